From an optimization exercise on the open Yosys and OpenROAD flow, aimed at small area and a short achievable clock period; shortcuts taken in it are not production practice. Where RTL was checked, it was by simulation tests only, not by an equivalence proof against the original. Runs are listed by start time; runs that overlapped did not see each other's results, and the first one shown may already differ from the original design. Not every run is shown, and edits may drop behaviour that the tests do not exercise. No functional check of the RTL was part of run 2. No activity file was given, so power comes from the tool's default toggle rates.

==> flow/design.v <==
`timescale 1ns / 1ps
module hammingDistance #(
    parameter BIT_WIDTH                      = 512,
    parameter LOG_BIT_SIZE                   = 9,
    parameter THRESHOLD                      = 32,
    parameter PIPELINE_PROFILE               = {LOG_BIT_SIZE{1'b0}},  
    parameter NUM_PIPELINE_STAGES            = 0
) (
    input clk,
    input rstb,
    input valid,
    input wnr,
    input [BIT_WIDTH - 1 : 0] vector,
    input [BIT_WIDTH - 1 : 0] address,
    output [BIT_WIDTH - 1 : 0] addressPipelined,
    output decisionReady,
    output wnrDelayed,
    output hit
);
genvar p;
generate
    if (NUM_PIPELINE_STAGES > 0) begin:pipelineStages
        reg [1 : 0] pipe[0 : NUM_PIPELINE_STAGES - 1];
        reg [BIT_WIDTH - 1 : 0] addressPipeline[0 : NUM_PIPELINE_STAGES - 1];
        for (p = 0; p < NUM_PIPELINE_STAGES; p = p + 1) begin:pipeStages
            always @(posedge clk or negedge rstb) begin
                if (~rstb) begin
                    pipe[p] <= 2'b0;
                    addressPipeline[p] <= {BIT_WIDTH{1'b0}};
                end
                else begin
                    pipe[p] <= (p == 0) ? {valid, wnr} : pipe[p - 1];
                    addressPipeline[p] <= (p == 0) ? vector : addressPipelined[p - 1];
                end
            end
        end
        assign {decisionReady, wnrDelayed} = pipe[NUM_PIPELINE_STAGES - 1];
        assign addressPipelined = addressPipeline[NUM_PIPELINE_STAGES - 1];
    end
    else begin:noPipelineStages
        assign {decisionReady, wnrDelayed} = {valid, wnr};
        assign addressPipelined = vector;
    end
endgenerate
genvar k, l, m;
generate
    for (k = 0; k <= LOG_BIT_SIZE; k = k + 1) begin:hammingLoop  
        reg [k : 0] sums[0 : BIT_WIDTH/{1'b1, {(k){1'b0}}} - 1];  
        if (k == 0) begin:zeroCaseSpecialCase
            for (l = 0; l < BIT_WIDTH/{1'b1, {(k){1'b0}}}; l = l + 1) begin:innerLoop
                if (PIPELINE_PROFILE[0] == 0) begin
                    always@* sums[l] <= vector[l] ^ address[l];
                end
                else begin
                    always @(posedge clk or negedge rstb) begin
                        if (~rstb) begin
                            sums[l] <= {BIT_WIDTH/{1'b1, {(k){1'b0}}}{1'b0}};
                        end
                        else begin
                            sums[l] <= vector[l] ^ address[l];
                        end
                    end
                end
            end
        end
        else begin:allOtherCases
            for (m = 0; m < BIT_WIDTH/{1'b1, {(k){1'b0}}}; m = m + 1) begin:innerLoop
                if (PIPELINE_PROFILE[k] == 0) begin
                    always@* sums[m] = hammingLoop[k - 1].sums[2 * (m + 1) - 1] + hammingLoop[k - 1].sums[2 * m]; 
                end
                else begin
                    always @(posedge clk or negedge rstb) begin
                        if (~rstb) begin
                            sums[m] <= {BIT_WIDTH/{1'b1, {(k){1'b0}}}{1'b0}};
                        end
                        else begin
                            sums[m] <= hammingLoop[k - 1].sums[2 * (m + 1) - 1] + hammingLoop[k - 1].sums[2 * m]; 
                        end
                    end
                end
            end
        end
    end
endgenerate
assign hit = hammingLoop[LOG_BIT_SIZE].sums[0] <= THRESHOLD;
endmodule
`timescale 1ps / 1ps
module memCell #(
    parameter BIT_WIDTH            = 512,
    parameter LOG_BIT_SIZE         = 9,
    parameter THRESHOLD            = 32,
    parameter HYSTERISIS           = 8,
    parameter HYSTERISIS_THRESHOLD = 25,
    parameter COUNTER_WIDTH        = 8
) (
    input clk,
    input rstb,
    input [BIT_WIDTH - 1 : 0] address,
    input valid,
    input wnr,
    input setAddress,
    input otherHit,
    output [BIT_WIDTH - 1 : 0] rdata,
    output decisionValid,
    output decisionSuccess,
    output reg locationEmpty,
    output locationStrong,
    output hit
);
reg [BIT_WIDTH - 1 : 0]                    softLocation;
reg [1 : 0]                                state;
wire                                       hammingDistanceReady;
wire                                       wnrDelayed;
wire                                       hammingHit;
reg                                        rdMemDelayed;
wire [BIT_WIDTH - 1 : 0]                   addressPipelined;
reg [BIT_WIDTH - 1 : 0]                    addressDelayed;
wire [BIT_WIDTH - 1 : 0]                   decisionPerBit;
reg [COUNTER_WIDTH * BIT_WIDTH - 1 : 0]    mem;
reg [COUNTER_WIDTH * BIT_WIDTH - 1 : 0]    new_data;
wire                                       modifyMem;
wire [BIT_WIDTH - 1 : 0]                   strength;
hammingDistance #(
    .BIT_WIDTH(BIT_WIDTH),
    .LOG_BIT_SIZE(LOG_BIT_SIZE),
    .THRESHOLD(THRESHOLD),
    .PIPELINE_PROFILE(0),
    .NUM_PIPELINE_STAGES(0)
) distance (
    .clk(clk),
    .rstb(rstb),
    .valid(valid),
    .wnr(wnr),
    .vector(address),
    .address(softLocation),
    .decisionReady(hammingDistanceReady),
    .wnrDelayed(wnrDelayed),
    .hit(hammingHit),
    .addressPipelined(addressPipelined)
);
assign hit           = hammingHit & ~locationEmpty;
assign decisionValid = hammingDistanceReady;
always @(posedge clk or negedge rstb) begin
    if (~rstb) begin
        locationEmpty <= 1'b1;
    end
    else begin
        if (setAddress) begin
            locationEmpty <= 1'b0;
        end
        else begin
            if (hit & otherHit & hammingDistanceReady & wnrDelayed & ~(&strength)) locationEmpty <= 1'b1;  
        end
    end
end
assign modifyMem = setAddress | ((hit & ~otherHit) & wnrDelayed & hammingDistanceReady);
always @(posedge clk) begin
    if (modifyMem) begin
        mem <= new_data;
    end
end
genvar k;
generate
    for (k = 0; k < BIT_WIDTH; k = k + 1) begin:strengthLoop
        wire [COUNTER_WIDTH - 1 : 0] magnitude = -mem[(k + 1) * COUNTER_WIDTH - 1 : k * COUNTER_WIDTH];  
        assign strength[k] = mem[(k + 1) * COUNTER_WIDTH - 1] ? magnitude >= HYSTERISIS : mem[(k + 1) * COUNTER_WIDTH - 1 : k * COUNTER_WIDTH] >= HYSTERISIS;
    end
endgenerate
genvar l;
generate
    for (l = 0; l < BIT_WIDTH; l = l + 1) begin:writeDataLoop
        wire [COUNTER_WIDTH - 1 : 0] negNewData = -new_data[(l + 1) * COUNTER_WIDTH - 1 : l * COUNTER_WIDTH];  
        wire [7 : 0] negMemContents = ~mem[(l + 1) * COUNTER_WIDTH - 1 : l * COUNTER_WIDTH] + {{(COUNTER_WIDTH - 2){1'b0}}, 2'b10};
        always @* begin
            if (setAddress) begin
                new_data[(l + 1) * COUNTER_WIDTH - 1 : l * COUNTER_WIDTH] <= addressPipelined[l] ? {{(COUNTER_WIDTH - 1){1'b0}}, 1'b1} : {(COUNTER_WIDTH){1'b1}};  
            end
            else begin
                if (addressPipelined[l]) begin
                    if ((~mem[(l + 1) *COUNTER_WIDTH - 1]) && (mem[(l + 1) * COUNTER_WIDTH - 1 : l * COUNTER_WIDTH] + {{(COUNTER_WIDTH - 1){1'b0}}, 1'b1} > HYSTERISIS_THRESHOLD)) begin
                        new_data[(l + 1) * COUNTER_WIDTH - 1 : l * COUNTER_WIDTH] <= HYSTERISIS_THRESHOLD;
                    end
                    else begin
                        new_data[(l + 1) * COUNTER_WIDTH - 1 : l * COUNTER_WIDTH] <= mem[(l + 1) * COUNTER_WIDTH - 1: l * COUNTER_WIDTH] + 1;
                    end
                end
                else begin
                    if ((mem[(l + 1) * COUNTER_WIDTH - 1]) && (negMemContents > HYSTERISIS_THRESHOLD)) begin
                        new_data[(l + 1) * COUNTER_WIDTH - 1 : l * COUNTER_WIDTH] <= -HYSTERISIS_THRESHOLD;
                    end
                    else begin
                        new_data[(l + 1) * COUNTER_WIDTH - 1 : l * COUNTER_WIDTH] <= mem[(l + 1) * COUNTER_WIDTH - 1: l * COUNTER_WIDTH] - 1;
                    end
                end
            end
        end
        always @(posedge clk or negedge rstb) begin
            if (~rstb) begin
                softLocation[l] <= 1'b0;
            end
            else begin
                if (setAddress) begin
                    softLocation[l] <= addressPipelined[l];  
                end
                else begin
                    if (modifyMem) begin  
                        softLocation[l] <=  (~new_data[(l + 1) * COUNTER_WIDTH - 1]) && new_data[(l + 1) * COUNTER_WIDTH - 1 : l * COUNTER_WIDTH] >= HYSTERISIS ? 1'b1 : 
                                          (new_data[(l + 1) * COUNTER_WIDTH - 1]) && negNewData >= HYSTERISIS ? 1'b0 :
                                           softLocation[l];
                    end
                end
            end
        end
        assign decisionPerBit[l] = mem[(l + 1) * COUNTER_WIDTH - 1] ? (strengthLoop[l].magnitude >= HYSTERISIS) :
                                                                          mem[(l + 1) * COUNTER_WIDTH - 1 : l * COUNTER_WIDTH] >= HYSTERISIS;
        assign rdata[l]          = ~mem[(l + 1) * COUNTER_WIDTH - 1] & hit & decisionValid;  
    end
endgenerate
assign decisionSuccess = &decisionPerBit;
assign locationStrong  = &strength;
endmodule
`timescale 1ns / 1ps
module trainedSDM #(
    parameter BIT_WIDTH              = 32,
    parameter BIT_WIDTH_SIZE         = 5,
    parameter THRESHOLD              = 4,
    parameter HYSTERISIS             = 4,
    parameter COUNTER_WIDTH          = 8,
    parameter NUM_LOCATIONS          = 8,
    parameter NUM_LOCATIONS_BIT_SIZE = 3
) (
    input clk,
    input rstb,
    input [BIT_WIDTH - 1 : 0] address,
    input valid,
    input wnr,
    output readValid,
    output readSuccess,
    output [BIT_WIDTH - 1 : 0] data
);
wire [NUM_LOCATIONS - 1 : 0]             hit;
wire [NUM_LOCATIONS - 1 : 0]             decisionValid;
wire [NUM_LOCATIONS - 1 : 0]             decisionSuccess;
wire [NUM_LOCATIONS - 1 : 0]             otherHit;
wire [NUM_LOCATIONS - 1 : 0]             setAddress;
wire [NUM_LOCATIONS - 1 : 0]             moreThanOneHit;
wire [BIT_WIDTH - 1 : 0]                 datac[0 : NUM_LOCATIONS - 1];
wire [NUM_LOCATIONS : 0]                 locationEmpty;
wire [NUM_LOCATIONS - 1 : 0]             locationStrong;
assign readValid   = |decisionValid;  
assign readSuccess = (|hit) & (~|moreThanOneHit) & (|(decisionSuccess & decisionValid & ~locationEmpty));
genvar p, q, r;
generate
    wire [NUM_LOCATIONS - 1 : 0] dataTranspose[0 : BIT_WIDTH - 1];
    for (p = 0; p < NUM_LOCATIONS; p = p + 1) begin:dataOuter
        for (q = 0; q < BIT_WIDTH; q = q + 1) begin:dataInner
            assign dataTranspose[q][p] = datac[p][q];
        end
    end
    for (r = 0; r < BIT_WIDTH; r = r + 1) begin:genData
        assign data[r] = |dataTranspose[r];
    end
endgenerate
genvar m;
generate
    assign locationEmpty[NUM_LOCATIONS] = 1'b0;
    for (m = 0; m < NUM_LOCATIONS; m = m + 1) begin:addressSetLoop
        assign setAddress[m] =  ~(|hit) & locationEmpty[m] & ~(|locationEmpty[NUM_LOCATIONS : m + 1]) & readValid;  
    end
endgenerate
genvar cells;
generate
    for (cells = 0; cells < NUM_LOCATIONS; cells = cells + 1) begin:memoryCells
        memCell #(
            .BIT_WIDTH(BIT_WIDTH),
            .LOG_BIT_SIZE(BIT_WIDTH_SIZE),
            .THRESHOLD(THRESHOLD),
            .HYSTERISIS(HYSTERISIS),
            .COUNTER_WIDTH(COUNTER_WIDTH)
        ) memcell (
            .clk(clk),
            .rstb(rstb),
            .address(address),
            .valid(valid),
            .wnr(wnr),
            .setAddress(setAddress[cells]),
            .otherHit(otherHit[cells]),
            .rdata(datac[cells]),
            .decisionValid(decisionValid[cells]),
            .decisionSuccess(decisionSuccess[cells]),
            .locationStrong(locationStrong[cells]),
            .locationEmpty(locationEmpty[cells]),
            .hit(hit[cells])
        );
    end
endgenerate
genvar k;
generate
    for (k = 0; k < NUM_LOCATIONS; k = k + 1) begin:otherHitGenerate
        wire [NUM_LOCATIONS - 1 : 0] maskedHits;
        if (k == 0) begin:zeroCaseSpecialCase
            assign maskedHits = {hit[NUM_LOCATIONS - 1 : 1], 1'b0};
        end
        else if (k == NUM_LOCATIONS - 1) begin:MSBCaseSpecialCase
            assign maskedHits = {1'b0, hit[NUM_LOCATIONS - 2 : 0]};
        end
        else begin:allOtherCases
            assign maskedHits = {hit[NUM_LOCATIONS - 1 : k + 1], 1'b0, hit[k - 1 : 0]};
        end
        assign otherHit[k] = |maskedHits;  
    end
endgenerate
assign moreThanOneHit = otherHit & hit;
endmodule
==> flow/run.sh <==
#!/bin/bash
# synth_recipe.tcl (not shown) runs the flow's synth.tcl, then flattens the netlist and writes it again
# the make line also repeats each setting of config.mk as NAME=value (left out here)
make -C /OpenROAD-flow-scripts/flow DESIGN_CONFIG=/design/flow/config.mk WORK_HOME=/design/flow/orfs CLKGATE_MAP_FILE= SYNTH_SCRIPT=/design/flow/synth_recipe.tcl finish
==> flow/config.mk <==
export PLATFORM = sky130hd
export DESIGN_NAME = trainedSDM
export DESIGN_NICKNAME = trainedSDM
export VERILOG_FILES = /design/flow/design.v
export SDC_FILE = /design/flow/constraint.sdc
export NUM_CORES = 8
export LEC_CHECK = 0
export CAP_MARGIN = 20
export CORE_MARGIN = 2
export CORE_UTILIZATION = 40
export SETUP_SLACK_MARGIN = 0.25
export SLEW_MARGIN = 20
==> flow/constraint.sdc <==
create_clock -name core_clock -period 13.0 [get_ports {clk}]
set_input_delay 2.6000 -clock core_clock [delete_from_list [all_inputs] [get_ports {clk}]]
set_output_delay 2.6000 -clock core_clock [all_outputs]
set_load 0.01 [all_outputs]
==> results of run 1 <==
what timing repair did:
action	CTS	global route
resized for setup	3	10
endpoints found under the setup margin	2	3
pin swaps	0	1
hold endpoints to repair	0	0
gates cloned	0	0
synthesized netlist by cell type, types with 176 or more instances:
cell type	count
and3_1	301
edfxtp_1	2048
buf_1	347
nor2_1	3131
and2_1	182
nand4_1	579
a21o_1	218
nand3_1	1227
inv_1	1567
fa_1	192
o211ai_1	305
ha_1	1634
o22ai_1	334
dfrtp_1	256
o21bai_1	200
nand2b_1	306
nand2_1	3252
nor3_1	1046
o21ai_0	2315
a21oi_1	2180
or3_1	337
clkbuf_1	1936
nor4_1	465
xor2_1	957
nor3b_1	277
nor2b_1	344
xnor2_1	1564
a21boi_0	176
a31oi_1	946
o31ai_1	364
per-stage QoR:
stage               cells  utilization [%]  instance area, um^2  setup TNS, ps  hold slack, ps
floorplan           32400                -               252000         -77080             469
global placement    39000             41.3               259000              0             486
detailed placement  39000             41.3               259000              0             489
CTS                 39500             43.0               269000              0             502
global route        39600             43.0               270000              0             524
finish              39600             43.0               270000              0             499
registers in the layout, indices dropped and copies added, names as in the netlist:
name / cells
memoryCells.memcell.mem: 2048
memoryCells.memcell.softLocation: 256
memoryCells.memcell.locationEmpty: 8
metal layers:
layer  up-vias  global-route usage [%]
met1    121000                    37.6
li1     115000                       -
met4        38                    22.0
met5         -                       0
met2     11200                    45.5
met3      2164                    5.28
area by class of cell:
type | count | area, um^2 | share of cell area [%]
diodes | 62 | 155 | 0.0575
clock buffers | 406 | 8560 | 3.17
clock inverters | 161 | 1960 | 0.727
inverters | 1584 | 6030 | 2.24
multi-input cells | 26100 | 169000 | 62.5
flip-flops and latches | 2312 | 68100 | 25.3
well taps | 8350 | 10400 | 3.87
repair buffers | 636 | 5820 | 2.16
cells by family (layout without fill, tap and decap cells):
family / after synthesis / count (layout) / share of synthesized area (%)
AO/OA/AOI/OAI: 9239 / 9239 / 23.5
other: 0 / 62 / 0
buffers and inverters: 4044 / 2787 / 6.15
XOR/XNOR: 2521 / 2521 / 8.79
flip-flops: 2312 / 2312 / 27.1
adder cells (fa/ha/maj): 1853 / 1853 / 9.78
multiplexers: 177 / 177 / 0.744
AND/OR/NAND/NOR: 12300 / 12300 / 23.9
final timing paths:
| kind | startpoint | endpoint | slack, ps | cells past startpoint |
|---|---|---|---|---|
| worst max-delay path | address[25] | data[12] | 260 | 19 |
| min in group asynchronous | rstb | memoryCells[0].memcell.softLocation[10]$_DFFE_PN0P_ | 1600 | 1 |
| worst min-delay path | memoryCells[2].memcell.softLocation[29]$_DFFE_PN0P_ | memoryCells[2].memcell.softLocation[29]$_DFFE_PN0P_ | 500 | 1 |
| worst max register to register | memoryCells[7].memcell.softLocation[13]$_DFFE_PN0P_ | memoryCells[6].memcell.softLocation[24]$_DFFE_PN0P_ | 3700 | 25 |
| max in group asynchronous | rstb | memoryCells[7].memcell.softLocation[6]$_DFFE_PN0P_ | 9090 | 3 |
| worst min register to register | memoryCells[2].memcell.softLocation[29]$_DFFE_PN0P_ | memoryCells[2].memcell.softLocation[29]$_DFFE_PN0P_ | 500 | 1 |
layout by cell type, fill, tap and decap left out, types with 318 or more instances in the layout:
cell and n:
buf_4 505, a21oi_1 2180, o31ai_1 363, nor2b_1 343, or3_1 333, nand3_1 1220, clkbuf_16 318, o22ai_1 333
xor2_1 956, nor2_1 3124, inv_1 1539, edfxtp_1 2048, nand4_1 579, a31oi_1 945, xnor2_1 1527, o21ai_0 2313
nor4_1 451, nor3_1 1022, nand2_1 3250, ha_1 1631
worst max-delay path, cell delays in order:
cell and delay [ps]:
buf_6 410, buf_4 390, xnor2_1 320, fa_1 530
fa_1 530, fa_1 440, fa_1 510, fa_1 440
fa_1 540, inv_1 40, ha_1 210, fa_1 400
and4b_1 340, o221ai_4 190, buf_12 230, o221ai_1 400
nor3_1 140, nor2_1 660, clkdlybuf4s50_1 700
==> impl_metrics.ini, run 1 <==
[placement]
io_buffer_count = 69
finalWeightedCongestion = 0.986
hpwl_mm = 744
dp_slack_ps = 68.1

[yosys]
syn_area_um2 = 251000
ys_warn_count = 9
synth_area_leaders = edfxtp_1, ha_1, xnor2_1
synth-seq-area-share_pct = 27.1
synth_top_area_cell = edfxtp_1
ys_types = 105
syn_inst = 32400
syn_area_per_cell_um2 = 7.74
synth_ff_type = edfxtp_1
netlist.area_leader.share_pct = 24.5
async_flop_share_pct = 11.4
syn_nets = 34300
ys_ff_latch = 2312
synth_edf_count = 2048

[sta]
max_slew_margin_pct = 17.1
fin_skew_ps = 47.3
setup_viol = 0
post-route-period-util_pct = 98.0
final_hold_viol_count = 0
rsz0062_at_grt = no
drv_slew = 0
max_freq_ghz = 0.0785
fin_ws_ps = 262
period_needed_ps = 12740
worst_slew_pin_slew_ps = 1240

[detailed_routing]
wl_met2_mm = 425
highest_layer = met5
drtIter0Drc = 29000
wl_met1_mm = 397
first_pass_iters = 9
wl_per_cell_um = 25.2
drt_wl_total_mm = 996
num_vias = 249000
dr_wl_met3_mm = 87.6
antenna_left = 0
via_per_inst = 6.30
drc = 0

[layout]
nets = 32800
fillers = 62700
layout-drive-gt1-share_pct = 5.62
area_growth_pct = 7.38

[clock_tree]
cts_tree = done
clkTransAtPathRegs_ps = 60
cts_made_buffers = 309
cts_root_buf = clkbuf_16
cts_hold_buffers = 0
clock_latency_ps = 1040
clockBufferDepth = 4
cts_setup_buffers = 0
cts.sinks = 2312
htree_levels = 5

[die]
core-area_um2 = 627000
fp.dieH_um = 796
die_w_um = 796
dieArea_um2 = 634000
start_util_pct = 40.1
row_count = 291
io_pins = 70

[worst_setup_path]
cp-end-kind = primary output
startpoint_type = input port
crit_arrival_ps = 10140
crit_required_ps = 10400
path_max_fanout = 24
crit_type = input port to primary output

[global_routing]
overflow = 0
grt_pass1_wl_mm = 1470
grt_use_total_pct = 29.8
first_global_vias = 229000
antenna_found_initial = 93
grt_start_max_net_pins = 113

[run_status]
status = finished clean

[job]
maxCapViolCount = 0

[worst_hold_path]
hp-class = flip-flop to flip-flop
Power of run 1 is left out: the tool's default activity adds up to more than one toggle a clock period on the data nets, which glitch-free logic cannot reach.
==> inputs of run 2 (changes only) <==
==> flow/design.v (replaced) <==
module hammingDistance (
    input  [31:0] vector,
    input  [31:0] address,
    output        hit
);
wire [31:0] x = vector ^ address;
wire [1:0] s2 [0:15];
wire [2:0] s4 [0:7];
wire [2:0] s8 [0:3];
wire [2:0] s16 [0:1];
function [2:0] sat5;
    input [3:0] v;
    sat5 = (v > 4'd5) ? 3'd5 : v[2:0];
endfunction
genvar g;
generate
    for (g = 0; g < 16; g = g + 1) begin : pairs
        assign s2[g] = {1'b0, x[2*g]} + {1'b0, x[2*g+1]};
    end
    for (g = 0; g < 8; g = g + 1) begin : quads
        assign s4[g] = {1'b0, s2[2*g]} + {1'b0, s2[2*g+1]};
    end
    for (g = 0; g < 4; g = g + 1) begin : octets
        assign s8[g] = sat5({1'b0, s4[2*g]} + {1'b0, s4[2*g+1]});
    end
    for (g = 0; g < 2; g = g + 1) begin : hexes
        assign s16[g] = sat5({1'b0, s8[2*g]} + {1'b0, s8[2*g+1]});
    end
endgenerate
wire [3:0] total = {1'b0, s16[0]} + {1'b0, s16[1]};
assign hit = total <= 4'd4;
endmodule
module memCell (
    input             clk,
    input             write,
    input      [31:0] newA,
    input      [159:0] newU,
    output reg [31:0] softAddr,
    output     [159:0] cnt,
    output     [31:0] nonNeg,      
    output            allStrong    
);
reg  [4:0]  u [0:31];
wire [31:0] isStrong;
genvar b;
generate
    for (b = 0; b < 32; b = b + 1) begin : bits
        always @(posedge clk) begin
            if (write) begin
                softAddr[b] <= newA[b];
                u[b]        <= newU[5*b +: 5];
            end
        end
        assign cnt[5*b +: 5] = u[b];
        assign isStrong[b] = u[b] >= 5'd8;
        assign nonNeg[b]   = softAddr[b] ? (u[b] >= 5'd4) : (u[b] <= 5'd4);
    end
endgenerate
assign allStrong = &isStrong;
endmodule
module counterUpdate (
    input        load,
    input        addr,
    input        a,
    input  [4:0] u,
    output       newA,
    output [4:0] newU
);
wire toward = addr ~^ a;
assign newA = load ? addr : ((~toward && u == 5'd1) ? ~a : a);
assign newU = load ? 5'd5 :
              toward ? ((u == 5'd29) ? u : u + 5'd1) :
              (u == 5'd1) ? 5'd8 : u - 5'd1;
endmodule
`timescale 1ns / 1ps
module trainedSDM (
    input         clk,
    input         rstb,
    input  [31:0] address,
    input         valid,
    input         wnr,
    output        readValid,
    output        readSuccess,
    output [31:0] data
);
wire [7:0]   near;
wire [7:0]   hit;
wire [7:0]   allStrong;
reg  [7:0]   empty;
wire [31:0]  softAddr [0:7];
wire [159:0] cnt      [0:7];
wire [31:0]  nonNeg   [0:7];
wire [7:0]   load;
wire [7:0]   update;
wire [7:0]   otherHit;
wire [7:0]   topEmpty;    
wire anyHit  = |hit;
wire multHit = |(hit & otherHit);
reg [31:0]  selA;
reg [159:0] selU;
integer j;
always @* begin
    selA = 32'd0;
    selU = 160'd0;
    for (j = 0; j < 8; j = j + 1) begin
        selA = selA | (softAddr[j] & {32{hit[j]}});
        selU = selU | (cnt[j] & {160{hit[j]}});
    end
end
wire [31:0]  newA;
wire [159:0] newU;
genvar i;
generate
    for (i = 0; i < 32; i = i + 1) begin : upd
        counterUpdate cu (
            .load(~anyHit),
            .addr(address[i]),
            .a(selA[i]),
            .u(selU[5*i +: 5]),
            .newA(newA[i]),
            .newU(newU[5*i +: 5])
        );
    end
    for (i = 0; i < 8; i = i + 1) begin : loc
        hammingDistance hd (
            .vector(address),
            .address(softAddr[i]),
            .hit(near[i])
        );
        memCell mc (
            .clk(clk),
            .write(load[i] | update[i]),
            .newA(newA),
            .newU(newU),
            .softAddr(softAddr[i]),
            .cnt(cnt[i]),
            .nonNeg(nonNeg[i]),
            .allStrong(allStrong[i])
        );
        assign hit[i]      = near[i] & ~empty[i];
        assign otherHit[i] = |(hit & ~(8'd1 << i));
        if (i == 7) begin : top
            assign topEmpty[i] = empty[i];
        end
        else begin : lower
            assign topEmpty[i] = empty[i] & ~|empty[7:i+1];
        end
        assign load[i]   = valid & ~anyHit & topEmpty[i];
        assign update[i] = valid & wnr & hit[i] & ~otherHit[i];
        always @(posedge clk or negedge rstb) begin
            if (~rstb)
                empty[i] <= 1'b1;
            else if (load[i])
                empty[i] <= 1'b0;
            else if (valid & wnr & hit[i] & otherHit[i] & ~allStrong[i])
                empty[i] <= 1'b1;
        end
    end
endgenerate
assign readValid   = valid;
assign readSuccess = valid & anyHit & ~multHit & |(allStrong & ~empty);
genvar b;
generate
    for (b = 0; b < 32; b = b + 1) begin : dbits
        assign data[b] = valid & |{hit[7] & nonNeg[7][b], hit[6] & nonNeg[6][b],
                                   hit[5] & nonNeg[5][b], hit[4] & nonNeg[4][b],
                                   hit[3] & nonNeg[3][b], hit[2] & nonNeg[2][b],
                                   hit[1] & nonNeg[1][b], hit[0] & nonNeg[0][b]};
    end
endgenerate
endmodule
==> run 2 against run 1 <==
Net effect: synthesized cell count shrank 78%; synthesized area shrank 66%; still clean on timing, DRC and antenna; register-to-register slack lost 500 ps; largest cell class is now flip-flops and latches; highest routed layer unchanged; sequential share of layout area grew 21 points; final cell count shrank 73%; non-clock buffer count grew 28.
==> impl_metrics.ini, run 2 <==
[yosys]
synth-seq-area-share_pct = 54.8
synth_mux_area_share_pct = 0.687
syn_area_per_cell_um2 = 11.7
syn_nets = 7647
synthSimpleGateAreaFrac_pct = 12.3
synth_xor_area_share_pct = 4.10
netlist.area_leader.share_pct = 54.6
async_flop_share_pct = 0.518
synth_ff_type = edfxtp_1
synthTopCellsByCount = edfxtp_1, a21oi_1, a22oi_1, nor2_1, o21ai_0
synth_top_family_by_area = compound AO/OA/AOI/OAI gates
synth_top_area_cell = edfxtp_1
synth-adder-area-share_pct = 7.51
ys_ff_latch = 1544
synth_edf_count = 1536
ys_types = 103
yosysMostFrequentCell = edfxtp_1
synth_compound_area_share_pct = 17.2
syn_area_um2 = 84500
syn_inst = 7195
ys_warn_count = 4
synth_area_leaders = edfxtp_1, a22oi_1, ha_1

[die]
row_count = 168
start_util_pct = 40.3
die_w_um = 464
fp.dieH_um = 464
core-area_um2 = 210000
dieArea_um2 = 215000
io_pins = 70

[clock_tree]
htree_levels = 4
cts_hold_buffers = 0
clock_latency_ps = 850
cts_tree = done
cts.sinks = 1544
cts_root_buf = clkbuf_16
cts_made_buffers = 166
clockBufferDepth = 3
clkTransAtPathRegs_ps = 60

[worst_setup_path]
cp-end-kind = primary output
cp_slowest_stage_delay_ps = 560
crit_path_top_delay_cell = fa_1
crit_type = input port to primary output
path_max_fanout = 8
ff2ff_setup_slack_ps = 3200
crit_arrival_ps = 10050
startpoint_type = input port
crit_required_ps = 10400
timing.rr.start = loc[6].mc.softAddr[0]$_DFFE_PP_
r2r_end = loc[2].mc.softAddr[30]$_DFFE_PP_
crit_top_cell = fa_1
critPathLaunch = address[3]
reg2regPathDepth = 33

[layout]
layout_common_cells = edfxtp_1, a21oi_1, a22oi_1, buf_4, nor2_1
top_regs = loc.mc.u x1280, loc.mc.softAddr x256, empty x8
final_area_um2 = 99600
final_common_cell = edfxtp_1
nets = 8140
layout-drive-gt1-share_pct = 15.2
regMostFlops = loc.mc.u
area_growth_pct = 17.9
final_util_pct = 47.5
largest_reg_flops = 1280

[sta]
drv_slew = 0
period_needed_ps = 12650
fin_skew_ps = 45.8
final_hold_viol_count = 0
max_slew_margin_pct = 17.8
fin_tns_setup_ps = 0
setup_viol = 0
worst_slew_pin_slew_ps = 1220
max_freq_ghz = 0.0791
rsz0062_at_grt = yes
post-route-period-util_pct = 97.3

[detailed_routing]
drt_wl_total_mm = 353
wl_per_cell_um = 33.1
via_per_inst = 6.62
drtIter0Drc = 11700
antenna_left = 0
first_pass_iters = 8
drc = 0
num_vias = 70600

[global_routing]
grt_start_max_net_pins = 101
grt_use_total_pct = 31.8
antenna_found_initial = 42
grt_pass1_wl_mm = 493
first_global_vias = 66400
overflow = 0

[placement]
io_buffer_count = 69
finalWeightedCongestion = 1.01
hpwl_mm = 249
placed_cell_area_um2 = 92500

[worst_hold_path]
hold_path_depth = 2
hp-start = empty[0]$_DFFE_PN1P_
hp-class = flip-flop to flip-flop
hold-path-endpoint = empty[0]$_DFFE_PN1P_

[run_status]
status = finished clean

[job]
maxCapViolCount = 0
==> run 2: changes by cell type in the layout (fill, tap and decap cells not counted), moves of 369 or more <==
cell and delta:
nor2_1 -2710, edfxtp_1 -512, nor3_1 -702, nor4_1 -369, xor2_1 -812, inv_1 -1230, o21ai_0 -1944, xnor2_1 -1323
a21oi_1 -1606, nand2_1 -3060, a31oi_1 -864, nand4_1 -483, nand3_1 -1035, ha_1 -1387
==> run 2: cells by family (layout without fill, tap and decap cells) <==
group	count (synthesis)	count (layout)
AO/OA/AOI/OAI	2183	2183
XOR/XNOR	392	392
adder cells (fa/ha/maj)	416	416
buffers and inverters	655	1287
flip-flops	1544	1544
multiplexers	55	55
other	0	30
AND/OR/NAND/NOR	1950	1950
==> run 2: area by class of cell <==
type / instances / area (um^2)
inverter: 316 / 1190
tap: 2805 / 3510
timing repair buffer: 664 / 6420
sequential: 1544 / 46300
clock buffer: 188 / 4260
antenna: 30 / 75.1
multi-input combinational: 4996 / 36600
fill: 18700 / 110000
clock inverter: 119 / 1240
==> run 2: repair_timing <==
item	in CTS	in global routing
gates cloned	5	2
setup buffers	19	16
gates resized for setup	157	148
pin swaps	49	91
endpoints found under the setup margin	33	33
==> run 2: worst max-delay path: cells and delay by family <==
kind                     cells  cell delay, ps
XOR/XNOR                     2             390
adder cells (fa/ha/maj)      8            3360
AO/OA/AOI/OAI                6            1000
AND/OR/NAND/NOR              4            1010
buffers and inverters       10            1670
==> run 2: how the worst max path moves through the flow <==
stage                                           end  slack (ps)  cells after the start
floorplan           loc[7].mc.softAddr[0]$_DFFE_PP_       -1080                     25
global placement                            data[1]        -200                     30
global route                                data[9]         170                     33
finish                                     data[28]         350                     30
detailed placement                          data[1]        -320                     30
CTS                                         data[1]          80                     31
==> run 2: through the flow <==
step	hold slack, ps	std cells	setup WS (ps)
floorplan	470	7195	-1080
global placement	530	10300	-201
detailed placement	541	10300	-319
CTS	547	10600	78.0
global route	565	10600	170
finish	551	10700	351
==> run 2: per-layer routing <==
metal | track usage, % | vias to the layer above | part of all wire [%]
met5 | 0 | - | 0.049
li1 | - | 29300 | -
met2 | 45.8 | 5634 | 42
met1 | 42.3 | 34500 | 37
met3 | 9.33 | 1081 | 14
met4 | 19.0 | 28 | 7.0
Power of run 2 is left out for the same reason.
==> inputs of run 3 (changes only) <==
==> flow/design.v (replaced) <==
module hammingDistance (
    input  [31:0] vector,
    input  [31:0] address,
    output        hit
);
wire [31:0] x = vector ^ address;
function [4:0] merge5;
    input [4:0] a;
    input [4:0] b;
    begin
        merge5[0] = a[0] | b[0];
        merge5[1] = a[1] | b[1] | (a[0] & b[0]);
        merge5[2] = a[2] | b[2] | (a[1] & b[0]) | (a[0] & b[1]);
        merge5[3] = a[3] | b[3] | (a[2] & b[0]) | (a[1] & b[1]) | (a[0] & b[2]);
        merge5[4] = a[4] | b[4] | (a[3] & b[0]) | (a[2] & b[1]) | (a[1] & b[2]) | (a[0] & b[3]);
    end
endfunction
wire [4:0] t2  [0:15];
wire [4:0] t4  [0:7];
wire [4:0] t8  [0:3];
wire [4:0] t16 [0:1];
wire [4:0] t32;
genvar g;
generate
    for (g = 0; g < 16; g = g + 1) begin : pairs
        assign t2[g] = {3'b000, x[2*g] & x[2*g+1], x[2*g] | x[2*g+1]};
    end
    for (g = 0; g < 8; g = g + 1) begin : quads
        assign t4[g] = merge5(t2[2*g], t2[2*g+1]);
    end
    for (g = 0; g < 4; g = g + 1) begin : octets
        assign t8[g] = merge5(t4[2*g], t4[2*g+1]);
    end
    for (g = 0; g < 2; g = g + 1) begin : hexes
        assign t16[g] = merge5(t8[2*g], t8[2*g+1]);
    end
endgenerate
assign t32 = merge5(t16[0], t16[1]);
assign hit = ~t32[4];
endmodule
module memCell (
    input              clk,
    input              write,
    input      [31:0]  newAn,
    input      [159:0] newU,
    output reg [31:0]  softAddrN,   
    output     [159:0] cnt,
    output     [31:0]  nonNeg,      
    output             allStrong    
);
reg  [4:0]  u [0:31];
wire [31:0] isStrong;
genvar b;
generate
    for (b = 0; b < 32; b = b + 1) begin : bits
        always @(posedge clk) begin
            if (write) begin
                softAddrN[b] <= newAn[b];
                u[b]         <= newU[5*b +: 5];
            end
        end
        assign cnt[5*b +: 5] = u[b];
        assign isStrong[b] = u[b][4] | u[b][3];
        assign nonNeg[b]   = softAddrN[b] ^ (u[b][4] | u[b][3] | u[b][2]);
    end
endgenerate
assign allStrong = &isStrong;
endmodule
module counterUpdate (
    input        addr,
    input        an,
    input  [4:0] u,
    output       newAn,
    output [4:0] newU
);
wire [5:0] o;
  wire _00_;
  wire _01_;
  wire _02_;
  wire _03_;
  wire _04_;
  wire _05_;
  wire _06_;
  wire _07_;
  wire _08_;
  wire _09_;
  wire _10_;
  wire _11_;
  wire _12_;
  wire _13_;
  wire _14_;
  wire _15_;
  wire _16_;
  wire _17_;
  wire _18_;
  wire _19_;
  wire _20_;
  wire _21_;
  wire _22_;
  wire _23_;
  wire _24_;
  wire _25_;
  wire _26_;
  wire _27_;
  wire _28_;
  wire _29_;
  assign _00_ = (~(u[4])&~(u[3]));
  assign _01_ = (~(an)&~(addr));
  assign _02_ = (~(an)) | (~(addr));
  assign _03_ = (~(_02_));
  assign _04_ = (~(_01_)&~(_03_));
  assign _05_ = (~(u[4])) | (~(u[2])) | (~(u[3]));
  assign _06_ = (~(_04_)) | (~(u[1])) | (~(_05_));
  assign _07_ = (~(_05_)) | (~(u[1]));
  assign _08_ = (~(_01_)&~(_03_)) | (~(_07_));
  assign _09_ = (~(_06_)) | (~(_08_));
  assign _10_ = (~(_00_)) | (~(u[1])) | (~(u[2])) | (~(an));
  assign _11_ = (~(u[1])&~(u[2]));
  assign _12_ = (~(_00_)) | (~(_11_));
  assign _13_ = ((u[0])) | (~(_10_)) | (~(_12_));
  assign _14_ = (~(_09_)) | (~(_13_));
  assign _15_ = (~(_14_));
  assign _16_ = (~(_15_)) | (~(u[2])) | (~(_08_));
  assign _17_ = (~(u[4]));
  assign _18_ = (~(u[1])&~(u[2])&~(_04_));
  assign _19_ = (~(u[0])&~(_12_));
  assign _20_ = (~(an));
  assign _21_ = (~(_19_)) | (~(_20_));
  assign _22_ = (~(addr)&~(_12_)) | (~(u[0]));
  assign _23_ = (~(_18_)) | (~(_21_)) | (~(_22_));
  assign _24_ = (~(_16_)&~(u[3])) | (~(_23_)&~(u[3]));
  assign o[4] = (~(_17_)&~(_24_)) | (~(_00_)&~(_16_));
  assign _25_ = (~(_16_)) | (~(_23_));
  assign o[3] = ((u[3])&~(_25_)) | (~(u[3])&(_25_));
  assign _26_ = ((_08_)&(u[2])) | ((_18_));
  assign _27_ = (~(_20_)&~(_26_)) | (~(_20_)&~(_14_)) | (~(_19_)&~(_26_)) | (~(_19_)&~(_14_));
  assign o[2] = (~(_14_)&~(_26_)) | (~(_27_));
  assign _28_ = (~(u[0])&~(_09_)) | (~(_05_)&~(_09_)) | (~(_10_)&~(_09_));
  assign o[1] = (~(_28_)&~(_15_));
  assign _29_ = (~(u[4])&~(u[2])&~(_02_));
  assign o[0] = (~(_13_)&~(_29_)) | ((_28_));
  assign o[5] = (~(_20_)&~(_19_)) | (~(addr)&~(_12_));
  assign out = o;
assign {newAn, newU} = o;
endmodule
`timescale 1ns / 1ps
module trainedSDM (
    input         clk,
    input         rstb,
    input  [31:0] address,
    input         valid,
    input         wnr,
    output        readValid,
    output        readSuccess,
    output [31:0] data
);
wire [7:0]   near;
wire [7:0]   hit;
wire [7:0]   allStrong;
reg  [7:0]   empty;
wire [31:0]  softAddrN [0:7];
wire [159:0] cnt       [0:7];
wire [31:0]  nonNeg    [0:7];
wire [7:0]   load;
wire [7:0]   update;
wire [7:0]   otherHit;
wire [7:0]   topEmpty;    
wire anyHit  = |hit;
wire multHit = |(hit & otherHit);
reg [31:0]  selAn;
reg [159:0] selU;
integer j;
always @* begin
    selAn = 32'd0;
    selU  = 160'd0;
    for (j = 0; j < 8; j = j + 1) begin
        selAn = selAn | (softAddrN[j] & {32{hit[j]}});
        selU  = selU  | (cnt[j] & {160{hit[j]}});
    end
end
wire [31:0]  newAn;
wire [159:0] newU;
genvar i;
generate
    for (i = 0; i < 32; i = i + 1) begin : upd
        counterUpdate cu (
            .addr(address[i]),
            .an(selAn[i]),
            .u(selU[5*i +: 5]),
            .newAn(newAn[i]),
            .newU(newU[5*i +: 5])
        );
    end
    for (i = 0; i < 8; i = i + 1) begin : loc
        hammingDistance hd (
            .vector(~address),
            .address(softAddrN[i]),
            .hit(near[i])
        );
        memCell mc (
            .clk(clk),
            .write(load[i] | update[i]),
            .newAn(newAn),
            .newU(newU),
            .softAddrN(softAddrN[i]),
            .cnt(cnt[i]),
            .nonNeg(nonNeg[i]),
            .allStrong(allStrong[i])
        );
        assign hit[i]      = near[i] & ~empty[i];
        assign otherHit[i] = |(hit & ~(8'd1 << i));
        if (i == 7) begin : top
            assign topEmpty[i] = empty[i];
        end
        else begin : lower
            assign topEmpty[i] = empty[i] & ~|empty[7:i+1];
        end
        assign load[i]   = valid & ~anyHit & topEmpty[i];
        assign update[i] = valid & wnr & hit[i] & ~otherHit[i];
        always @(posedge clk or negedge rstb) begin
            if (~rstb)
                empty[i] <= 1'b1;
            else if (load[i])
                empty[i] <= 1'b0;
            else if (valid & wnr & hit[i] & otherHit[i] & ~allStrong[i])
                empty[i] <= 1'b1;
        end
    end
endgenerate
assign readValid   = valid;
assign readSuccess = valid & anyHit & ~multHit & |(allStrong & ~empty);
genvar b;
generate
    for (b = 0; b < 32; b = b + 1) begin : dbits
        assign data[b] = valid & |{hit[7] & nonNeg[7][b], hit[6] & nonNeg[6][b],
                                   hit[5] & nonNeg[5][b], hit[4] & nonNeg[4][b],
                                   hit[3] & nonNeg[3][b], hit[2] & nonNeg[2][b],
                                   hit[1] & nonNeg[1][b], hit[0] & nonNeg[0][b]};
    end
endgenerate
endmodule
--- a/flow/config.mk
+++ b/flow/config.mk
@@ -7,6 +7,7 @@
 export LEC_CHECK = 0
 export CAP_MARGIN = 20
 export CORE_MARGIN = 2
-export CORE_UTILIZATION = 40
-export SETUP_SLACK_MARGIN = 0.25
+export CORE_UTILIZATION = 55
+export SETUP_SLACK_MARGIN = 5
 export SLEW_MARGIN = 20
+export TNS_END_PERCENT = 5
==> run 3 against run 2 <==
Net effect: count of clock-buffer cells in the layout did not move; synthesized cell count fell by 9.2%; register-to-register slack improved by 2500 ps; still clean on timing, DRC and antenna; synthesized area fell by 6.3%; largest cell class unchanged.
==> impl_metrics.ini, run 3 <==
[clock_tree]
cts_hold_buffers = 0
htree_levels = 4
clkTransAtPathRegs_ps = 60
clock_latency_ps = 840
clockBufferDepth = 3
cts.sinks = 1544
cts_root_buf = clkbuf_16
cts_tree = done
cts_made_buffers = 160

[layout]
finalNonFillerCells = 8979
area_growth_pct = 23.8
layout-drive-gt1-share_pct = 20.1
regArea_um2 = 46300
final_common_cell = edfxtp_1
regMostFlops = loc.mc.u
fillers = 10100
largest_reg_flops = 1280
final_area_um2 = 98000
top_regs = loc.mc.u x1280, loc.mc.softAddrN x256, empty x8
multi_input_area_um2 = 35400
layout_common_cells = edfxtp_1, a222oi_1, nand2_1, nor3_1, xnor2_1
nets = 7001

[yosys]
yosysMostFrequentCell = edfxtp_1
synthTopCellsByCount = edfxtp_1, a222oi_1, nand2_1, xnor2_1, nor3_1
syn_area_per_cell_um2 = 12.1
synth-seq-area-share_pct = 58.5
ys_warn_count = 5
synth_top_area_cell = edfxtp_1
synth_area_leaders = edfxtp_1, a222oi_1, xnor2_1
syn_inst = 6534
ys_types = 102
ys_ff_latch = 1544
synth_ff_type = edfxtp_1
syn_area_um2 = 79200
async_flop_share_pct = 0.518
synth_edf_count = 1536
syn_nets = 6602
netlist.area_leader.share_pct = 58.3

[worst_setup_path]
crit_type = input port to primary output
crit_path_top_delay_cell = xnor2_4
crit_top_cell = nor2_1
crit_required_ps = 10400
cp_slowest_stage_delay_ps = 380
crit_arrival_ps = 6530
startpoint_type = input port
path_max_fanout = 7
reg2regPathDepth = 20
crit_chain = buf_12 > buf_12 > xnor2_4 > buf_4 > o22ai_2 > nor2_1 > a2111oi_4 > buf_4 > o22ai_1 > nor3_1 > nor2_1 > nor3_4 > buf_12 > buf_4 > nor2_2 > nand2_2 > maj3_1 > nor2_1 > nor2_1 > nor2_1 > o2111a_2 > buf_6
cp-end-kind = primary output

[job]
maxCapViolCount = 0

[worst_hold_path]
hp-class = flip-flop to flip-flop
hold_path_depth = 2

[detailed_routing]
antenna_left = 0
wl_per_cell_um = 40.5
num_vias = 69900
drt_wl_total_mm = 363
first_pass_iters = 13
via_per_inst = 7.79
drtIter0Drc = 15100
drc = 0

[power]
power_density_nw_per_um2 = 110
comb_power_share_pct = 6.1
p_leak_nw = 30.5
seqPwrFrac_pct = 50.2
ir_drop_mv = 0.148
intPower_mw = 8.33
power_switching_share_pct = 23.0
power.switching_mw = 2.49
pwr-share-clk_pct = 43.8

[die]
core-area_um2 = 143000
start_util_pct = 55.2
dieArea_um2 = 147000
io_pins = 70
fp.dieH_um = 383
die_w_um = 383
row_count = 139

[placement]
hpwl_mm = 233
io_buffer_count = 69
finalWeightedCongestion = 1.08
placed_cell_area_um2 = 82500
dp_slack_ps = 1350
dp_cells = 8257

[global_routing]
overflow = 0
grt_start_max_net_pins = 122
met2_usage_pct = 66.8
grtUsageMet3_pct = 15.9
first_global_vias = 62700
grt_use_total_pct = 47.6
antenna_found_initial = 25
use_met1_pct = 62.3
grt_pass1_wl_mm = 487
top_usage_layer = met2

[sta]
final_hold_viol_count = 0
rsz0062_at_grt = yes
max_freq_ghz = 0.109
fin_skew_ps = 44.2
max_slew_margin_pct = 15.8
post-route-period-util_pct = 70.3
worst_slew_pin_slew_ps = 1250
fin_tns_setup_ps = 0
hold_ws_ps = 549
drv_slew = 0
setup_viol = 0
period_needed_ps = 9130
fin_ws_ps = 3870

[run_status]
status = finished clean
-- run 3: cell count changes after synthesis, moves of 116 or more --
cell,change
a22oi_1,-264
ha_1,-232
o22ai_1,+216
fa_1,-152
a222oi_1,+384
and3_1,-116
a21oi_1,-428
nand2_1,+219
inv_1,-205
xnor2_1,+163
-- run 3: kinds of logic after synthesis --
family,Yosys count,synth area share (%)
buffers and inverters,484,3.04
flip-flops,1544,58.5
AO/OA/AOI/OAI,1986,19.0
XOR/XNOR,580,6.50
AND/OR/NAND/NOR,1890,12.1
multiplexers,10,0.136
adder cells (fa/ha/maj),40,0.607
-- run 3: final timing paths --
kind                                              startpoint                                 to  slack [ps]
setup / recovery                                 address[29]                        readSuccess        3870
hold / removal                          empty[2]$_DFFE_PN1P_               empty[2]$_DFFE_PN1P_         550
setup reg to reg           loc[5].mc.softAddrN[23]$_DFFE_PP_  loc[1].mc.softAddrN[15]$_DFFE_PP_        5700
hold reg to reg                         empty[2]$_DFFE_PN1P_               empty[2]$_DFFE_PN1P_         550
max in group asynchronous                               rstb               empty[0]$_DFFE_PN1P_       10480
min in group asynchronous                               rstb               empty[2]$_DFFE_PN1P_        2490
-- run 3: area by class of cell --
class | count | area share (%)
multi-input cells | 4507 | 36.1
clock buffers | 188 | 4.26
flip-flops and latches | 1544 | 47.3
inverters | 112 | 0.433
well taps | 1903 | 2.43
repair buffers | 608 | 8.30
diodes | 10 | 0.0255
clock inverters | 107 | 1.22
-- run 3: worst max-delay path, delay by kind of cell --
family                   cells  cell delay [ps]
adder cells (fa/ha/maj)      1              370
buffers and inverters        7             1060
XOR/XNOR                     1              380
AO/OA/AOI/OAI                4              820
AND/OR/NAND/NOR              9             1270
-- run 3: power by group through the flow --
stage	combinational, mW	sequential, mW	clock (mW)
detailed placement	0.480	5.54	0
floorplan	0.306	5.53	0
finish	0.657	5.43	4.74
global placement	0.477	5.54	0
CTS	0.595	5.43	4.72
global route	0.674	5.43	4.92
-- run 3: per-stage QoR --
step | power, mW | utilization [%]
6_report | 10.8 | 68.4
3_5_place_dp | 6.02 | 57.5
5_1_grt | 11.0 | 68.4
2_1_floorplan | 5.84 | -
3_3_place_gp | 6.01 | 57.5
4_1_cts | 10.8 | 66.9
-- run 3: repair_timing --
| item | CTS | global route |
|---|---|---|
| pin swaps | 131 | 143 |
| gates cloned | 58 | 11 |
| setup buffers | 245 | 95 |
| resized for setup | 979 | 189 |
| setup endpoints to repair | 3022 | 1211 |
-- run 3: per-layer routing --
layer | routed length, um | up-vias
met5 | 253 | -
met4 | 32400 | 18
met3 | 60700 | 1510
met2 | 149000 | 6767
met1 | 121000 | 34000
li1 | - | 27700
==> inputs of run 4 (changes only) <==
==> flow/design.v (replaced) <==
module hammingDistance (
    input  [31:0] vector,
    input  [31:0] addressN,    
    input         empty,
    input         valid,
    input         wnr,
    output        hit,         
    output        validHit,    
    output        writeHit     
);
wire [31:0] x = vector ~^ addressN;
wire [1:0] pn [0:15];
wire [3:0] q  [0:7];
wire [4:0] on [0:3];
wire [4:0] h  [0:1];
genvar g;
generate
    for (g = 0; g < 16; g = g + 1) begin : pairs
        assign pn[g][0] = ~(x[2*g] | x[2*g+1]);
        assign pn[g][1] = ~(x[2*g] & x[2*g+1]);
    end
    for (g = 0; g < 8; g = g + 1) begin : quads
        wire [1:0] a = pn[2*g];
        wire [1:0] b = pn[2*g+1];
        assign q[g][0] = ~(a[0] & b[0]);
        assign q[g][1] = ~((a[0] | b[0]) & a[1] & b[1]);
        assign q[g][2] = ~((a[1] | b[0]) & (a[0] | b[1]));
        assign q[g][3] = ~(a[1] | b[1]);
    end
    for (g = 0; g < 4; g = g + 1) begin : octets
        wire [3:0] a = q[2*g];
        wire [3:0] b = q[2*g+1];
        assign on[g][0] = ~(a[0] | b[0]);
        assign on[g][1] = ~(a[1] | b[1] | (a[0] & b[0]));
        assign on[g][2] = ~(a[2] | b[2] | (a[1] & b[0]) | (a[0] & b[1]));
        assign on[g][3] = ~(a[3] | b[3] | (a[2] & b[0]) | (a[1] & b[1]) | (a[0] & b[2]));
        assign on[g][4] = ~((a[3] & b[0]) | (a[2] & b[1]) | (a[1] & b[2]) | (a[0] & b[3]));
    end
    for (g = 0; g < 2; g = g + 1) begin : sixteens
        wire [4:0] a = on[2*g];
        wire [4:0] b = on[2*g+1];
        assign h[g][0] = ~(a[0] & b[0]);
        assign h[g][1] = ~(a[1] & b[1] & (a[0] | b[0]));
        assign h[g][2] = ~(a[2] & b[2] & (a[1] | b[0]) & (a[0] | b[1]));
        assign h[g][3] = ~(a[3] & b[3] & (a[2] | b[0]) & (a[1] | b[1]) & (a[0] | b[2]));
        assign h[g][4] = ~(a[4] & b[4] & (a[3] | b[0]) & (a[2] | b[1]) & (a[1] | b[2]) & (a[0] | b[3]));
    end
endgenerate
wire far = h[0][4] | h[1][4] | (h[0][3] & h[1][0]) | (h[0][2] & h[1][1]) |
           (h[0][1] & h[1][2]) | (h[0][0] & h[1][3]);
assign hit      = ~(empty | far);
assign validHit = ~(empty | far | ~valid);
assign writeHit = ~(empty | far | ~wnr);
endmodule
module memCell (
    input              clk,
    input              write,
    input      [31:0]  newAn,
    input      [159:0] newU,
    output reg [31:0]  softAddrN,   
    output     [159:0] cnt,
    output     [31:0]  nonNeg,      
    output             allStrong    
);
reg  [4:0]  u [0:31];
wire [31:0] isStrong;
genvar b;
generate
    for (b = 0; b < 32; b = b + 1) begin : bits
        always @(posedge clk) begin
            if (write) begin
                softAddrN[b] <= newAn[b];
                u[b]         <= newU[5*b +: 5];
            end
        end
        assign cnt[5*b +: 5] = u[b];
        assign isStrong[b] = u[b][4] | u[b][3];
        assign nonNeg[b]   = softAddrN[b] ^ (u[b][4] | u[b][3] | u[b][2]);
    end
endgenerate
assign allStrong = &isStrong;
endmodule
module counterUpdate (
    input        addr,
    input        an,
    input  [4:0] u,
    output       newAn,
    output [4:0] newU
);
wire [5:0] o;
  wire _00_;
  wire _01_;
  wire _02_;
  wire _03_;
  wire _04_;
  wire _05_;
  wire _06_;
  wire _07_;
  wire _08_;
  wire _09_;
  wire _10_;
  wire _11_;
  wire _12_;
  wire _13_;
  wire _14_;
  wire _15_;
  wire _16_;
  wire _17_;
  wire _18_;
  wire _19_;
  wire _20_;
  wire _21_;
  wire _22_;
  wire _23_;
  wire _24_;
  wire _25_;
  wire _26_;
  wire _27_;
  wire _28_;
  wire _29_;
  assign _00_ = (~(u[4])&~(u[3]));
  assign _01_ = (~(an)&~(addr));
  assign _02_ = (~(an)) | (~(addr));
  assign _03_ = (~(_02_));
  assign _04_ = (~(_01_)&~(_03_));
  assign _05_ = (~(u[4])) | (~(u[2])) | (~(u[3]));
  assign _06_ = (~(_04_)) | (~(u[1])) | (~(_05_));
  assign _07_ = (~(_05_)) | (~(u[1]));
  assign _08_ = (~(_01_)&~(_03_)) | (~(_07_));
  assign _09_ = (~(_06_)) | (~(_08_));
  assign _10_ = (~(_00_)) | (~(u[1])) | (~(u[2])) | (~(an));
  assign _11_ = (~(u[1])&~(u[2]));
  assign _12_ = (~(_00_)) | (~(_11_));
  assign _13_ = ((u[0])) | (~(_10_)) | (~(_12_));
  assign _14_ = (~(_09_)) | (~(_13_));
  assign _15_ = (~(_14_));
  assign _16_ = (~(_15_)) | (~(u[2])) | (~(_08_));
  assign _17_ = (~(u[4]));
  assign _18_ = (~(u[1])&~(u[2])&~(_04_));
  assign _19_ = (~(u[0])&~(_12_));
  assign _20_ = (~(an));
  assign _21_ = (~(_19_)) | (~(_20_));
  assign _22_ = (~(addr)&~(_12_)) | (~(u[0]));
  assign _23_ = (~(_18_)) | (~(_21_)) | (~(_22_));
  assign _24_ = (~(_16_)&~(u[3])) | (~(_23_)&~(u[3]));
  assign o[4] = (~(_17_)&~(_24_)) | (~(_00_)&~(_16_));
  assign _25_ = (~(_16_)) | (~(_23_));
  assign o[3] = ((u[3])&~(_25_)) | (~(u[3])&(_25_));
  assign _26_ = ((_08_)&(u[2])) | ((_18_));
  assign _27_ = (~(_20_)&~(_26_)) | (~(_20_)&~(_14_)) | (~(_19_)&~(_26_)) | (~(_19_)&~(_14_));
  assign o[2] = (~(_14_)&~(_26_)) | (~(_27_));
  assign _28_ = (~(u[0])&~(_09_)) | (~(_05_)&~(_09_)) | (~(_10_)&~(_09_));
  assign o[1] = (~(_28_)&~(_15_));
  assign _29_ = (~(u[4])&~(u[2])&~(_02_));
  assign o[0] = (~(_13_)&~(_29_)) | ((_28_));
  assign o[5] = (~(_20_)&~(_19_)) | (~(addr)&~(_12_));
  assign out = o;
assign {newAn, newU} = o;
endmodule
`timescale 1ns / 1ps
module trainedSDM (
    input         clk,
    input         rstb,
    input  [31:0] address,
    input         valid,
    input         wnr,
    output        readValid,
    output        readSuccess,
    output [31:0] data
);
wire [7:0]   hit;
wire [7:0]   validHit;
wire [7:0]   allStrong;
reg  [7:0]   empty;
wire [31:0]  softAddrN [0:7];
wire [159:0] cnt       [0:7];
wire [255:0] nonNeg;
wire [7:0]   selHit;
wire [7:0]   write;
wire [7:0]   load;
wire [7:0]   kill;
decide dec (
    .hit(hit),
    .validHit(validHit),
    .empty(empty),
    .allStrong(allStrong),
    .nonNeg(nonNeg),
    .valid(valid),
    .wnr(wnr),
    .write(write),
    .load(load),
    .kill(kill),
    .readSuccess(readSuccess),
    .data(data)
);
wire [31:0]  newAn;
wire [159:0] newU;
selectUpdate su (
    .selHit(selHit),
    .address(address),
    .softAddrN({softAddrN[7], softAddrN[6], softAddrN[5], softAddrN[4],
                softAddrN[3], softAddrN[2], softAddrN[1], softAddrN[0]}),
    .cnt({cnt[7], cnt[6], cnt[5], cnt[4], cnt[3], cnt[2], cnt[1], cnt[0]}),
    .newAn(newAn),
    .newU(newU)
);
genvar i;
generate
    for (i = 0; i < 8; i = i + 1) begin : loc
        hammingDistance hd (
            .vector(address),
            .addressN(softAddrN[i]),
            .empty(empty[i]),
            .valid(valid),
            .wnr(wnr),
            .hit(hit[i]),
            .validHit(validHit[i]),
            .writeHit(selHit[i])
        );
        memCell mc (
            .clk(clk),
            .write(write[i]),
            .newAn(newAn),
            .newU(newU),
            .softAddrN(softAddrN[i]),
            .cnt(cnt[i]),
            .nonNeg(nonNeg[32*i +: 32]),
            .allStrong(allStrong[i])
        );
        always @(posedge clk or negedge rstb) begin
            if (~rstb)
                empty[i] <= 1'b1;
            else if (load[i])
                empty[i] <= 1'b0;
            else if (kill[i])
                empty[i] <= 1'b1;
        end
    end
endgenerate
assign readValid = valid;
endmodule
module decide (
    input  [7:0]   hit,         
    input  [7:0]   validHit,    
    input  [7:0]   empty,
    input  [7:0]   allStrong,
    input  [255:0] nonNeg,      
    input          valid,
    input          wnr,
    output [7:0]   write,       
    output [7:0]   load,        
    output [7:0]   kill,        
    output         readSuccess,
    output [31:0]  data
);
wire [7:0] otherHit;
wire [7:0] topEmpty;    
wire [3:0] any2  = hit[7:4] | hit[3:0];
wire [3:0] mult2 = hit[7:4] & hit[3:0];
wire [1:0] any4  = any2[3:2] | any2[1:0];
wire [1:0] mult4 = mult2[3:2] | mult2[1:0] | (any2[3:2] & any2[1:0]);
wire anyHit  = any4[1] | any4[0];
wire multHit = mult4[1] | mult4[0] | (any4[1] & any4[0]);
genvar i;
generate
    for (i = 0; i < 8; i = i + 1) begin : loc
        assign otherHit[i] = |(hit & ~(8'd1 << i));
        if (i == 7) begin : top
            assign topEmpty[i] = empty[i];
        end
        else begin : lower
            assign topEmpty[i] = empty[i] & ~|empty[7:i+1];
        end
        assign load[i]  = valid & ~anyHit & topEmpty[i];
        assign write[i] = valid & ~otherHit[i] & (hit[i] ? wnr : topEmpty[i]);
        assign kill[i]  = valid & wnr & hit[i] & otherHit[i] & ~allStrong[i];
    end
endgenerate
assign readSuccess = valid & |(allStrong & ~empty) & anyHit & ~multHit;
genvar b;
generate
    for (b = 0; b < 32; b = b + 1) begin : dbits
        assign data[b] = |{validHit[7] & nonNeg[224+b], validHit[6] & nonNeg[192+b],
                           validHit[5] & nonNeg[160+b], validHit[4] & nonNeg[128+b],
                           validHit[3] & nonNeg[96+b],  validHit[2] & nonNeg[64+b],
                           validHit[1] & nonNeg[32+b],  validHit[0] & nonNeg[b]};
    end
endgenerate
endmodule
module selectUpdate (
    input  [7:0]    selHit,
    input  [31:0]   address,
    input  [255:0]  softAddrN,    
    input  [1279:0] cnt,          
    output [31:0]   newAn,
    output [159:0]  newU
);
reg [31:0]  selAn;
reg [159:0] selU;
integer j;
always @* begin
    selAn = 32'd0;
    selU  = 160'd0;
    for (j = 0; j < 8; j = j + 1) begin
        selAn = selAn | (softAddrN[32*j +: 32] & {32{selHit[j]}});
        selU  = selU  | (cnt[160*j +: 160] & {160{selHit[j]}});
    end
end
genvar i;
generate
    for (i = 0; i < 32; i = i + 1) begin : upd
        counterUpdate cu (
            .addr(address[i]),
            .an(selAn[i]),
            .u(selU[5*i +: 5]),
            .newAn(newAn[i]),
            .newU(newU[5*i +: 5])
        );
    end
endgenerate
endmodule
==> flow/flow/run.sh (new file) <==
#!/bin/bash
# Own layout flow: the standard ORFS flow (standard.sh), run with a patched
# copy of ORFS's scripts folder:
#  - ABC maps the modules hammingDistance, decide and selectUpdate (the paths
#    from the address to the outputs and to the counters) on their own with
#    delay-driven scripts, and the rest with ORFS's speed script less its
#    final buffering and sizing,
#  - the resizer may resize to any footprint,
#  - the port buffers are buf_4 cells (every port is still buffered).
# Each tool's output is in the ORFS logs (orfs/logs/...); this script's own
# steps log to patch.log and flow.log.
set -euo pipefail
W=$PWD
rm -rf "$W/scripts"
cp -r "$FLOW_HOME/scripts" "$W/scripts"
python3 flow/patch.py "$W/scripts" > "$W/patch.log" 2>&1
cp flow/abc_speed.script "$W/scripts/abc_speed.script"
cp flow/abc_hamming.script flow/abc_decide.script flow/abc_update.script "$W/scripts/"
export SCRIPTS_DIR="$W/scripts"
export FAST_MODULES="hammingDistance=$W/scripts/abc_hamming.script decide=$W/scripts/abc_decide.script selectUpdate=$W/scripts/abc_update.script"
export BUFFER_PORTS_ARGS="-buffer_cell sky130_fd_sc_hd__buf_4"
bash standard.sh > "$W/flow.log" 2>&1
==> flow/flow/abc_decide.script (new file) <==
strash
dch
map -D 600
upsize -D 600
dnsize -D 600
==> flow/flow/abc_hamming.script (new file) <==
strash
dch
map -D 1600
upsize -D 1600
dnsize -D 1600
==> flow/flow/abc_speed.script (new file) <==
&get -n
&st
&dch
&nf
&st
&syn2
&if -g -K 6
&synch2
&nf
&st
&syn2
&if -g -K 6
&synch2
&nf
&st
&syn2
&if -g -K 6
&synch2
&nf
&st
&syn2
&if -g -K 6
&synch2
&nf
&st
&syn2
&if -g -K 6
&synch2
&nf
&put
topo
==> flow/flow/abc_update.script (new file) <==
strash
dch
map -D 1300 -a
upsize -D 1300
dnsize -D 1300
==> flow/flow/patch.py (new file) <==
"""Patch a copy of ORFS's scripts folder (argument) for this flow:
1. synth.tcl: modules named in FAST_MODULES (module=abc-script pairs) keep
   their hierarchy until the end of synthesis and are mapped by ABC on their
   own with their own script; the rest of the design is mapped as before.
   synth_recipe.tcl still flattens everything at the end.
2. util.tcl: repair_design/repair_timing may resize to any cell, not only to
   cells of the same footprint.
"""
import sys, pathlib
d = pathlib.Path(sys.argv[1])

def patch(name, old, new, count=1):
    p = d / name
    t = p.read_text()
    assert t.count(old) == count, (name, old)
    p.write_text(t.replace(old, new))

patch('synth.tcl', 'hierarchy -check -top $::env(DESIGN_NAME)\n',
      '''hierarchy -check -top $::env(DESIGN_NAME)
# modules mapped on their own, each with its own ABC script: FAST_MODULES
# holds module=script pairs
set fast_modules {}
foreach pair [env_var_or_empty FAST_MODULES] {
  lassign [split $pair =] m s
  lappend fast_modules $m $s
  setattr -mod -set keep_hierarchy 1 $m
}
''')
patch('synth.tcl', '  log_cmd abc {*}$abc_args\n',
      '''  if { [llength $fast_modules] } {
    foreach {m s} $fast_modules {
      log_cmd abc -script $s {*}$lib_args {*}$lib_dont_use_args -constr $::env(OBJECTS_DIR)/abc.constr $m
    }
    log_cmd abc {*}$abc_args $::env(DESIGN_NAME)
  } else {
    log_cmd abc {*}$abc_args
  }
''')
patch('util.tcl', '  append_env_var additional_args MATCH_CELL_FOOTPRINT -match_cell_footprint 0\n',
      '  # no footprint matching\n', count=3)
print('patched', d)
==> flow/standard.sh (new file) <==
#!/bin/bash
# synth_recipe.tcl (not shown) runs the flow's synth.tcl, then flattens the netlist and writes it again
# the make line also repeats each setting of config.mk as NAME=value (left out here)
make -C /OpenROAD-flow-scripts/flow DESIGN_CONFIG=/design/flow/config.mk WORK_HOME=/design/flow/orfs CLKGATE_MAP_FILE= SYNTH_SCRIPT=/design/flow/synth_recipe.tcl "${@:-finish}"
--- a/flow/config.mk
+++ b/flow/config.mk
@@ -8,6 +8,8 @@
 export CAP_MARGIN = 20
 export CORE_MARGIN = 2
 export CORE_UTILIZATION = 55
+export CTS_CLUSTER_DIAMETER = 100
+export CTS_CLUSTER_SIZE = 20
 export SETUP_SLACK_MARGIN = 5
 export SLEW_MARGIN = 20
-export TNS_END_PERCENT = 5
+export TNS_END_PERCENT = 0
removed: flow/run.sh
==> run 4 against run 3 <==
Net effect: still clean; count of clock-buffer cells in the layout is 85 lower; setup slack gained 590 ps; core utilization shrank 4.9 points; clock power decreased by 39%; non-clock buffer count down 316; critical path type unchanged; largest cell class unchanged; highest routed layer unchanged.
==> impl_metrics.ini, run 4 <==
[layout]
top_regs = loc.mc.u x1280, loc.mc.softAddrN x256, empty x8
final_common_cell = edfxtp_1
layout-drive-gt1-share_pct = 15.9
area_growth_pct = 14.9
regMostFlops = loc.mc.u
largest_reg_flops = 1280
layout_common_cells = edfxtp_1, nand2_1, a22oi_1, nor2_1, clkinv_1
nets = 7469

[sta]
worst_slew_pin_slew_ps = 1190
fin_tns_setup_ps = 0
hold_ws_ps = 555
rsz0062_at_grt = yes
fin_skew_ps = 49.4
setup_viol = 0
final_hold_viol_count = 0
max_freq_ghz = 0.117
fin_ws_ps = 4460
drv_slew = 0
max_slew_margin_pct = 21.0
period_needed_ps = 8540
post-route-period-util_pct = 65.7

[yosys]
synth_ff_type = edfxtp_1
syn_area_um2 = 78000
netlist.area_leader.share_pct = 59.1
syn_nets = 7151
synth_edf_count = 1536
ys_ff_latch = 1544
syn_inst = 7083
synth-seq-area-share_pct = 59.4
synthTopCellsByCount = edfxtp_1, nand2_1, a22oi_1, nor2_1, clkinv_1
syn_area_per_cell_um2 = 11.0
synth_top_area_cell = edfxtp_1
synth_area_leaders = edfxtp_1, a22oi_1, nand2_1
ys_types = 57
yosysMostFrequentCell = edfxtp_1
ys_warn_count = 6
async_flop_share_pct = 0.518

[worst_setup_path]
crit_type = input port to primary output
cp-end-kind = primary output
crit_arrival_ps = 5940
startpoint_type = input port
path_max_fanout = 11
crit_required_ps = 10400

[job]
maxCapViolCount = 0

[power]
power_density_nw_per_um2 = 98.8
ir_drop_mv = 0.154
p_leak_nw = 29.3

[clock_tree]
clockBufferDepth = 3
cts_made_buffers = 89
clock_latency_ps = 760
cts_root_buf = clkbuf_16
htree_levels = 3
cts_tree = done
cts.sinks = 1544
clkTransAtPathRegs_ps = 80

[detailed_routing]
num_vias = 62400
drc = 0
drtIter0Drc = 8348
first_pass_iters = 9
wl_per_cell_um = 30.8
drt_wl_total_mm = 287
antenna_left = 0
via_per_inst = 6.70

[global_routing]
first_global_vias = 58900
grt_pass1_wl_mm = 406
grt_use_total_pct = 38.6
antenna_found_initial = 9
grt_start_max_net_pins = 132
overflow = 0

[die]
row_count = 138
dieArea_um2 = 145000
fp.dieH_um = 381
core-area_um2 = 141000
start_util_pct = 55.3
io_pins = 70
die_w_um = 381

[placement]
io_buffer_count = 69
finalWeightedCongestion = 1.06
dp_slack_ps = 3090
hpwl_mm = 191

[run_status]
status = finished clean

[worst_hold_path]
hp-class = flip-flop to flip-flop
-- run 4: cell types whose count changed after synthesis, sizes merged, moves of 79 or more --
cell / change
a21oi: -79
a222oi: -443
a22o: +118
a22oi: +472
and3: -164
buf: -154
clkbuf: -153
clkinv: +459
nand2: +590
nand4: +123
nor2: +454
o21ai: -92
xnor2: -127
-- run 4: power breakdown --
group | switching [mW] | internal (mW)
clock network | 1.61 | 1.27
registers | 0 | 5.42
logic | 0.374 | 0.180
-- run 4: per-module statistics from Yosys, one instance, submodules excluded --
module	flip-flops and latches	cells	copies in the design
trainedSDM	1544	2289	1
selectUpdate	0	2737	1
decide	0	249	1
hammingDistance	0	226	8
-- run 4: metrics by stage --
step	std cells	utilization, %	cell area, um^2	power, mW
after global routing	9313	63.5	89700	9.07
after global placement	9043	57.6	81400	5.95
final	9316	63.5	89700	8.86
after floorplan	7083	-	78200	5.81
after CTS	9280	62.9	88800	8.84
after detailed placement	9043	57.6	81400	5.96
-- run 4: what timing repair did --
action | 4_1_cts | 5_1_grt
gates resized for setup | 631 | 110
setup endpoints to repair | 794 | 973
buffers inserted | 113 | 28
hold buffers | 0 | 0
cloned | 11 | 5
pin swaps | 117 | 57
-- run 4: cell type report --
class,instances,area [um^2]
sequential,1544,46300
fill,11100,51600
tap,1890,2360
multi-input combinational,4886,32900
clock buffer,103,2300
timing repair buffer,292,3390
clock inverter,10,146
antenna,3,7.51
inverter,588,2220
-- run 4: critical path: stages --
cell       delay [ps]
buf_12            180
xor2_2            310
or2_2             190
nand2_1            60
o21ai_1           170
nor2_1            130
a2111oi_4         280
o22ai_1           140
o41ai_2           280
nand3_2           270
nor3b_4           400
clkbuf_16         280
buf_4             140
a22oi_1            50
nand4_1           240
buf_4             180
-- run 4: logic make-up after synthesis --
family / Yosys count / synth area share [%]
simple gates: 2783 / 16.1
fa+ha+maj: 32 / 0.513
xor+xnor: 480 / 5.46
buf+inv: 653 / 3.45
compound gates: 1591 / 15.1
flops: 1544 / 59.4
-- run 4: per-layer routing --
metal  up-vias  wire length, um  share of wire (%)  track usage [%]
met4         8            17900                6.2             19.9
met1     30600           110000                 38             53.2
met5         -               55              0.019                0
met2      3936           128000                 45             59.6
met3       694            31600                 11             6.23
li1      27100                -                  -                -
-- run 4: worst paths after layout --
kind	startpoint	slack [ps]	end	depth (start not counted)
min	empty[2]$_DFFE_PN1P_	560	empty[2]$_DFFE_PN1P_	2
max	address[12]	4460	data[2]	16
min reg2reg	empty[2]$_DFFE_PN1P_	560	empty[2]$_DFFE_PN1P_	2
min in group asynchronous	rstb	1870	empty[4]$_DFFE_PN1P_	1
max reg2reg	loc[6].mc.softAddrN[11]$_DFFE_PP_	6070	loc[6].mc.u[2][3]$_DFFE_PP_	26
max in group asynchronous	rstb	11090	empty[1]$_DFFE_PN1P_	1
==> inputs of run 5 (changes only) <==
==> flow/design.v: back to that of run 3 <==
==> flow/run.sh (new file) <==
#!/bin/bash
# synth_recipe.tcl (not shown) runs the flow's synth.tcl, then flattens the netlist and writes it again
# the make line also repeats each setting of config.mk as NAME=value (left out here)
make -C /OpenROAD-flow-scripts/flow DESIGN_CONFIG=/design/flow/config.mk WORK_HOME=/design/flow/orfs CLKGATE_MAP_FILE= SYNTH_SCRIPT=/design/flow/synth_recipe.tcl finish
removed: flow/flow/run.sh
removed: flow/flow/abc_decide.script
removed: flow/flow/abc_hamming.script
removed: flow/flow/abc_speed.script
removed: flow/flow/abc_update.script
removed: flow/flow/patch.py
removed: flow/standard.sh
==> run 5 against run 4 <==
Net effect: still clean; design area grew 2.9%; synthesized cell count shrank 7.8%; sequential share of layout area shrank 1.4 points; non-clock buffer count grew 129; count of clock-buffer cells in the layout shrank 8; sequential power is essentially flat; fmax shrank 6.0%; clock power is essentially flat; critical path depth grew 4; total power grew 0.73%; first-iteration DRC count grew 77%.
==> impl_metrics.ini, run 5 <==
[yosys]
ys_types = 102
synth_top_area_cell = edfxtp_1
syn_nets = 6602
yosysMostFrequentCell = edfxtp_1
syn_inst = 6534
ys_ff_latch = 1544
synthTopCellsByCount = edfxtp_1, a222oi_1, nand2_1, xnor2_1, nor3_1
syn_area_um2 = 79200
synth_area_leaders = edfxtp_1, a222oi_1, xnor2_1
synth-seq-area-share_pct = 58.5
syn_area_per_cell_um2 = 12.1
synth_ff_type = edfxtp_1
netlist.area_leader.share_pct = 58.3
async_flop_share_pct = 0.518
ys_warn_count = 5
synth_edf_count = 1536

[die]
io_pins = 70
row_count = 139
fp.dieH_um = 383
die_w_um = 383
core-area_um2 = 143000
start_util_pct = 55.2
dieArea_um2 = 147000

[detailed_routing]
antenna_left = 0
num_vias = 67300
wl_per_cell_um = 40.0
drtIter0Drc = 14800
drt_wl_total_mm = 344
via_per_inst = 7.81
drc = 0
first_pass_iters = 11

[worst_setup_path]
startpoint_type = input port
path_max_fanout = 7
crit_type = input port to primary output
crit_path_top_delay_cell = nor4_1
r2r_end = loc[0].mc.softAddrN[17]$_DFFE_PP_
cp-end-kind = primary output
reg2regPathDepth = 18
crit_required_ps = 10400
cp_slowest_stage_delay_ps = 410
crit_arrival_ps = 6490
ff2ff_setup_slack_ps = 6010
timing.rr.start = loc[5].mc.softAddrN[13]$_DFFE_PP_
crit_chain = buf_6 > buf_12 > buf_12 > xor2_4 > nand4_1 > a22oi_1 > nand4_1 > nor4_1 > o2111ai_2 > nor2_4 > and3b_4 > buf_4 > or4_4 > xor2_1 > a21oi_1 > nor2_1 > a31oi_1 > o21ai_1 > o2111a_2 > buf_6

[global_routing]
grt_use_total_pct = 45.5
grt_pass1_wl_mm = 467
overflow = 0
antenna_found_initial = 40
grt_start_max_net_pins = 123
first_global_vias = 60100

[placement]
finalWeightedCongestion = 1.13
dp_cells = 8255
io_buffer_count = 69
dp_slack_ps = 1420
hpwl_mm = 232

[power]
power_switching_share_pct = 22.9
power_density_nw_per_um2 = 96.7
pwr-share-clk_pct = 32.2
p_leak_nw = 27.6
power_mw = 8.92
intPower_mw = 6.88
ir_drop_mv = 0.131
comb_power_share_pct = 7.1
seqPwrFrac_pct = 60.8
power.switching_mw = 2.04

[layout]
largest_reg_flops = 1280
finalNonFillerCells = 8607
top_regs = loc.mc.u x1280, loc.mc.softAddrN x256, empty x8
nets = 6742
area_growth_pct = 16.5
layout_common_cells = edfxtp_1, a222oi_1, nand2_1, nor3_1, xnor2_1
layout-drive-gt1-share_pct = 15.4
final_common_cell = edfxtp_1
regMostFlops = loc.mc.u

[sta]
worst_slew_pin_slew_ps = 1350
fin_skew_ps = 47.3
fin_tns_setup_ps = 0
max_slew_margin_pct = 10.2
post-route-period-util_pct = 69.9
period_needed_ps = 9090
final_hold_viol_count = 0
setup_viol = 0
fin_ws_ps = 3910
drv_slew = 0
rsz0062_at_grt = yes
max_freq_ghz = 0.110

[job]
maxCapViolCount = 0

[clock_tree]
cts_hold_buffers = 0
htree_levels = 3
cts.sinks = 1544
clkTransAtPathRegs_ps = 90
cts_tree = done
cts_made_buffers = 88
cts_root_buf = clkbuf_16
clockBufferDepth = 3
clock_latency_ps = 770

[worst_hold_path]
hold-path-endpoint = empty[2]$_DFFE_PN1P_
hp-start = empty[2]$_DFFE_PN1P_
hold_path_depth = 2
hp-class = flip-flop to flip-flop

[run_status]
status = finished clean
==> run 5: changes by cell type in the layout (fill, tap and decap cells not counted), sizes merged, moves of 118 or more <==
cell	change
nand2	-590
a22o	-118
a22oi	-472
nand4	-123
clkinv	-437
a222oi	+443
xnor2	+127
nor2	-454
and3	+164
==> run 5: area by class of cell <==
cell class	count	area, um^2
clock inverter	10	180
antenna	15	37.5
timing repair buffer	421	5610
inverter	112	425
clock buffer	95	2250
multi-input combinational	4507	35000
tap	1903	2380
sequential	1544	46300
fill	10600	51100
==> run 5: critical path: cells and delay by family <==
kind	cells	cell delay [ps]
simple gates	7	1590
compound gates	6	1100
xor+xnor	2	450
buf+inv	5	730
==> run 5: worst max path at each step <==
stage                     start                                to  slack (ps)  cells past startpoint
floorplan            address[1]  loc[7].mc.softAddrN[0]$_DFFE_PP_        3690                     19
global placement    address[24]                           data[0]        1150                     13
detailed placement  address[29]                           data[0]        1420                     14
CTS                  address[4]                       readSuccess        3990                     19
global route         address[9]                       readSuccess        3810                     18
finish              address[30]                       readSuccess        3910                     20
==> run 5: cells by family (layout without fill, tap and decap cells) <==
group                    Yosys count  count (layout)  share of synthesized area, %
AO/OA/AOI/OAI                   1986            1986                          19.0
XOR/XNOR                         580             580                          6.50
adder cells (fa/ha/maj)           40              40                         0.607
buffers and inverters            484             638                          3.04
flip-flops                      1544            1544                          58.5
multiplexers                      10              10                         0.136
other                              0              15                             0
AND/OR/NAND/NOR                 1890            1891                          12.1
==> run 5: per-stage QoR <==
stage               hold slack [ps]  utilization [%]  area [um^2]
floorplan                       462                -        80200
global placement                528             57.5        82400
detailed placement              531             57.5        82400
CTS                             544             63.1        90400
global route                    568             64.3        92200
finish                          559             64.4        92200
==> run 5: power groups by stage <==
stage                     Sequential, mW  Clock (mW)  Combinational [mW]
after floorplan                     5.53           0               0.306
after global placement              5.54           0               0.466
after detailed placement            5.54           0               0.470
after CTS                           5.42        2.88               0.557
after global routing                5.42        3.03               0.650
final                               5.42        2.87               0.630
==> run 5: timing repair <==
item	in CTS	in global routing
endpoints found under the setup margin	2866	597
buffers inserted	132	53
resized for setup	758	210
cloned	38	2
endpoints found under the hold margin	0	0
pin swaps	96	90
==> run 5: layer usage <==
metal  track usage (%)  vias up  share of wire (%)
li1                  -    27000                  -
met1              59.8    33000                 34
met2              64.1     6013                 41
met3              14.5     1163                 16
met4              32.0       40                8.7
met5             0.747        -               0.12
==> inputs of run 6 (changes only) <==
==> flow/design.v: back to that of run 4 <==
==> flow/flow/run.sh (new file) <==
#!/bin/bash
# Own layout flow: the standard ORFS flow (standard.sh), run with a patched
# copy of ORFS's scripts folder:
#  - ABC maps the modules hammingDistance, decide and selectUpdate (the paths
#    from the address to the outputs and to the counters) on their own with
#    delay-driven scripts, and counterUpdate and the rest of the design
#    (off the critical paths) with an area-driven script,
#  - the resizer may resize to any footprint,
#  - the port buffers are buf_4 cells (every port is still buffered).
# Each tool's output is in the ORFS logs (orfs/logs/...); this script's own
# steps log to patch.log and flow.log.
set -euo pipefail
W=$PWD
rm -rf "$W/scripts"
cp -r "$FLOW_HOME/scripts" "$W/scripts"
python3 flow/patch.py "$W/scripts" > "$W/patch.log" 2>&1
cp flow/abc_area_map.script "$W/scripts/abc_speed.script"
cp flow/abc_hamming.script flow/abc_decide.script flow/abc_update.script flow/abc_area_map.script "$W/scripts/"
export SCRIPTS_DIR="$W/scripts"
export FAST_MODULES="hammingDistance=$W/scripts/abc_hamming.script decide=$W/scripts/abc_decide.script selectUpdate=$W/scripts/abc_update.script counterUpdate=$W/scripts/abc_area_map.script"
export BUFFER_PORTS_ARGS="-buffer_cell sky130_fd_sc_hd__buf_4"
bash standard.sh > "$W/flow.log" 2>&1
==> flow/flow/abc_area_map.script (new file) <==
strash
dch
map -a
topo
==> flow/flow/abc_decide.script (new file) <==
strash
dch
map -D 600
upsize -D 600
dnsize -D 600
==> flow/flow/abc_hamming.script (new file) <==
strash
dch
map -D 1600
upsize -D 1600
dnsize -D 1600
==> flow/flow/abc_update.script (new file) <==
strash
dch
map -D 1300 -a
upsize -D 1300
dnsize -D 1300
==> flow/flow/patch.py (new file) <==
"""Patch a copy of ORFS's scripts folder (argument) for this flow:
1. synth.tcl: modules named in FAST_MODULES (module=abc-script pairs) keep
   their hierarchy until the end of synthesis and are mapped by ABC on their
   own with their own script; the rest of the design is mapped as before.
   synth_recipe.tcl still flattens everything at the end.
2. util.tcl: repair_design/repair_timing may resize to any cell, not only to
   cells of the same footprint.
"""
import sys, pathlib
d = pathlib.Path(sys.argv[1])

def patch(name, old, new, count=1):
    p = d / name
    t = p.read_text()
    assert t.count(old) == count, (name, old)
    p.write_text(t.replace(old, new))

patch('synth.tcl', 'hierarchy -check -top $::env(DESIGN_NAME)\n',
      '''hierarchy -check -top $::env(DESIGN_NAME)
# modules mapped on their own, each with its own ABC script: FAST_MODULES
# holds module=script pairs
set fast_modules {}
foreach pair [env_var_or_empty FAST_MODULES] {
  lassign [split $pair =] m s
  lappend fast_modules $m $s
  setattr -mod -set keep_hierarchy 1 $m
}
''')
patch('synth.tcl', '  log_cmd abc {*}$abc_args\n',
      '''  if { [llength $fast_modules] } {
    foreach {m s} $fast_modules {
      log_cmd abc -script $s {*}$lib_args {*}$lib_dont_use_args -constr $::env(OBJECTS_DIR)/abc.constr $m
    }
    log_cmd abc {*}$abc_args $::env(DESIGN_NAME)
  } else {
    log_cmd abc {*}$abc_args
  }
''')
patch('util.tcl', '  append_env_var additional_args MATCH_CELL_FOOTPRINT -match_cell_footprint 0\n',
      '  # no footprint matching\n', count=3)
print('patched', d)
==> flow/standard.sh (new file) <==
#!/bin/bash
# synth_recipe.tcl (not shown) runs the flow's synth.tcl, then flattens the netlist and writes it again
# the make line also repeats each setting of config.mk as NAME=value (left out here)
make -C /OpenROAD-flow-scripts/flow DESIGN_CONFIG=/design/flow/config.mk WORK_HOME=/design/flow/orfs CLKGATE_MAP_FILE= SYNTH_SCRIPT=/design/flow/synth_recipe.tcl "${@:-finish}"
removed: flow/run.sh
==> run 6 against run 5 <==
Net effect: register-to-register slack better by 70 ps; count of clock-buffer cells in the layout shrank 6; clock power fell by 2%; critical path type unchanged; largest cell class unchanged; critical path depth fell by 4.
==> impl_metrics.ini, run 6 <==
[run_status]
status = finished clean

[layout]
layout_common_cells = edfxtp_1, a22oi_1, nand2_1, nor2_1
nets = 6946
area_growth_pct = 16.5
top_regs = loc.mc.u x1280, loc.mc.softAddrN x256, empty x8
multi_input_area_um2 = 32100
regMostFlops = loc.mc.u
fillers = 10300
largest_reg_flops = 1280
regArea_um2 = 46300
layout-drive-gt1-share_pct = 16.3
final_common_cell = edfxtp_1

[sta]
fin_skew_ps = 40.8
post-route-period-util_pct = 65.3
period_needed_ps = 8480
fin_ws_ps = 4520
max_slew_margin_pct = 7.30
max_freq_ghz = 0.118
drv_slew = 0
rsz0062_at_grt = yes
fin_tns_setup_ps = 0
final_hold_viol_count = 0
worst_slew_pin_slew_ps = 1390
setup_viol = 0

[power]
power_density_nw_per_um2 = 99.8
ir_drop_mv = 0.143
power_mw = 8.83
p_leak_nw = 27.3

[yosys]
syn_area_um2 = 76000
synth_ff_type = edfxtp_1
synth-seq-area-share_pct = 60.9
synth_compound_area_share_pct = 16.6
yosysMostFrequentCell = edfxtp_1
syn_inst = 6490
syn_area_per_cell_um2 = 11.7
synth_mux_area_share_pct = 0
synth_top_family_by_area = compound AO/OA/AOI/OAI gates
async_flop_share_pct = 0.518
synth_edf_count = 1536
ys_ff_latch = 1544
synthTopCellsByCount = edfxtp_1, a22oi_1, nand2_1, nor2_1, clkinv_1
synth_area_leaders = edfxtp_1, a22oi_1, xnor2_1
synth-adder-area-share_pct = 0.527
netlist.area_leader.share_pct = 60.7
synth_top_area_cell = edfxtp_1
ys_types = 51
ys_warn_count = 6
synth_xor_area_share_pct = 5.61
synthSimpleGateAreaFrac_pct = 13.9
syn_nets = 6558

[worst_setup_path]
crit_top_cell = buf_4
cp-end-kind = primary output
startpoint_type = input port
ff2ff_setup_slack_ps = 6080
cp_slowest_stage_delay_ps = 610
endpoint = readSuccess
timing.rr.start = loc[2].mc.softAddrN[24]$_DFFE_PP_
cp.depth = 16
crit_arrival_ps = 5880
reg2regPathDepth = 27
critPathBufInv = 4
critPathLaunch = address[18]
critical-path-top-delay-family = compound AO/OA/AOI/OAI gates
crit_path_top_delay_cell = nor2_1
path_max_fanout = 11
crit_type = input port to primary output
r2r_end = loc[1].mc.u[24][4]$_DFFE_PP_
crit_chain = buf_12 > xor2_4 > nor2_1 > o22ai_1 > nor2_1 > a2111oi_4 > o221ai_2 > o22ai_2 > nand4_1 > buf_4 > nor2_4 > buf_4 > a22oi_1 > o2111ai_2 > a211oi_4 > buf_4
crit_required_ps = 10400

[die]
dieArea_um2 = 141000
fp.dieH_um = 376
die_w_um = 376
core-area_um2 = 137000
start_util_pct = 55.4
io_pins = 70
row_count = 136

[detailed_routing]
via_per_inst = 6.95
antenna_left = 0
drc = 0
drt_wl_total_mm = 278
num_vias = 60400
first_pass_iters = 7
wl_per_cell_um = 32.0
drtIter0Drc = 8351

[clock_tree]
cts_tree = done
clockBufferDepth = 3
clock_latency_ps = 760
cts_made_buffers = 89
clkTransAtPathRegs_ps = 80
cts_hold_buffers = 0
htree_levels = 3
cts_root_buf = clkbuf_16
cts.sinks = 1544

[global_routing]
grt_start_max_net_pins = 141
grt_use_total_pct = 38.6
grt_pass1_wl_mm = 394
overflow = 0
first_global_vias = 57000
antenna_found_initial = 5

[placement]
finalWeightedCongestion = 1.05
io_buffer_count = 69
hpwl_mm = 184
dp_slack_ps = 2940

[worst_hold_path]
hp-class = flip-flop to flip-flop

[job]
maxCapViolCount = 0
==> run 6: changes by cell type in the layout (fill, tap and decap cells not counted), moves of 61 or more <==
cell / before / now
inv_2: 2 / 76
and3_1: 166 / 0
a21oi_1: 150 / 17
inv_1: 108 / 12
nand3_1: 136 / 69
a22oi_1: 223 / 963
a222oi_1: 443 / 0
nor2_1: 295 / 541
a211oi_1: 67 / 1
o21ai_0: 259 / 181
nor3_1: 369 / 308
nand2_1: 403 / 653
clkinv_1: 0 / 316
nand4_1: 95 / 316
==> run 6: worst min-delay path by stage <==
stage          slack, ps                    to  cells after the start            startpoint
2_1_floorplan        490  empty[0]$_DFFE_PN1P_                      2  empty[0]$_DFFE_PN1P_
3_3_place_gp         540  empty[1]$_DFFE_PN1P_                      2  empty[1]$_DFFE_PN1P_
3_5_place_dp         540  empty[3]$_DFFE_PN1P_                      2  empty[3]$_DFFE_PN1P_
4_1_cts              560  empty[5]$_DFFE_PN1P_                      2  empty[5]$_DFFE_PN1P_
5_1_grt              580  empty[3]$_DFFE_PN1P_                      2  empty[3]$_DFFE_PN1P_
6_report             560  empty[5]$_DFFE_PN1P_                      2  empty[5]$_DFFE_PN1P_
==> run 6: cell type report <==
cell class | instances | area share, %
inverters | 409 | 1.75
well taps | 1794 | 2.54
clock buffers | 89 | 2.52
multi-input cells | 4504 | 36.2
flip-flops and latches | 1544 | 52.3
repair buffers | 330 | 4.43
diodes | 7 | 0.0198
clock inverters | 10 | 0.177
==> run 6: logic make-up (layout without fill, tap and decap cells) <==
group                    count (synthesis)  in the layout
AND/OR/NAND/NOR                       2281           2281
AO/OA/AOI/OAI                         1711           1711
flip-flops                            1544           1544
XOR/XNOR                               480            480
buffers and inverters                  442            838
adder cells (fa/ha/maj)                 32             32
other                                    0              7
==> run 6: repair_timing <==
item / in CTS / in global routing
endpoints found under the hold margin: 0 / 0
pin swaps: 135 / 69
setup buffers: 147 / 29
cloned: 13 / 4
gates resized for setup: 664 / 128
setup endpoints to repair: 1313 / 1227
==> run 6: Yosys stat by module, one instance, submodules excluded <==
module	copies in the design	area [um^2]	cells	flops+latches
counterUpdate	32	191	38	0
trainedSDM	1	51000	2257	1544
selectUpdate	1	6970	960	0
decide	1	1640	249	0
hammingDistance	8	1280	226	0
==> run 6: power by group <==
part           switching [mW]  total, mW  internal (mW)
sequential                  0       5.42           5.42
clock                    1.58       2.82           1.24
combinational           0.389      0.588          0.199
total                    1.97       8.83           6.86
==> run 6: per-layer routing <==
metal | vias to the layer above | wire length (um) | global-route usage (%)
met1 | 29900 | 106000 | 52.8
met5 | - | 23 | 0
met4 | 4 | 16400 | 19.0
met3 | 639 | 30600 | 7.47
li1 | 26000 | - | -
met2 | 3924 | 125000 | 59.5
==> run 6: metrics by stage <==
step / util (%) / hold WS, ps / instances / instance area (um^2)
6_report: 64.5 / 564 / 8687 / 88500
3_5_place_dp: 57.9 / 543 / 8387 / 79500
5_1_grt: 64.5 / 584 / 8680 / 88500
4_1_cts: 63.8 / 560 / 8646 / 87600
2_1_floorplan: - / 488 / 6490 / 76200
3_3_place_gp: 57.9 / 535 / 8387 / 79500
==> run 6: tightest hold or removal path, stage by stage, from the launching register on <==
cell and delay [ps]:
dfstp_2 410, nor2_1 110, nor2_1 50
==> inputs of run 7 (changes only) <==
--- a/flow/design.v
+++ b/flow/design.v
@@ -2,11 +2,7 @@
     input  [31:0] vector,
     input  [31:0] addressN,    
     input         empty,
-    input         valid,
-    input         wnr,
-    output        hit,         
-    output        validHit,    
-    output        writeHit     
+    output        hit
 );
 wire [31:0] x = vector ~^ addressN;
 wire [1:0] pn [0:15];
@@ -46,11 +42,8 @@
         assign h[g][4] = ~(a[4] & b[4] & (a[3] | b[0]) & (a[2] | b[1]) & (a[1] | b[2]) & (a[0] | b[3]));
     end
 endgenerate
-wire far = h[0][4] | h[1][4] | (h[0][3] & h[1][0]) | (h[0][2] & h[1][1]) |
-           (h[0][1] & h[1][2]) | (h[0][0] & h[1][3]);
-assign hit      = ~(empty | far);
-assign validHit = ~(empty | far | ~valid);
-assign writeHit = ~(empty | far | ~wnr);
+assign hit = ~(empty | h[0][4] | h[1][4] | (h[0][3] & h[1][0]) | (h[0][2] & h[1][1]) |
+                (h[0][1] & h[1][2]) | (h[0][0] & h[1][3]));
 endmodule
 module memCell (
     input              clk,
@@ -169,7 +162,6 @@
     output [31:0] data
 );
 wire [7:0]   hit;
-wire [7:0]   validHit;
 wire [7:0]   allStrong;
 reg  [7:0]   empty;
 wire [31:0]  softAddrN [0:7];
@@ -181,12 +173,12 @@
 wire [7:0]   kill;
 decide dec (
     .hit(hit),
-    .validHit(validHit),
     .empty(empty),
     .allStrong(allStrong),
     .nonNeg(nonNeg),
     .valid(valid),
     .wnr(wnr),
+    .selHit(selHit),
     .write(write),
     .load(load),
     .kill(kill),
@@ -211,11 +203,7 @@
             .vector(address),
             .addressN(softAddrN[i]),
             .empty(empty[i]),
-            .valid(valid),
-            .wnr(wnr),
-            .hit(hit[i]),
-            .validHit(validHit[i]),
-            .writeHit(selHit[i])
+            .hit(hit[i])
         );
         memCell mc (
             .clk(clk),
@@ -241,12 +229,12 @@
 endmodule
 module decide (
     input  [7:0]   hit,         
-    input  [7:0]   validHit,    
     input  [7:0]   empty,
     input  [7:0]   allStrong,
     input  [255:0] nonNeg,      
     input          valid,
     input          wnr,
+    output [7:0]   selHit,      
     output [7:0]   write,       
     output [7:0]   load,        
     output [7:0]   kill,        
@@ -276,14 +264,15 @@
         assign kill[i]  = valid & wnr & hit[i] & otherHit[i] & ~allStrong[i];
     end
 endgenerate
+assign selHit = hit & {8{wnr}};
 assign readSuccess = valid & |(allStrong & ~empty) & anyHit & ~multHit;
 genvar b;
 generate
     for (b = 0; b < 32; b = b + 1) begin : dbits
-        assign data[b] = |{validHit[7] & nonNeg[224+b], validHit[6] & nonNeg[192+b],
-                           validHit[5] & nonNeg[160+b], validHit[4] & nonNeg[128+b],
-                           validHit[3] & nonNeg[96+b],  validHit[2] & nonNeg[64+b],
-                           validHit[1] & nonNeg[32+b],  validHit[0] & nonNeg[b]};
+        assign data[b] = valid & |{hit[7] & nonNeg[224+b], hit[6] & nonNeg[192+b],
+                                   hit[5] & nonNeg[160+b], hit[4] & nonNeg[128+b],
+                                   hit[3] & nonNeg[96+b],  hit[2] & nonNeg[64+b],
+                                   hit[1] & nonNeg[32+b],  hit[0] & nonNeg[b]};
     end
 endgenerate
 endmodule
==> flow/flow/abc_hamming.script (replaced) <==
strash
dch
map -D 1450
upsize -D 1450
dnsize -D 1450
==> run 7 against run 6 <==
Net effect: global-route usage fell by 1.3 points; critical path type unchanged; worst hold slack lost 8.8 ps; design area shrank 4.7%; sequential cell count unchanged; register-to-register slack hardly changed; die area is 0.15% lower; critical endpoint unchanged; routed wire length shrank 3.5%; sequential power barely moved; synthesized area shrank 0.15%; count of clock-buffer cells in the layout is 9 higher; highest routed layer unchanged; critical path depth increased by 1; clock skew shrank 11 ps.
==> impl_metrics.ini, run 7 <==
[run_status]
status = finished clean

[placement]
io_buffer_count = 69
dp_cells = 8300
placed_cell_area_um2 = 79200
hpwl_mm = 177
finalWeightedCongestion = 1.03
dp_slack_ps = 2920

[power]
seqPwrFrac_pct = 61.8
comb_power_share_pct = 5.3
power_density_nw_per_um2 = 104
pwr-share-clk_pct = 32.9
power_mw = 8.77
p_leak_nw = 25.1
power.switching_mw = 1.94
intPower_mw = 6.84
power_switching_share_pct = 22.1
ir_drop_mv = 0.126

[layout]
regArea_um2 = 46300
largest_reg_flops = 1280
fillers = 10700
layout_common_cells = edfxtp_1, a22oi_1, nand2_1, nor2_1, xnor2_1
regMostFlops = loc.mc.u
nets = 6703
final_area_um2 = 84400
multi_input_area_um2 = 30100
top_regs = loc.mc.u x1280, loc.mc.softAddrN x256, empty x8
final_util_pct = 61.5
finalNonFillerCells = 8447
final_common_cell = edfxtp_1
layout-drive-gt1-share_pct = 10.8
area_growth_pct = 11.2

[sta]
fin_tns_setup_ps = 0
fin_skew_ps = 29.5
drv_slew = 0
final_hold_viol_count = 0
setup_viol = 0
max_slew_margin_pct = 24.8
period_needed_ps = 8660
worst_slew_pin_slew_ps = 1130
fin_ws_ps = 4340
post-route-period-util_pct = 66.6
hold_ws_ps = 555
max_freq_ghz = 0.115
rsz0062_at_grt = yes

[worst_setup_path]
cp-end-kind = primary output
ff2ff_setup_slack_ps = 6070
crit_type = input port to primary output
path_max_fanout = 17
crit_arrival_ps = 6060
crit_chain = buf_8 > xor2_4 > nand2_1 > a21oi_1 > o21ai_1 > nand2_1 > o21ai_0 > a2111oi_2 > nand4_1 > nor2_4 > buf_12 > inv_2 > nand4_1 > nor2_1 > nand3b_1 > nor3_4 > buf_4
critPathLaunch = address[3]
endpoint = readSuccess
startpoint_type = input port
crit_required_ps = 10400
cp_slowest_stage_delay_ps = 470
timing.rr.start = loc[2].mc.softAddrN[9]$_DFFE_PP_
crit_path_top_delay_cell = a2111oi_2
r2r_end = loc[2].mc.u[30][2]$_DFFE_PP_
reg2regPathDepth = 26

[yosys]
synth_top_area_cell = edfxtp_1
syn_area_per_cell_um2 = 11.8
synth_edf_count = 1536
synth-seq-area-share_pct = 61.0
syn_nets = 6485
async_flop_share_pct = 0.518
synth_ff_type = edfxtp_1
syn_inst = 6417
netlist.area_leader.share_pct = 60.8
ys_warn_count = 6
ys_ff_latch = 1544
synthTopCellsByCount = edfxtp_1, a22oi_1, nand2_1, nor2_1, xnor2_1
ys_types = 56
yosysMostFrequentCell = edfxtp_1
syn_area_um2 = 75900
synth_area_leaders = edfxtp_1, a22oi_1, xnor2_1

[global_routing]
grt_pass1_wl_mm = 382
overflow = 0
antenna_found_initial = 8
first_global_vias = 56200
grt_start_max_net_pins = 121
grt_use_total_pct = 37.3

[clock_tree]
cts_tree = done
htree_levels = 3
cts_made_buffers = 89
cts_hold_buffers = 0
clockBufferDepth = 3
cts_root_buf = clkbuf_16
clock_latency_ps = 740
clkTransAtPathRegs_ps = 90
cts.sinks = 1544

[worst_hold_path]
hp-class = flip-flop to flip-flop

[job]
maxCapViolCount = 0

[die]
start_util_pct = 55.3
dieArea_um2 = 141000
die_w_um = 376
fp.dieH_um = 376
row_count = 136
core-area_um2 = 137000
io_pins = 70

[detailed_routing]
drt_wl_total_mm = 268
wl_per_cell_um = 31.7
first_pass_iters = 8
drtIter0Drc = 8450
num_vias = 59300
antenna_left = 0
via_per_inst = 7.02
drc = 0
-- run 7: Yosys stat by module, one instance, submodules excluded --
module           flip-flops and latches  cells  times used
decide                                0    272           1
counterUpdate                         0     38          32
hammingDistance                       0    214           8
selectUpdate                          0    960           1
trainedSDM                         1544   2257           1
-- run 7: cells by family (layout without fill, tap and decap cells) --
kind of cell,count (synthesis),count (layout),synth area share [%]
AOI/OAI and AO/OA,1793,1793,17.3
DFF,1544,1544,61.0
other,0,2,0
buffers and inverters,425,659,2.27
adders and majority gates,32,32,0.527
xor gates and xnor gates,488,488,5.79
and+or+nand+nor,2135,2135,13.1
-- run 7: worst min-delay path by stage --
| stage | from | to | slack (ps) | cells after the start |
|---|---|---|---|---|
| after detailed placement | empty[0]$_DFFE_PN1P_ | empty[0]$_DFFE_PN1P_ | 540 | 2 |
| after floorplan | empty[0]$_DFFE_PN1P_ | empty[0]$_DFFE_PN1P_ | 490 | 2 |
| after global routing | empty[1]$_DFFE_PN1P_ | empty[1]$_DFFE_PN1P_ | 600 | 2 |
| final | empty[0]$_DFFE_PN1P_ | empty[0]$_DFFE_PN1P_ | 550 | 2 |
| after global placement | empty[0]$_DFFE_PN1P_ | empty[0]$_DFFE_PN1P_ | 540 | 2 |
| after CTS | empty[0]$_DFFE_PN1P_ | empty[0]$_DFFE_PN1P_ | 560 | 2 |
-- run 7: timing repair --
item / 4_1_cts / 5_1_grt
cloned: 4 / 0
resized for setup: 306 / 16
setup buffers: 33 / 0
setup endpoints to repair: 1796 / 1476
pin swaps: 21 / 3
-- run 7: power groups by stage --
| stage | clock network, mW | logic, mW | registers (mW) |
|---|---|---|---|
| 6_report | 2.88 | 0.467 | 5.42 |
| 2_1_floorplan | 0 | 0.272 | 5.53 |
| 4_1_cts | 2.92 | 0.454 | 5.42 |
| 3_3_place_gp | 0 | 0.413 | 5.54 |
| 5_1_grt | 3.07 | 0.501 | 5.42 |
| 3_5_place_dp | 0 | 0.419 | 5.54 |
-- run 7: final cells by class --
| type | count | share of cell area [%] |
|---|---|---|
| Sequential cell | 1544 | 54.9 |
| Multi-Input combinational cell | 4448 | 35.6 |
| Clock buffer | 98 | 2.76 |
| Tap cell | 1794 | 2.66 |
| Timing Repair Buffer | 160 | 2.08 |
| Inverter | 392 | 1.80 |
| Clock inverter | 9 | 0.156 |
| Antenna cell | 2 | 0.00593 |
-- run 7: per-layer routing --
layer  track usage (%)  wire length (um)
met1              50.4            103000
met2              57.9            121000
met3              7.46             29000
met4              18.5             15500
met5                 0                63
-- run 7: worst max-delay path: cells and delay by family --
| family | cells | cell delay (ps) |
|---|---|---|
| buffers and inverters | 4 | 760 |
| xor gates and xnor gates | 1 | 280 |
| and+or+nand+nor | 8 | 1330 |
| AOI/OAI and AO/OA | 4 | 1080 |
==> inputs of run 8 (changes only) <==
==> flow/flow/abc_hamming.script (replaced) <==
strash
dch
map -D 1100
upsize -D 1100
dnsize -D 1100
==> run 8 against run 7 <==
Net effect: still clean on timing, DRC and antenna; worst hold slack worse by 25 ps; die area increased by 5.0%; register-to-register slack gained 160 ps; final cell count is 15% higher; first-iteration DRC count increased by 20%; synthesized cell count grew 17%; largest cell class unchanged.
==> impl_metrics.ini, run 8 <==
[clock_tree]
cts_made_buffers = 90
cts_hold_buffers = 0
htree_levels = 3
cts_tree = done
clockBufferDepth = 3
clock_latency_ps = 760
clkTransAtPathRegs_ps = 90
cts_root_buf = clkbuf_16
cts.sinks = 1544

[global_routing]
grt_use_total_pct = 40.5
grt_start_max_net_pins = 119
grt_pass1_wl_mm = 433
antenna_found_initial = 15
first_global_vias = 62400
overflow = 0

[yosys]
ys_warn_count = 6
synth_top_area_cell = edfxtp_1
synth_ff_type = edfxtp_1
synth_edf_count = 1536
synth_area_leaders = edfxtp_1, a22oi_1, nand2_1
ys_types = 49
synthTopCellsByCount = edfxtp_1, nand2_1, a22oi_1, nor2_1, nand4_1
async_flop_share_pct = 0.518
yosysMostFrequentCell = edfxtp_1
syn_area_per_cell_um2 = 10.6
syn_area_um2 = 79800
syn_nets = 7557
synth-seq-area-share_pct = 58.1
ys_ff_latch = 1544
syn_inst = 7489
netlist.area_leader.share_pct = 57.8

[worst_setup_path]
reg2regPathDepth = 27
crit_required_ps = 10400
cp-end-kind = primary output
crit_arrival_ps = 5600
r2r_end = loc[4].mc.u[21][4]$_DFFE_PP_
timing.rr.start = loc[4].mc.softAddrN[23]$_DFFE_PP_
crit_chain = clkbuf_16 > nand2_1 > nand2_2 > nor2_4 > nand2_2 > a221oi_4 > nand4_1 > nor2_1 > nand4_1 > nor2_4 > buf_12 > buf_4 > buf_12 > a22oi_1 > a41oi_2 > buf_4
ff2ff_setup_slack_ps = 6230
path_max_fanout = 8
crit_type = input port to primary output
startpoint_type = input port
cp_slowest_stage_delay_ps = 470
crit_path_top_delay_cell = a221oi_4

[layout]
layout-drive-gt1-share_pct = 11.3
regMostFlops = loc.mc.u
final_common_cell = edfxtp_1
layout_common_cells = edfxtp_1, nand2_1, a22oi_1, nor2_1, nand4_1
final_util_pct = 61.6
area_growth_pct = 11.1
largest_reg_flops = 1280
nets = 7843
finalNonFillerCells = 9702
top_regs = loc.mc.u x1280, loc.mc.softAddrN x256, empty x8

[detailed_routing]
first_pass_iters = 9
dr_wl_met3_mm = 40.6
antenna_left = 0
highest_layer = met5
wl_met1_mm = 114
wl_per_cell_um = 31.6
drtIter0Drc = 10100
wl_met2_mm = 130
drc = 0
via_per_inst = 7.00
drt_wl_total_mm = 306
num_vias = 67900

[power]
power_mw = 8.83
ir_drop_mv = 0.164
power_density_nw_per_um2 = 99.8
p_leak_nw = 28.9

[die]
row_count = 139
start_util_pct = 55.4
dieArea_um2 = 148000
die_w_um = 385
core-area_um2 = 144000
fp.dieH_um = 385
io_pins = 70

[sta]
hold_ws_ps = 530
worst_slew_pin_slew_ps = 1380
max_freq_ghz = 0.122
drv_slew = 0
setup_viol = 0
fin_tns_setup_ps = 0
rsz0062_at_grt = yes
period_needed_ps = 8200
post-route-period-util_pct = 63.1
max_slew_margin_pct = 7.93
fin_skew_ps = 45.0
final_hold_viol_count = 0

[worst_hold_path]
hold-path-endpoint = empty[0]$_DFFE_PN1P_
hp-class = flip-flop to flip-flop
hold_path_depth = 2
hp-start = empty[0]$_DFFE_PN1P_

[job]
maxCapViolCount = 0

[placement]
dp_cells = 9477
io_buffer_count = 69
hpwl_mm = 207
finalWeightedCongestion = 1.06

[run_status]
status = finished clean
run 8: worst max-delay path: cells and delay by family:
family	cells	cell delay, ps
buffers and inverters	5	840
AND/OR/NAND/NOR	8	1270
AO/OA/AOI/OAI	3	860
run 8: where the power goes:
group | switching (mW) | total, mW | internal [mW]
Sequential | 0 | 5.42 | 5.42
Combinational | 0.360 | 0.515 | 0.155
Clock | 1.61 | 2.90 | 1.29
run 8: kinds of logic (layout without fill, tap and decap cells):
| family | after synthesis | count (layout) | synth area share [%] |
|---|---|---|---|
| xor+xnor | 288 | 288 | 3.16 |
| simple gates | 3383 | 3385 | 20.2 |
| fa+ha+maj | 32 | 32 | 0.502 |
| other cells | 0 | 6 | 0 |
| flops | 1544 | 1544 | 58.1 |
| buf+inv | 569 | 871 | 2.84 |
| compound gates | 1673 | 1673 | 15.2 |
run 8: metrics by stage:
stage	instance area (um^2)	worst slack, ps
floorplan	79800	1010
global placement	83200	3400
detailed placement	83200	3300
CTS	88100	4970
global route	88600	4780
finish	88600	4800
run 8: cell type report:
| type | count | area, um^2 |
|---|---|---|
| Multi-Input combinational cell | 5378 | 32400 |
| Tap cell | 1903 | 2380 |
| Timing Repair Buffer | 225 | 2820 |
| Antenna cell | 6 | 15.0 |
| Inverter | 536 | 2110 |
| Clock inverter | 11 | 215 |
| Fill cell | 11300 | 55300 |
| Sequential cell | 1544 | 46300 |
| Clock buffer | 99 | 2310 |
run 8: modules after synthesis (local to each module, per instance):
module	copies in the design	flops+latches	area [um^2]	cells
trainedSDM	1	1544	51000	2257
selectUpdate	1	0	6970	960
decide	1	0	1820	272
hammingDistance	8	0	1730	348
counterUpdate	32	0	191	38
run 8: timing repair:
| item | 4_1_cts | 5_1_grt |
|---|---|---|
| pin swaps | 97 | 42 |
| cloned | 13 | 2 |
| resized for setup | 300 | 57 |
| setup endpoints to repair | 1588 | 819 |
| buffers inserted | 81 | 13 |
run 8: per-layer routing:
| layer | global-route usage, % | vias up |
|---|---|---|
| li1 | - | 29300 |
| met1 | 54.9 | 32300 |
| met2 | 59.8 | 5313 |
| met3 | 9.78 | 963 |
| met4 | 23.2 | 12 |
| met5 | 0 | - |
run 8: how the worst max path moves through the flow:
stage | cells past startpoint | start | slack (ps) | end
finish | 16 | address[23] | 4800 | data[22]
global route | 29 | address[3] | 4780 | loc[1].mc.u[29][4]$_DFFE_PP_
CTS | 17 | address[25] | 4970 | readSuccess
detailed placement | 27 | address[24] | 3300 | loc[1].mc.u[2][4]$_DFFE_PP_
global placement | 27 | address[24] | 3400 | loc[7].mc.u[3][4]$_DFFE_PP_
floorplan | 13 | address[8] | 1010 | loc[7].mc.softAddrN[0]$_DFFE_PP_

## static timing again, ports no longer ideal
The flow's constraints put no driver on any port. The routed layouts listed below were extracted and timed again, unchanged, in two steps. Step 1 sets driving cells, clkbuf_16 on the clock port and buf_2 on the other inputs (assumed; they add their load-dependent delay and slew). Step 2 times the ports against the registers' clock, not the clock port: input delays grow and output delays shrink by t, the midpoint of the rising clock arrivals with the driver on. a / b / c = ideal / step 1 / step 2; a / b = the first two.
run | t, ns | slack for setup (ns) | cell pins on the clock port's net
run 1 | 1.146 | 0.262 / 0.223 / 0.223 | 1
run 2 | 0.925 | 0.351 / 0.323 / 0.323 | 1
run 3 | 0.899 | 3.865 / 3.818 / 3.359 | 1
run 4 | 0.816 | 4.459 / 4.303 / 3.842 | 1
run 5 | 0.832 | 3.910 / 3.816 / 3.708 | 1
run 6 | 0.831 | 4.516 / 4.383 / 3.800 | 1
run 7 | 0.811 | 4.337 / 4.250 / 3.744 | 1
run 8 | 0.822 | 4.800 / 4.554 / 3.972 | 1
After both steps setup and hold are still met in every run listed. The setup slack of run 8, which loses most, moves by -0.246 ns with the drivers and by -0.828 ns with both steps.
